Context: an optimization exercise on an open-source flow, tuned for small area. The choices shown serve that exercise and are no tape-out recipe.
RTL that was checked went through simulation tests only; none was proved equivalent to the original.
Order is by start time. A run may have started before the one above it ended, and the first run may already hold edits.
The series may have gaps, and a smaller design here may also do less where the tests do not look.
The RTL of runs 3, 4 and 7 was laid out without a check of its function.
The clock cells of runs 8, 9 and 11 to 14 come from the design's own scripts or RTL, not from TritonCTS.
The clock input has no modelled driver; a real chip could not lean on it and would need a root buffer or a full tree.

<file path="flow/config.mk">
export PLATFORM = sky130hd
export DESIGN_NAME = pit
export DESIGN_NICKNAME = pit
export VERILOG_FILES = /design/flow/design.v
export SDC_FILE = /design/flow/constraint.sdc
export NUM_CORES = 4
export LEC_CHECK = 0
export CAP_MARGIN = 20
export CORE_MARGIN = 2
export CORE_UTILIZATION = 40
export SLEW_MARGIN = 20
</file>
<file path="flow/constraint.sdc">
create_clock -name core_clock -period 10.0 [get_ports {s_axi_aclk}]
set_input_delay 2.0000 -clock core_clock [delete_from_list [all_inputs] [get_ports {s_axi_aclk}]]
set_output_delay 2.0000 -clock core_clock [all_outputs]
set_load 0.01 [all_outputs]
</file>
<file path="flow/design.v">
`timescale 1 ns / 1 ps
module pit_sv #(
    parameter integer C_S_AXI_ADDR_WIDTH = 4
)
(
    input logic                             s_axi_aclk,
    input logic                             s_axi_aresetn,
    input logic                             s_axi_awvalid,
    output logic                            s_axi_awready,
    input logic [C_S_AXI_ADDR_WIDTH-1:0]    s_axi_awaddr,
    input logic [2:0]                       s_axi_awprot,
    input logic                             s_axi_wvalid,
    output logic                            s_axi_wready,
    input logic [31:0]                      s_axi_wdata,
    input logic [3:0]                       s_axi_wstrb,
    output logic                            s_axi_bvalid,
    input logic                             s_axi_bready,
    output logic [1:0]                      s_axi_bresp,
    input logic                             s_axi_arvalid,
    output logic                            s_axi_arready,
    input logic [C_S_AXI_ADDR_WIDTH-1:0]    s_axi_araddr,
    input logic [2:0]                       s_axi_arprot,
    output logic [31:0]                     s_axi_rdata,
    output logic [1:0]                      s_axi_rresp,
    output logic                            s_axi_rvalid,
    input logic                             s_axi_rready,
    output logic                            irq
);
typedef enum logic [2:0] { WRITE_IDLE, WRITE_WAIT_HANDSHAKE, WRITE_WAIT_RESPONSE } write_states;
typedef enum logic [2:0] { READ_IDLE, READ_WAIT_HANDSHAKE, READ_WAIT_RESPONSE } read_states;
write_states cs_write;
read_states cs_read;
logic reset;
logic [31:0] timer_counter;
logic [31:0] control_register;
logic [31:0] delay_value_register;
logic [C_S_AXI_ADDR_WIDTH-1:0] write_address;
logic [C_S_AXI_ADDR_WIDTH-1:0] read_address;
localparam CONTROL_REG_OFFSET = 32'h00;
localparam DELAY_REG_OFFSET = 32'h04;
assign s_axi_awready = (cs_write == WRITE_WAIT_HANDSHAKE);
assign s_axi_wready = (cs_write == WRITE_WAIT_HANDSHAKE);
assign s_axi_bvalid = (cs_write == WRITE_WAIT_RESPONSE);
assign s_axi_arready = (cs_read == READ_WAIT_HANDSHAKE);
assign s_axi_rvalid = (cs_read == READ_WAIT_RESPONSE);
assign s_axi_bresp = 0;
assign s_axi_rresp = 0;
assign reset = !s_axi_aresetn;
always_ff @(posedge s_axi_aclk) begin
    if (reset) begin 
        cs_write <= WRITE_IDLE;
        delay_value_register <= 0;
        control_register <= 0;
    end
    else begin
        if (cs_write == WRITE_IDLE) begin
            if (s_axi_awvalid && s_axi_wvalid) begin
                cs_write <= WRITE_WAIT_HANDSHAKE;
                write_address <= s_axi_awaddr;
            end
            else cs_write <= cs_write;
        end
        else if (cs_write == WRITE_WAIT_HANDSHAKE) begin
            cs_write <= WRITE_WAIT_RESPONSE;
            if (write_address == CONTROL_REG_OFFSET) control_register <= s_axi_wdata;
            else delay_value_register <= s_axi_wdata;
        end
        else begin 
            if (s_axi_bvalid && s_axi_bready) cs_write <= WRITE_IDLE;
            else cs_write <= cs_write;
        end
    end
end
always_ff @(posedge s_axi_aclk) begin
    if (reset) cs_read <= READ_IDLE;
    else begin
        if (cs_read == READ_IDLE) begin 
            if (s_axi_arvalid) begin 
                cs_read <= READ_WAIT_HANDSHAKE;
                read_address <= s_axi_araddr;
            end
            else cs_read <= cs_read;
        end
        else if (cs_read == READ_WAIT_HANDSHAKE) begin
            cs_read <= READ_WAIT_RESPONSE;
            if (read_address == CONTROL_REG_OFFSET) s_axi_rdata <= control_register;
            else s_axi_rdata <= delay_value_register;
        end
        else begin
            if (s_axi_rvalid && s_axi_rready) cs_read <= READ_IDLE;
            else cs_read <= cs_read;
        end
    end
end
always_ff @(posedge s_axi_aclk) begin 
    if (reset) begin
        timer_counter <= 0;
        irq <= 0;
    end
    else begin 
        if (s_axi_wready && write_address == DELAY_REG_OFFSET) timer_counter <= s_axi_wdata - 1;
        else if (control_register[0]) begin
            if (timer_counter == 0) begin
                timer_counter <= delay_value_register -1;
                if (control_register[1]) irq <= 1;
            end
            else begin
                timer_counter <= timer_counter -1;
                irq <= 0;
            end
        end
        else timer_counter <= timer_counter;
    end
end
endmodule
`timescale 1 ns / 1 ps
module pit #(
    parameter integer C_S_AXI_ADDR_WIDTH = 4
)
(
    input wire                              s_axi_aclk,
    input wire                              s_axi_aresetn,
    input wire                              s_axi_awvalid,
    output wire                             s_axi_awready,
    input wire [C_S_AXI_ADDR_WIDTH-1:0]     s_axi_awaddr,
    input wire [2:0]                        s_axi_awprot,
    input wire                              s_axi_wvalid,
    output wire                             s_axi_wready,
    input wire [31:0]                       s_axi_wdata,
    input wire [3:0]                        s_axi_wstrb,
    output wire                             s_axi_bvalid,
    input wire                              s_axi_bready,
    output wire [1:0]                       s_axi_bresp,
    input wire                              s_axi_arvalid,
    output wire                             s_axi_arready,
    input wire [C_S_AXI_ADDR_WIDTH-1:0]     s_axi_araddr,
    input wire [2:0]                        s_axi_arprot,
    output wire [31:0]                      s_axi_rdata,
    output wire [1:0]                       s_axi_rresp,
    output wire                             s_axi_rvalid,
    input wire                              s_axi_rready,
    output wire                             irq
);
	pit_sv 
        #(.C_S_AXI_ADDR_WIDTH(C_S_AXI_ADDR_WIDTH))
    pit_sv_inst (    
    .s_axi_aclk(s_axi_aclk),
    .s_axi_aresetn(s_axi_aresetn),
    .s_axi_awvalid(s_axi_awvalid),
    .s_axi_awready(s_axi_awready),
    .s_axi_awaddr(s_axi_awaddr),
    .s_axi_awprot(s_axi_awprot),
    .s_axi_wvalid(s_axi_wvalid),
    .s_axi_wready(s_axi_wready),
    .s_axi_wdata(s_axi_wdata),
    .s_axi_wstrb(s_axi_wstrb),
    .s_axi_bvalid(s_axi_bvalid),
    .s_axi_bready(s_axi_bready),
    .s_axi_bresp(s_axi_bresp),
    .s_axi_arvalid(s_axi_arvalid),
    .s_axi_arready(s_axi_arready),
    .s_axi_araddr(s_axi_araddr),
    .s_axi_arprot(s_axi_arprot),
    .s_axi_rdata(s_axi_rdata),
    .s_axi_rresp(s_axi_rresp),
    .s_axi_rvalid(s_axi_rvalid),
    .s_axi_rready(s_axi_rready),
    .irq(irq)
	);
endmodule
</file>
<file path="flow/run.sh">
#!/bin/bash
# synth_recipe.tcl (not shown) runs the flow's synth.tcl, then flattens the netlist and writes it again
# the make line also repeats each setting of config.mk as NAME=value (left out here)
make -C /OpenROAD-flow-scripts/flow DESIGN_CONFIG=/design/flow/config.mk WORK_HOME=/design/flow/orfs CLKGATE_MAP_FILE= SYNTH_SCRIPT=/design/flow/synth_recipe.tcl finish
</file>
==> impl_metrics.csv, run 1 <==
group,metric,value,unit
placed_design,portBuffers,84,
placed_design,gp_congestion,0.834,
hold_path,hp-start,"pit_sv_inst.control_register[11]",
worst_setup_path,worstPathMaxFanout,16,
logic_synthesis,yosysWarningCount,1,
route,drtIter0Drc,510,
route,first_pass_iters,5,
die,die_w,134,microns
finish,final_layout_size_suffix_gt1_frac,0.153,
logic_synthesis,synth_top_family_by_area,"simple AND/OR/NAND/NOR gates",
logic_synthesis,ys_types,62,
logic_synthesis,synth-xor-area-share,0.0104,
sta,period_share,0.517,
sta,fin_setup_tns,0,ns
route,antenna_left,0,
logic_synthesis,syn_inst,722,
finish,ff_latch_area,3220,sq um
run,cap_viol_max_count,0,
logic_synthesis,synth_compound_area_frac,0.179,
die,pin_count,99,
route,wl,18600,microns
sta,finClkSkew,0.00888,ns
logic_synthesis,syn_area_per_cell,9.33,sq um
logic_synthesis,synthArstFlopShare,0,
worst_setup_path,worst_setup_path_end_kind,"register",
sta,worst_hold_slack,0.451,ns
worst_setup_path,reg2reg_slack,5.41,ns
worst_setup_path,arrival,5.47,ns
clock_network,cts_hold_buf,0,
die,start_util,0.408,
sta,max_slew_margin,0.329,
global_route,grt_pass1_vias,5407,
logic_synthesis,synth_area,6740,sq um
finish,fin_nets,843,
run_status,status,"no timing/DRC/antenna violations",
clock_network,cts_resized,0,
global_route,grt.total_usage,0.214,
clock_network,cts_tree,"built",
sta,period_needed,5.17,ns
logic_synthesis,synth_seq_area_share,0.478,
placed_design,pre_cts_slack,4.47,ns
global_route,grt_pass1_wl,30000,microns
route,routedWlPerCell,18.3,microns
clock_network,cts.clk_slew.worst_paths,0.06,ns
worst_setup_path,critical_path_required,10.31,ns
worst_setup_path,reg2reg_to,"pit_sv_inst.timer_counter[18]",
finish,num-fill-cells,1504,
die,dieArea,17900,sq um
sta,setup_ws,4.83,ns
hold_path,holdPathEnd,"pit_sv_inst.control_register[11]",
sta,rsz0062_at_grt,"false",
clock_network,clock_sinks,141,
die,core,16500,sq um
placed_design,dp_hpwl,11900,microns
global_route,grt.overflow.total,0,
sta,timing.fmax,194,MHz
finish,fin_cells,1018,
logic_synthesis,synth_fa_ha_area_frac,0.00186,
worst_setup_path,reg2reg_depth,13,
clock_network,cts_setup_buffers,0,
clock_network,worstSkewPairLatency,0.43,ns
logic_synthesis,netlist.area_leader.share,0.300,
worst_setup_path,crit_type,"input pin to register",
sta,setup_violations,0,
die,die_y,134,microns
global_route,grt_max_degree,85,
logic_synthesis,synth.largest_area_cell,"dfxtp_1",
logic_synthesis,synthFlopType,"dfxtp_1",
die,num_rows,47,
worst_setup_path,cp-start-kind,"input pin",
logic_synthesis,synth-simple-area-share,0.188,
logic_synthesis,synth_seq_cells,141,
worst_setup_path,reg2reg_from,"pit_sv_inst.cs_write[1]",
route,vias_per_cell,5.64,
clock_network,cts_made_buffers,17,
sta,finalHoldViolCount,0,
sta,tightest_slew,1.00,ns
logic_synthesis,yosys-top-cells-area,"dfxtp_1, edfxtp_1, nand2_1",
clock_network,clockRootBuffer,"clkbuf_16",
hold_path,hold_class,"register to register",
finish,antenna_cells,0,
logic_synthesis,synth-edff-count,40,
global_route,antenna_found_initial,0,
clock_network,h-tree-depth,4,
route,vias,5744,
hold_path,hold_path_depth,2,
route,drc,0,
logic_synthesis,muxShareOfSynthArea,0.0997,
clock_network,clockBufferDepth,2,
finish,multi_input_comb_area,3270,sq um
sta,slew_viol_final,0,
finish,syn2layout_area_growth,23.2,%
placed_design,dp_cells,986,
[cells in the final DEF, fill, tap and decap left out, types with 3 or more instances in the layout]
cell type        instances
nand2_1                150
dfxtp_1                101
clkdlybuf4s50_1         84
a21oi_1                 74
edfxtp_1                40
mux2_2                  39
o21ai_0                 37
nor2_1                  27
clkbuf_16               18
nor4_1                  17
a31oi_1                 17
mux2i_1                 15
nand4_1                 12
buf_4                   12
nor3_1                  10
a311oi_1                10
a31o_2                   9
o21a_1                   7
xnor2_1                  7
clkinv_2                 6
a211oi_1                 6
a31oi_2                  5
nand2b_1                 5
nand3_1                  5
or3_1                    5
mux2_4                   4
and2_1                   4
conb_1                   4
nor2b_1                  3
nor4_2                   3
inv_1                    3
a21o_1                   3
and4_1                   3
inv_6                    3
[how the worst max path moves through the flow]
stage | from | endpoint | slack [ns]
floorplan | s_axi_aresetn | pit_sv_inst.s_axi_rdata[0] | 4.87
detailed placement | s_axi_wdata[1] | pit_sv_inst.timer_counter[18] | 4.47
global placement | s_axi_wdata[1] | pit_sv_inst.timer_counter[18] | 4.63
CTS | s_axi_wdata[1] | pit_sv_inst.timer_counter[18] | 4.92
global route | s_axi_wdata[1] | pit_sv_inst.timer_counter[18] | 4.52
finish | s_axi_wdata[1] | pit_sv_inst.timer_counter[18] | 4.83
[layer usage]
metal  track usage  part of all wire  vias up
met1         0.294              0.46     2793
met3        0.0480             0.055       29
met5             0                 0        -
met2         0.336              0.47      178
li1              -                 -     2744
met4        0.0691             0.013        0
[stage by stage]
step	cell area (sq um)	utilization
6_report	8300	0.502
5_1_grt	8300	0.502
3_3_place_gp	7720	0.467
2_1_floorplan	6750	-
3_5_place_dp	7720	0.467
4_1_cts	8300	0.502
[registers in the layout, indices dropped and copies added (netlist names)]
| register | cells |
|---|---|
| pit_sv_inst.control_register | 32 |
| pit_sv_inst.cs_read | 2 |
| pit_sv_inst.cs_write | 2 |
| pit_sv_inst.delay_value_register | 32 |
| pit_sv_inst.irq | 1 |
| pit_sv_inst.read_address | 4 |
| pit_sv_inst.s_axi_rdata | 32 |
| pit_sv_inst.timer_counter | 32 |
| pit_sv_inst.write_address | 4 |
[final cells by class]
class                           count  share of cell area
Clock buffer                       20              0.0576
Clock inverter                     12              0.0127
Inverter                            5             0.00241
Multi-Input combinational cell    524               0.394
Sequential cell                   141               0.388
Tap cell                          220              0.0332
Timing Repair Buffer               96               0.112
[synthesized netlist by cell type, types with 9 or more instances]
| master | count |
|---|---|
| mux2_2 | 39 |
| a31oi_1 | 17 |
| dfxtp_1 | 101 |
| nor4_1 | 18 |
| a21oi_1 | 74 |
| nor2_1 | 29 |
| mux2i_1 | 15 |
| clkbuf_1 | 38 |
| a311oi_1 | 10 |
| edfxtp_1 | 40 |
| a31o_2 | 9 |
| o21ai_0 | 37 |
| nand2_1 | 150 |
| nor3_1 | 11 |
| nand4_1 | 12 |
[cell families after synthesis]
family,count (synthesis)
and+or+nand+nor,265
adders and majority gates,1
DFF,141
buffers and inverters,60
AOI/OAI and AO/OA,186
muxes,60
xor gates and xnor gates,8
other,1
[critical path, cell delays in order]
cell	delay, ns
clkdlybuf4s50_1	0.45
mux2_1	0.29
a31oi_1	0.38
ha_1	0.26
inv_1	0.05
a311oi_2	0.36
nand4b_1	0.31
nor3_2	0.83
nor4bb_1	0.44
nor3_1	0.08
Power of run 1 is not shown: the default activity estimate is doubtful for this run.
==> run 2: changes to the inputs <==
--- a/flow/design.v
+++ b/flow/design.v
@@ -26,90 +26,62 @@
     input logic                             s_axi_rready,
     output logic                            irq
 );
-typedef enum logic [2:0] { WRITE_IDLE, WRITE_WAIT_HANDSHAKE, WRITE_WAIT_RESPONSE } write_states;
-typedef enum logic [2:0] { READ_IDLE, READ_WAIT_HANDSHAKE, READ_WAIT_RESPONSE } read_states;
-write_states cs_write;
-read_states cs_read;
-logic reset;
-logic [31:0] timer_counter;
-logic [31:0] control_register;
-logic [31:0] delay_value_register;
-logic [C_S_AXI_ADDR_WIDTH-1:0] write_address;
-logic [C_S_AXI_ADDR_WIDTH-1:0] read_address;
-localparam CONTROL_REG_OFFSET = 32'h00;
-localparam DELAY_REG_OFFSET = 32'h04;
-assign s_axi_awready = (cs_write == WRITE_WAIT_HANDSHAKE);
-assign s_axi_wready = (cs_write == WRITE_WAIT_HANDSHAKE);
-assign s_axi_bvalid = (cs_write == WRITE_WAIT_RESPONSE);
-assign s_axi_arready = (cs_read == READ_WAIT_HANDSHAKE);
-assign s_axi_rvalid = (cs_read == READ_WAIT_RESPONSE);
-assign s_axi_bresp = 0;
-assign s_axi_rresp = 0;
-assign reset = !s_axi_aresetn;
+logic rst;
+logic w_hs, w_resp, r_hs, r_resp;
+logic ctrl_z, dly_z, cnt_z;           
+logic [31:0] ctrl, dly, cnt;
+assign rst = !s_axi_aresetn;
+assign s_axi_awready = w_hs;
+assign s_axi_wready  = w_hs;
+assign s_axi_bvalid  = w_resp;
+assign s_axi_arready = r_hs;
+assign s_axi_rvalid  = r_resp;
+assign s_axi_bresp = 2'b00;
+assign s_axi_rresp = 2'b00;
+wire w_ctrl = w_hs && (s_axi_awaddr == 4'h0);
+wire w_dly  = w_hs && (s_axi_awaddr != 4'h0);
+wire w_cnt  = w_hs && (s_axi_awaddr == 4'h4);
+wire en0 = ctrl[0] && !ctrl_z;
+wire en1 = ctrl[1] && !ctrl_z;
+wire zero = cnt_z || (cnt == 32'd1);
 always_ff @(posedge s_axi_aclk) begin
-    if (reset) begin 
-        cs_write <= WRITE_IDLE;
-        delay_value_register <= 0;
-        control_register <= 0;
-    end
-    else begin
-        if (cs_write == WRITE_IDLE) begin
-            if (s_axi_awvalid && s_axi_wvalid) begin
-                cs_write <= WRITE_WAIT_HANDSHAKE;
-                write_address <= s_axi_awaddr;
-            end
-            else cs_write <= cs_write;
-        end
-        else if (cs_write == WRITE_WAIT_HANDSHAKE) begin
-            cs_write <= WRITE_WAIT_RESPONSE;
-            if (write_address == CONTROL_REG_OFFSET) control_register <= s_axi_wdata;
-            else delay_value_register <= s_axi_wdata;
-        end
-        else begin 
-            if (s_axi_bvalid && s_axi_bready) cs_write <= WRITE_IDLE;
-            else cs_write <= cs_write;
-        end
+    if (rst) begin
+        w_hs <= 1'b0; w_resp <= 1'b0;
+        r_hs <= 1'b0; r_resp <= 1'b0;
+    end else begin
+        w_hs   <= !w_hs && !w_resp && s_axi_awvalid && s_axi_wvalid;
+        w_resp <= w_hs || (w_resp && !s_axi_bready);
+        r_hs   <= !r_hs && !r_resp && s_axi_arvalid;
+        r_resp <= r_hs || (r_resp && !s_axi_rready);
     end
 end
 always_ff @(posedge s_axi_aclk) begin
-    if (reset) cs_read <= READ_IDLE;
-    else begin
-        if (cs_read == READ_IDLE) begin 
-            if (s_axi_arvalid) begin 
-                cs_read <= READ_WAIT_HANDSHAKE;
-                read_address <= s_axi_araddr;
-            end
-            else cs_read <= cs_read;
-        end
-        else if (cs_read == READ_WAIT_HANDSHAKE) begin
-            cs_read <= READ_WAIT_RESPONSE;
-            if (read_address == CONTROL_REG_OFFSET) s_axi_rdata <= control_register;
-            else s_axi_rdata <= delay_value_register;
-        end
-        else begin
-            if (s_axi_rvalid && s_axi_rready) cs_read <= READ_IDLE;
-            else cs_read <= cs_read;
-        end
+    if (w_ctrl) ctrl <= s_axi_wdata;
+    if (w_dly)  dly  <= s_axi_wdata;
+end
+always_ff @(posedge s_axi_aclk) begin
+    if (rst) begin
+        ctrl_z <= 1'b1; dly_z <= 1'b1; cnt_z <= 1'b1;
+    end else begin
+        if (w_ctrl) ctrl_z <= 1'b0;
+        if (w_dly)  dly_z  <= 1'b0;
+        if (w_cnt || en0) cnt_z <= 1'b0;
     end
 end
-always_ff @(posedge s_axi_aclk) begin 
-    if (reset) begin
-        timer_counter <= 0;
-        irq <= 0;
-    end
-    else begin 
-        if (s_axi_wready && write_address == DELAY_REG_OFFSET) timer_counter <= s_axi_wdata - 1;
-        else if (control_register[0]) begin
-            if (timer_counter == 0) begin
-                timer_counter <= delay_value_register -1;
-                if (control_register[1]) irq <= 1;
-            end
-            else begin
-                timer_counter <= timer_counter -1;
-                irq <= 0;
-            end
-        end
-        else timer_counter <= timer_counter;
+always_ff @(posedge s_axi_aclk) begin
+    if (!r_resp)
+        s_axi_rdata <= (s_axi_araddr == 4'h0) ? (ctrl_z ? 32'd0 : ctrl)
+                                              : (dly_z  ? 32'd0 : dly);
+end
+always_ff @(posedge s_axi_aclk) begin
+    if (w_cnt) cnt <= s_axi_wdata;
+    else if (en0) cnt <= zero ? (dly_z ? 32'd0 : dly) : cnt - 32'd1;
+end
+always_ff @(posedge s_axi_aclk) begin
+    if (rst) irq <= 1'b0;
+    else if (!w_cnt && en0) begin
+        if (zero) irq <= irq || en1;
+        else irq <= 1'b0;
     end
 end
 endmodule
==> run 2 against run 1 <==
Effect of this change:
- still clean
- worst hold slack about the same
- core utilization increased by 2.1 points
- critical path depth decreased by 5
- via count decreased by 27%
- worst setup slack improved by 1.1 ns
- largest cell class is now registers
==> impl_metrics.csv, run 2 <==
group,metric,value,unit
run_status,status,"no timing/DRC/antenna violations",
worst_setup_path,cp-start-kind,"input pin",
global_route,grt_pass1_vias,4216,
route,routedWlPerCell,17.7,microns
clock_network,cts_setup_buffers,0,
logic_synthesis,synth_seq_cells,136,
global_route,met2_usage,0.284,
placed_design,pre_cts_slack,5.46,ns
die,core,14600,sq um
hold_path,hp-start,"pit_sv_inst.r_hs",
die,dieArea,16000,sq um
finish,antenna_cells,0,
die,num_rows,44,
global_route,use_met1,0.227,
run,cap_viol_max_count,0,
sta,tightest_slew,1.04,ns
sta,fin_setup_tns,0,ns
logic_synthesis,yosys-top-cells-area,"edfxtp_1, nand3_1, nand2_1",
route,antenna_left,0,
global_route,use_met3,0.0409,
logic_synthesis,syn_area_per_cell,12.4,sq um
die,die_w,127,microns
route,vias,4169,
route,drtIter0Drc,346,
route,first_pass_iters,4,
global_route,grt_pass1_wl,21700,microns
route,vias_per_cell,5.47,
route,wl,13500,microns
die,start_util,0.411,
logic_synthesis,synth_area,6020,sq um
sta,rsz0062_at_grt,"false",
sta,slew_viol_final,0,
sta,max_slew_margin,0.308,
worst_setup_path,reg2reg_slack,6.82,ns
placed_design,dp_cells,730,
finish,fin_nets,624,
finish,final_cell_mix,"edfxtp_1, clkdlybuf4s50_1, nand2_1",
clock_network,cts_tree,"built",
clock_network,worstSkewPairLatency,0.42,ns
finish,syn2layout_area_growth,27.2,%
placed_design,dp_hpwl,8330,microns
clock_network,cts_hold_buf,0,
sta,timing.fmax,245,MHz
worst_setup_path,reg2reg_depth,5,
clock_network,clockBufferDepth,2,
worst_setup_path,crit_type,"input pin to register",
global_route,grt.total_usage,0.176,
hold_path,holdPathEnd,"pit_sv_inst.r_hs",
sta,setup_ws,5.91,ns
logic_synthesis,synthFlopType,"edfxtp_1",
sta,setup_violations,0,
sta,period_share,0.409,
clock_network,clock_sinks,136,
logic_synthesis,netlist.area_leader.share,0.638,
logic_synthesis,synthArstFlopShare,0,
finish,final_layout_size_suffix_gt1_frac,0.0882,
worst_setup_path,critical_path_required,10.12,ns
placed_design,portBuffers,84,
logic_synthesis,synth_seq_area_share,0.665,
die,pin_count,99,
logic_synthesis,yosysWarningCount,1,
global_route,grt_max_degree,66,
worst_setup_path,reg2reg_to,"pit_sv_inst.cnt[3]",
sta,finClkSkew,0.00672,ns
finish,num-fill-cells,1301,
worst_setup_path,worst_setup_path_end_kind,"register",
hold_path,hold_path_depth,1,
global_route,grt_busiest_layer,"met2",
die,die_y,127,microns
logic_synthesis,ys_types,51,
global_route,grt.overflow.total,0,
logic_synthesis,yosys-top-cells-count,"edfxtp_1, nand2_1, nand3_1",
sta,period_needed,4.09,ns
worst_setup_path,reg2reg_from,"pit_sv_inst.cnt[10]",
worst_setup_path,arrival,4.21,ns
clock_network,clockRootBuffer,"clkbuf_16",
clock_network,h-tree-depth,4,
hold_path,hold_class,"register to register",
finish,final_common_cell,"edfxtp_1",
logic_synthesis,syn_inst,485,
clock_network,cts_resized,0,
logic_synthesis,synth-edff-count,128,
route,drc,0,
worst_setup_path,worstPathMaxFanout,22,
logic_synthesis,yosysMostFrequentCell,"edfxtp_1",
global_route,antenna_found_initial,0,
logic_synthesis,synth.largest_area_cell,"edfxtp_1",
clock_network,cts_made_buffers,17,
placed_design,gp_congestion,0.866,
finish,fin_cells,762,
sta,finalHoldViolCount,0,
clock_network,cts.clk_slew.worst_paths,0.06,ns
[run 2: changes by cell type in the layout (fill, tap and decap cells not counted), moves of 16 or more]
cell      delta
nand3_1     +53
a21oi_1     -70
mux2_2      -39
edfxtp_1    +88
nand2_1     -89
dfxtp_1     -93
a31oi_1     -16
[run 2: cell families (layout without fill, tap and decap cells)]
family / Yosys count / count (layout) / share of synthesized area
other: 1 / 4 / 0.000623
XOR/XNOR: 26 / 26 / 0.0391
buffers and inverters: 39 / 129 / 0.0283
adder cells (fa/ha/maj): 2 / 2 / 0.00416
flip-flops: 136 / 136 / 0.665
AND/OR/NAND/NOR: 198 / 198 / 0.168
AO/OA/AOI/OAI: 83 / 83 / 0.0946
[run 2: through the flow]
stage	util	cell area, sq um	hold slack, ns
6_report	0.523	7660	0.451
4_1_cts	0.523	7660	0.450
3_3_place_gp	0.480	7030	0.426
3_5_place_dp	0.480	7030	0.444
5_1_grt	0.523	7660	0.467
2_1_floorplan	-	6030	0.446
[run 2: how the worst max path moves through the flow]
| stage | from | end | slack [ns] |
|---|---|---|---|
| 2_1_floorplan | s_axi_awaddr[0] | pit_sv_inst.dly[0] | 6.06 |
| 3_3_place_gp | s_axi_awaddr[1] | pit_sv_inst.cnt[26] | 5.54 |
| 3_5_place_dp | s_axi_awaddr[1] | pit_sv_inst.cnt[19] | 5.46 |
| 4_1_cts | s_axi_awaddr[1] | pit_sv_inst.cnt[19] | 5.85 |
| 5_1_grt | s_axi_awaddr[1] | pit_sv_inst.cnt[26] | 5.73 |
| 6_report | s_axi_awaddr[1] | pit_sv_inst.cnt[19] | 5.91 |
[run 2: cell type report]
cell class,count,area (sq um),area share
flip-flops and latches,136,4000,0.523
multi-input cells,313,1880,0.245
repair buffers,92,901,0.118
clock buffers,17,425,0.0555
well taps,184,230,0.0301
clock inverters,15,206,0.0269
inverters,5,18.8,0.00245
[run 2: critical path, stage by stage]
cell and delay (ns):
clkdlybuf4s50_1 0.43, nor3_1 0.24, nand3_1 0.74, nand2_1 0.61, o221ai_1 0.18
[run 2: metal layers]
metal / part of all wire / vias up
met3: 0.050 / 23
li1: - / 2037
met5: 0 / -
met4: 0.020 / 0
met2: 0.48 / 108
met1: 0.45 / 2001
Power of run 2 is not shown: the default activity estimate is doubtful for this run.
==> run 3: changes to the inputs <==
--- a/flow/design.v
+++ b/flow/design.v
@@ -29,7 +29,7 @@
 logic rst;
 logic w_hs, w_resp, r_hs, r_resp;
 logic ctrl_z, dly_z, cnt_z;           
-logic [31:0] ctrl, dly, cnt;
+logic [31:0] ctrl, dly;
 assign rst = !s_axi_aresetn;
 assign s_axi_awready = w_hs;
 assign s_axi_wready  = w_hs;
@@ -43,7 +43,6 @@
 wire w_cnt  = w_hs && (s_axi_awaddr == 4'h4);
 wire en0 = ctrl[0] && !ctrl_z;
 wire en1 = ctrl[1] && !ctrl_z;
-wire zero = cnt_z || (cnt == 32'd1);
 always_ff @(posedge s_axi_aclk) begin
     if (rst) begin
         w_hs <= 1'b0; w_resp <= 1'b0;
@@ -68,15 +67,30 @@
         if (w_cnt || en0) cnt_z <= 1'b0;
     end
 end
-always_ff @(posedge s_axi_aclk) begin
-    if (!r_resp)
-        s_axi_rdata <= (s_axi_araddr == 4'h0) ? (ctrl_z ? 32'd0 : ctrl)
-                                              : (dly_z  ? 32'd0 : dly);
-end
-always_ff @(posedge s_axi_aclk) begin
-    if (w_cnt) cnt <= s_axi_wdata;
-    else if (en0) cnt <= zero ? (dly_z ? 32'd0 : dly) : cnt - 32'd1;
-end
+logic [31:0] rdata_n;
+wire rd_c = !r_resp && (s_axi_araddr == 4'h0) && !ctrl_z;
+wire rd_d = !r_resp && (s_axi_araddr != 4'h0) && !dly_z;
+assign s_axi_rdata = ~rdata_n;
+always_ff @(posedge s_axi_aclk)
+    rdata_n <= ~(({32{rd_c}} & ctrl) | ({32{rd_d}} & dly) | ({32{r_resp}} & s_axi_rdata));
+logic [31:0] cnt_n;
+wire zero = cnt_z || (cnt_n == 32'hFFFF_FFFE);
+wire ld_w = w_cnt;                                
+wire ld_r = !w_cnt && en0 && zero && !dly_z;      
+wire dec  = !w_cnt && !(en0 && zero);             
+wire [32:0] brw;                                  
+assign brw[0] = !w_cnt && en0 && !zero;
+genvar i;
+generate for (i = 0; i < 32; i = i + 1) begin : g_cnt
+    assign brw[i+1] = brw[i] && cnt_n[i];
+end endgenerate
+wire ld = w_cnt || (en0 && zero);
+logic [31:0] cnt_nx;
+always_comb
+    for (int j = 0; j < 32; j++)
+        cnt_nx[j] = brw[j] ? !cnt_n[j] : (ld ? !((ld_w && s_axi_wdata[j]) || (ld_r && dly[j])) : cnt_n[j]);
+always_ff @(posedge s_axi_aclk)
+    cnt_n <= cnt_nx;
 always_ff @(posedge s_axi_aclk) begin
     if (rst) irq <= 1'b0;
     else if (!w_cnt && en0) begin
==> flow/flow/run.sh (new file) <==
#!/bin/bash
set -o pipefail
export BUFFER_PORTS_ARGS="-buffer_cell sky130_fd_sc_hd__buf_1"
export CTS_ARGS="-sink_clustering_enable -repair_clock_nets -dont_use_dummy_load -buf_list {sky130_fd_sc_hd__clkbuf_4 sky130_fd_sc_hd__clkbuf_8}"
bash standard.sh > standard.log 2>&1
==> flow/standard.sh (new file) <==
#!/bin/bash
# synth_recipe.tcl (not shown) runs the flow's synth.tcl, then flattens the netlist and writes it again
# the make line also repeats each setting of config.mk as NAME=value (left out here)
make -C /OpenROAD-flow-scripts/flow DESIGN_CONFIG=/design/flow/config.mk WORK_HOME=/design/flow/orfs CLKGATE_MAP_FILE= SYNTH_SCRIPT=/design/flow/synth_recipe.tcl "${@:-finish}"
removed: flow/run.sh
==> run 3 against run 2 <==
Effect of this change:
- critical path depth increased by 1
- design area decreased by 20%
- cell count decreased by 13%
- maximum frequency decreased by 0.86%
- critical endpoint is now pit_sv_inst.cnt_n[31]
- still clean on timing, DRC and antenna
- clock skew increased by 0.013 ns
- sequential cell count unchanged
- synthesized cell count decreased by 18%
- routed wire length decreased by 13%
- die area decreased by 9.4%
==> impl_metrics.csv, run 3 <==
group,metric,value,unit
run,cap_viol_max_count,0,
logic_synthesis,synth_fa_ha_area_frac,0,
sta,rsz0062_at_grt,"false",
sta,period_needed,4.12,ns
sta,finalHoldViolCount,0,
route,drc,0,
clock_network,cts.clk_slew.worst_paths,0.07,ns
finish,final_common_cell,"edfxtp_1",
placed_design,gp_congestion,0.755,
clock_network,cts_setup_buffers,0,
die,num_rows,42,
logic_synthesis,synth-edff-count,96,
route,antenna_left,0,
logic_synthesis,synth_seq_area_share,0.677,
logic_synthesis,syn_inst,400,
sta,slew_viol_final,0,
die,die_w,121,microns
clock_network,clockBufferDepth,2,
logic_synthesis,synthFlopType,"edfxtp_1",
hold_path,hold_class,"register to register",
logic_synthesis,synth_compound_area_frac,0.165,
worst_setup_path,critical_path_required,10.12,ns
global_route,grt_pass1_wl,18700,microns
logic_synthesis,syn_area_per_cell,13.6,sq um
logic_synthesis,synth.largest_area_cell,"edfxtp_1",
logic_synthesis,synth_top_family_by_area,"compound AO/OA/AOI/OAI gates",
worst_setup_path,crit_type,"input pin to register",
die,core,13200,sq um
logic_synthesis,yosysWarningCount,1,
sta,max_slew_margin,0.374,
sta,finClkSkew,0.0195,ns
sta,fin_setup_tns,0,ns
clock_network,cts_made_buffers,17,
global_route,grt_max_degree,37,
die,die_y,121,microns
placed_design,dp_hpwl,7720,microns
worst_setup_path,worstPathMaxFanout,33,
logic_synthesis,synth-simple-area-share,0.104,
sta,setup_ws,5.88,ns
worst_setup_path,worst_setup_path_end_kind,"register",
logic_synthesis,synth_area,5440,sq um
global_route,grt_pass1_vias,3592,
global_route,antenna_found_initial,0,
die,pin_count,99,
placed_design,portBuffers,84,
placed_design,pre_cts_slack,5.40,ns
route,wl,11800,microns
worst_setup_path,cp-start-kind,"input pin",
clock_network,cts_resized,0,
finish,fin_cells,660,
route,first_pass_iters,8,
clock_network,worstSkewPairLatency,0.43,ns
sta,setup_violations,0,
finish,final_cell_mix,"edfxtp_1, buf_1, nand2_1",
logic_synthesis,yosys-top-cells-count,"edfxtp_1, nand2_1, dfxtp_1",
finish,fin_nets,543,
clock_network,clockRootBuffer,"clkbuf_8",
clock_network,h-tree-depth,4,
logic_synthesis,netlist.area_leader.share,0.530,
global_route,grt.total_usage,0.168,
logic_synthesis,muxShareOfSynthArea,0,
finish,post-route-util,0.464,
logic_synthesis,synthArstFlopShare,0,
route,routedWlPerCell,17.9,microns
global_route,grt.overflow.total,0,
finish,syn2layout_area_growth,13.1,%
logic_synthesis,yosys-top-cells-area,"edfxtp_1, dfxtp_1, a222oi_1",
sta,period_share,0.412,
die,start_util,0.411,
logic_synthesis,synth-xor-area-share,0,
placed_design,dp_cells,643,
finish,final_layout_size_suffix_gt1_frac,0.110,
logic_synthesis,synth_seq_cells,136,
route,vias,3582,
clock_network,clock_sinks,136,
sta,timing.fmax,243,MHz
route,vias_per_cell,5.43,
sta,tightest_slew,0.939,ns
logic_synthesis,yosysMostFrequentCell,"edfxtp_1",
clock_network,cts_hold_buf,0,
logic_synthesis,ys_types,44,
run_status,status,"no timing/DRC/antenna violations",
die,dieArea,14500,sq um
finish,antenna_cells,0,
route,drtIter0Drc,350,
clock_network,cts_tree,"built",
finish,num-fill-cells,1241,
worst_setup_path,arrival,4.24,ns
run 3: changes by cell type in the layout (fill, tap and decap cells not counted), sizes merged, moves of 20 or more:
cell,delta
inv,+33
o21ai,-28
clkdlybuf4s50,-84
edfxtp,-32
nand3,-51
a222oi,+36
buf,+83
a221oi,+20
dfxtp,+32
run 3: area by class of cell:
cell class | instances | area [sq um] | area share
flip-flops and latches | 136 | 3680 | 0.599
repair buffers | 91 | 368 | 0.0598
well taps | 176 | 220 | 0.0358
inverters | 39 | 146 | 0.0238
multi-input cells | 201 | 1500 | 0.244
clock buffers | 17 | 234 | 0.0380
run 3: worst paths after layout:
kind / from / endpoint / slack, ns / depth (start not counted)
worst max-delay path: s_axi_awaddr[2] / pit_sv_inst.cnt_n[31] / 5.88 / 6
worst min register to register: pit_sv_inst.ctrl[21] / pit_sv_inst.rdata_n[21] / 0.44 / 1
worst max register to register: pit_sv_inst.cnt_n[4] / pit_sv_inst.cnt_n[31] / 6.60 / 6
worst min-delay path: pit_sv_inst.ctrl[21] / pit_sv_inst.rdata_n[21] / 0.44 / 1
run 3: worst max-delay path, cell delays in order:
cell	delay [ns]
buf_1	0.08
and2_1	0.18
and2_2	0.51
a2111oi_4	0.87
buf_4	0.46
a221oi_1	0.13
run 3: layer usage:
metal	vias up	track usage	routed length [microns]
met4	0	0.0531	119
met1	1741	0.224	5520
li1	1731	-	-
met3	11	0.0443	663
met5	-	0	0
met2	99	0.270	5500
run 3: cells by family (layout without fill, tap and decap cells):
group,after synthesis,count (layout)
compound gates,91,91
simple gates,106,106
flops,136,136
other cells,1,4
buf+inv,66,147
run 3: metrics by stage:
stage / area (sq um) / hold WS, ns
finish: 6150 / 0.436
global route: 6150 / 0.461
CTS: 6150 / 0.435
detailed placement: 5910 / 0.434
global placement: 5910 / 0.426
floorplan: 5450 / 0.425
Power of run 3 is not shown: the default activity estimate is doubtful for this run.
==> run 4: changes to the inputs <==
--- a/flow/design.v
+++ b/flow/design.v
@@ -81,16 +81,12 @@
 wire [32:0] brw;                                  
 assign brw[0] = !w_cnt && en0 && !zero;
 genvar i;
-generate for (i = 0; i < 32; i = i + 1) begin : g_cnt
+generate for (i = 0; i < 32; i = i + 2) begin : g_cnt
     assign brw[i+1] = brw[i] && cnt_n[i];
+    assign brw[i+2] = brw[i] && (cnt_n[i] && cnt_n[i+1]);
 end endgenerate
-wire ld = w_cnt || (en0 && zero);
-logic [31:0] cnt_nx;
-always_comb
-    for (int j = 0; j < 32; j++)
-        cnt_nx[j] = brw[j] ? !cnt_n[j] : (ld ? !((ld_w && s_axi_wdata[j]) || (ld_r && dly[j])) : cnt_n[j]);
 always_ff @(posedge s_axi_aclk)
-    cnt_n <= cnt_nx;
+    cnt_n <= ~(({32{ld_w}} & s_axi_wdata) | ({32{ld_r}} & dly) | ({32{dec}} & ~(cnt_n ^ brw[31:0])));
 always_ff @(posedge s_axi_aclk) begin
     if (rst) irq <= 1'b0;
     else if (!w_cnt && en0) begin
==> flow/flow/run.sh (replaced) <==
#!/bin/bash
set -o pipefail
export BUFFER_PORTS_ARGS="-buffer_cell sky130_fd_sc_hd__buf_1"
export CTS_ARGS="-sink_clustering_enable -repair_clock_nets -dont_use_dummy_load -buf_list {sky130_fd_sc_hd__clkbuf_4}"
bash standard.sh > standard.log 2>&1
==> run 4 against run 3 <==
Effect of this change:
- critical path depth fell by 1
- critical endpoint is now pit_sv_inst.rdata_n[16]
- sequential share of layout area fell by 4.0 points
- worst setup slack improved by 0.32 ns
- area after synthesis fell by 1.2%
- design area fell by 2.1%
- largest cell class unchanged
- highest routed layer unchanged
- clock skew rose by 0.0049 ns
- maximum frequency rose by 8.3%
- clock-buffer cell count did not move
- die area fell by 1.1%
- sequential cell count did not move
==> impl_metrics.csv, run 4 <==
group,metric,value,unit
run_status,status,"no timing/DRC/antenna violations",
finish,fin_nets,589,
sta,period_needed,3.80,ns
clock_network,clockRootBuffer,"clkbuf_4",
logic_synthesis,syn_inst,428,
die,dieArea,14400,sq um
die,die_w,120,microns
logic_synthesis,yosysWarningCount,1,
worst_setup_path,critical_path_required,10.35,ns
route,wl,12000,microns
finish,ff_latch_area,3360,sq um
logic_synthesis,synth_seq_area_share,0.626,
clock_network,cts_made_buffers,17,
finish,final_layout_size_suffix_gt1_frac,0.0720,
route,first_pass_iters,8,
clock_network,cts_resized,0,
logic_synthesis,ys_types,35,
worst_setup_path,arrival,4.16,ns
sta,finClkSkew,0.0244,ns
finish,antenna_cells,0,
clock_network,worstSkewPairLatency,0.52,ns
sta,fin_setup_tns,0,ns
global_route,antenna_found_initial,0,
route,antenna_left,0,
run,cap_viol_max_count,0,
sta,timing.fmax,263,MHz
route,routedWlPerCell,17.4,microns
sta,setup_ws,6.20,ns
finish,final_common_cell,"buf_1",
die,num_rows,42,
hold_path,hold_class,"register to register",
worst_setup_path,worstPathMaxFanout,19,
logic_synthesis,yosysMostFrequentCell,"dfxtp_1",
die,core,13200,sq um
sta,tightest_slew,0.988,ns
sta,setup_violations,0,
logic_synthesis,yosys-top-cells-area,"edfxtp_1, dfxtp_1, a222oi_1",
logic_synthesis,synth-edff-count,64,
logic_synthesis,synth.largest_area_cell,"edfxtp_1",
clock_network,cts.clk_slew.worst_paths,0.10,ns
sta,rsz0062_at_grt,"false",
die,pin_count,99,
route,vias_per_cell,5.32,
sta,max_slew_margin,0.335,
worst_setup_path,cp-start-kind,"input pin",
finish,syn2layout_area_growth,12.0,%
sta,period_share,0.380,
worst_setup_path,worst_setup_path_end_kind,"register",
logic_synthesis,synthFlopType,"dfxtp_1",
die,start_util,0.408,
placed_design,dp_hpwl,7620,microns
logic_synthesis,yosys-top-cells-count,"dfxtp_1, edfxtp_1, inv_1",
global_route,grt_pass1_wl,19200,microns
logic_synthesis,syn_area_per_cell,12.6,sq um
global_route,grt_pass1_vias,3663,
sta,worst_hold_slack,0.417,ns
global_route,grt_max_degree,38,
route,vias,3673,
clock_network,cts_tree,"built",
finish,final_cell_mix,"buf_1, dfxtp_1, edfxtp_1",
global_route,grt.total_usage,0.175,
sta,slew_viol_final,0,
placed_design,portBuffers,84,
route,drc,0,
route,drtIter0Drc,311,
clock_network,clock_sinks,136,
sta,finalHoldViolCount,0,
logic_synthesis,synthArstFlopShare,0,
die,die_y,120,microns
logic_synthesis,synth_area,5380,sq um
global_route,grt.overflow.total,0,
clock_network,cts_setup_buffers,0,
clock_network,cts_hold_buf,0,
worst_setup_path,crit_type,"input pin to register",
clock_network,clockBufferDepth,2,
placed_design,gp_congestion,0.787,
logic_synthesis,synth_seq_cells,136,
logic_synthesis,netlist.area_leader.share,0.358,
finish,post-route-util,0.457,
finish,num-fill-cells,1228,
placed_design,pre_cts_slack,5.43,ns
clock_network,h-tree-depth,4,
finish,multi_input_comb_area,1720,sq um
## run 4: cell count changes after synthesis, sizes merged, moves of 6 or more
cell and change:
a22o -6, o21ai +11, edfxtp -32, xor2 +16
nand2 -16, ha +16, nand2b -9, dfxtp +32
a222oi +10, xnor2 +16, inv +15, a21oi -9
## run 4: final timing paths
check                                          endpoint  cells past startpoint  slack [ns]                 start
worst max-delay path            pit_sv_inst.rdata_n[16]                      5        6.20       s_axi_araddr[1]
worst min-delay path            pit_sv_inst.rdata_n[17]                      1        0.42  pit_sv_inst.ctrl[17]
worst max register to register    pit_sv_inst.cnt_n[17]                      9        7.61  pit_sv_inst.cnt_n[5]
worst min register to register  pit_sv_inst.rdata_n[17]                      1        0.42  pit_sv_inst.ctrl[17]
## run 4: worst max-delay path: stages
cell,delay (ns)
buf_1,0.07
nor4_1,0.84
nor3b_4,0.76
buf_4,0.39
a222oi_1,0.10
## run 4: final cells by class
type | count | share of cell area
well taps | 176 | 0.0366
inverters | 54 | 0.0337
multi-input cells | 215 | 0.286
repair buffers | 92 | 0.0644
clock buffers | 17 | 0.0212
flip-flops and latches | 136 | 0.558
## run 4: kinds of logic (layout without fill, tap and decap cells)
family                     count (synthesis)  in the layout  synth area share
AOI/OAI and AO/OA                         89             89             0.142
xor gates and xnor gates                  32             32            0.0521
adders and majority gates                 16             16            0.0372
buffers and inverters                     80            163            0.0628
DFF                                      136            136             0.626
muxes                                      1              1           0.00186
other                                      1              4          0.000698
and+or+nand+nor                           73             73            0.0775
## run 4: routing by layer
layer,part of all wire,up-vias,track usage
met1,0.46,1778,0.229
met4,0.019,0,0.0735
met2,0.46,105,0.274
met3,0.056,18,0.0466
li1,-,1772,-
met5,0,-,0
## run 4: metrics by stage
stage / instances / cell area [sq um]
2_1_floorplan: 431 / 5390
3_3_place_gp: 672 / 5860
3_5_place_dp: 672 / 5860
4_1_cts: 689 / 5990
5_1_grt: 690 / 6020
6_report: 690 / 6020
Power of run 4 is not shown: the default activity estimate is doubtful for this run.
==> run 5: changes to the inputs <==
--- a/flow/design.v
+++ b/flow/design.v
@@ -81,9 +81,14 @@
 wire [32:0] brw;                                  
 assign brw[0] = !w_cnt && en0 && !zero;
 genvar i;
-generate for (i = 0; i < 32; i = i + 2) begin : g_cnt
+generate for (i = 0; i < 32; i = i + 4) begin : g_cnt
+    wire p1 = cnt_n[i] && cnt_n[i+1];
+    wire p2 = p1 && cnt_n[i+2];
+    wire p3 = p2 && cnt_n[i+3];
     assign brw[i+1] = brw[i] && cnt_n[i];
-    assign brw[i+2] = brw[i] && (cnt_n[i] && cnt_n[i+1]);
+    assign brw[i+2] = brw[i] && p1;
+    assign brw[i+3] = brw[i] && p2;
+    assign brw[i+4] = brw[i] && p3;
 end endgenerate
 always_ff @(posedge s_axi_aclk)
     cnt_n <= ~(({32{ld_w}} & s_axi_wdata) | ({32{ld_r}} & dly) | ({32{dec}} & ~(cnt_n ^ brw[31:0])));
--- a/flow/config.mk
+++ b/flow/config.mk
@@ -5,7 +5,7 @@
 export SDC_FILE = /design/flow/constraint.sdc
 export NUM_CORES = 4
 export LEC_CHECK = 0
-export CAP_MARGIN = 20
+export CAP_MARGIN = 0
 export CORE_MARGIN = 2
 export CORE_UTILIZATION = 40
-export SLEW_MARGIN = 20
+export SLEW_MARGIN = 0
==> run 5 against run 4 <==
Effect of this change:
- still clean on timing, DRC and antenna
- design area fell by 3.8%
- via count fell by 3.5%
- sequential share of layout area rose by 2.2 points
- die area fell by 3.5%
- first-iteration DRC count rose by 31%
- largest cell class unchanged
- maximum frequency rose by 3.6%
- global-route usage barely moved
- core utilization rose by 0.23 points
- cell count fell by 6.1%
- synthesized cell count fell by 8.9%
- worst hold slack improved by 0.014 ns
- area after synthesis fell by 3.6%
==> impl_metrics.csv, run 5 <==
group,metric,value,unit
run_status,status,"no timing/DRC/antenna violations",
global_route,grt.overflow.total,0,
logic_synthesis,synthArstFlopShare,0,
clock_network,worstSkewPairLatency,0.52,ns
global_route,grt_max_degree,38,
hold_path,holdPathEnd,"pit_sv_inst.rdata_n[24]",
finish,syn2layout_area_growth,11.8,%
sta,setup_violations,0,
finish,final_cell_mix,"buf_1, dfxtp_1, edfxtp_1",
worst_setup_path,crit_type,"input pin to register",
clock_network,cts_setup_buffers,0,
logic_synthesis,synth.largest_area_cell,"edfxtp_1",
sta,period_needed,3.67,ns
run,cap_viol_max_count,0,
finish,final_common_cell,"buf_1",
die,dieArea,13900,sq um
sta,fin_setup_tns,0,ns
logic_synthesis,synth_seq_area_share,0.649,
clock_network,cts.clk_slew.worst_paths,0.08,ns
hold_path,hold_class,"register to register",
worst_setup_path,worstPathMaxFanout,21,
logic_synthesis,synth-edff-count,64,
sta,timing.fmax,272,MHz
logic_synthesis,yosys-top-cells-count,"dfxtp_1, edfxtp_1, a222oi_1",
die,num_rows,41,
die,core,12600,sq um
sta,rsz0062_at_grt,"false",
finish,multi_input_comb_area,1540,sq um
worst_setup_path,crit_path_cell_trace,"buf_1 > nor4_1 > nor3b_2 > buf_4 > a222oi_1",
clock_network,cts_hold_buf,0,
clock_network,cts_resized,0,
clock_network,h-tree-depth,4,
sta,period_share,0.367,
finish,fin_cells,648,
worst_setup_path,reg2reg_to,"pit_sv_inst.cnt_n[1]",
worst_setup_path,reg2reg_from,"pit_sv_inst.cnt_n[6]",
worst_setup_path,reg2reg_slack,7.30,ns
die,die_w,118,microns
placed_design,portBuffers,84,
global_route,grt_pass1_wl,19000,microns
worst_setup_path,critical_path_required,10.36,ns
global_route,grt.total_usage,0.176,
sta,finClkSkew,0.0340,ns
sta,tightest_slew,1.05,ns
die,pin_count,99,
route,vias_per_cell,5.47,
logic_synthesis,yosysMostFrequentCell,"dfxtp_1",
clock_network,cts_tree,"built",
worst_setup_path,slowest_stage,"nor3b_2",
route,drc,0,
die,die_y,118,microns
clock_network,clockBufferDepth,2,
finish,fin_nets,543,
die,start_util,0.411,
logic_synthesis,synthFlopType,"dfxtp_1",
logic_synthesis,synth_seq_cells,136,
finish,num-fill-cells,1215,
logic_synthesis,ys_types,44,
logic_synthesis,yosysWarningCount,1,
placed_design,dp_cells,631,
clock_network,clock_sinks,136,
sta,worst_hold_slack,0.431,ns
clock_network,clockRootBuffer,"clkbuf_4",
route,routedWlPerCell,17.9,microns
logic_synthesis,netlist.area_leader.share,0.371,
logic_synthesis,synth_area,5180,sq um
hold_path,hp-start,"pit_sv_inst.ctrl[24]",
route,first_pass_iters,10,
sta,max_slew_margin,0.296,
worst_setup_path,arrival,4.04,ns
logic_synthesis,syn_inst,390,
route,antenna_left,0,
route,drtIter0Drc,406,
sta,finalHoldViolCount,0,
placed_design,gp_congestion,0.787,
finish,ff_latch_area,3360,sq um
worst_setup_path,slowest_delay,0.77,ns
global_route,grt_pass1_vias,3646,
worst_setup_path,worst_setup_path_end_kind,"register",
worst_setup_path,cp-start-kind,"input pin",
route,vias,3544,
finish,final_layout_size_suffix_gt1_frac,0.0777,
logic_synthesis,syn_area_per_cell,13.3,sq um
finish,antenna_cells,0,
placed_design,dp_hpwl,7350,microns
route,wl,11600,microns
global_route,antenna_found_initial,0,
worst_setup_path,reg2reg_depth,6,
sta,slew_viol_final,0,
hold_path,hold_path_depth,1,
logic_synthesis,yosys-top-cells-area,"edfxtp_1, dfxtp_1, a222oi_1",
clock_network,cts_made_buffers,17,
run 5: cells by family (layout without fill, tap and decap cells):
group / Yosys count / after routing / synth area share
adder cells (fa/ha/maj): 8 / 8 / 0.0193
AND/OR/NAND/NOR: 72 / 72 / 0.0872
flip-flops: 136 / 136 / 0.649
XOR/XNOR: 21 / 21 / 0.0355
buffers and inverters: 70 / 153 / 0.0596
AO/OA/AOI/OAI: 82 / 82 / 0.149
other: 1 / 4 / 0.000724
run 5: layer usage:
layer,track usage,share of wire,up-vias
li1,-,-,1692
met1,0.236,0.47,1714
met2,0.264,0.45,130
met3,0.0577,0.071,8
met4,0.0648,0.0080,0
met5,0,0,-
run 5: worst max-delay path: cells and delay by family:
| family | cells | cell delay, ns |
|---|---|---|
| AO/OA/AOI/OAI | 1 | 0.10 |
| buffers and inverters | 2 | 0.51 |
| AND/OR/NAND/NOR | 2 | 1.42 |
run 5: worst max path at each step:
stage / start / to / slack [ns]
2_1_floorplan: s_axi_awaddr[0] / pit_sv_inst.dly[0] / 6.06
3_3_place_gp: s_axi_araddr[1] / pit_sv_inst.rdata_n[20] / 5.75
3_5_place_dp: s_axi_araddr[1] / pit_sv_inst.rdata_n[17] / 5.71
4_1_cts: s_axi_araddr[1] / pit_sv_inst.rdata_n[3] / 6.31
5_1_grt: s_axi_araddr[1] / pit_sv_inst.rdata_n[2] / 6.15
6_report: s_axi_araddr[1] / pit_sv_inst.rdata_n[2] / 6.33
run 5: through the flow:
stage                     utilization  cell area, sq um  worst slack, ns
after floorplan                     -              5190             6.06
after global placement          0.449              5660             5.75
after detailed placement        0.449              5660             5.71
after CTS                       0.459              5790             6.31
after global routing            0.459              5790             6.15
final                           0.459              5790             6.33
run 5: area by class of cell:
type | instances | share of cell area
Sequential cell | 136 | 0.581
Tap cell | 172 | 0.0372
Timing Repair Buffer | 92 | 0.0648
Multi-Input combinational cell | 187 | 0.267
Clock buffer | 17 | 0.0220
Inverter | 44 | 0.0285
Power of run 5 is not shown: the default activity estimate is doubtful for this run.
==> run 6: changes to the inputs <==
--- a/flow/config.mk
+++ b/flow/config.mk
@@ -5,7 +5,7 @@
 export SDC_FILE = /design/flow/constraint.sdc
 export NUM_CORES = 4
 export LEC_CHECK = 0
-export CAP_MARGIN = 0
+export CAP_MARGIN = 20
 export CORE_MARGIN = 2
 export CORE_UTILIZATION = 40
-export SLEW_MARGIN = 0
+export SLEW_MARGIN = 20
==> run 6 against run 5 <==
Effect of this change:
- design area stayed put
- die area stayed put
- critical path type unchanged
- highest routed layer unchanged
- cell count stayed put
- largest cell class unchanged
- sequential cell count stayed put
- routed wire length stayed put
- critical endpoint unchanged
- still clean on timing, DRC and antenna
- worst hold slack stayed put
- global-route usage stayed put
- worst setup slack stayed put
==> impl_metrics.csv, run 6 <==
group,metric,value,unit
worst_setup_path,crit_type,"input pin to register",
logic_synthesis,yosysWarningCount,1,
worst_setup_path,critical_path_required,10.36,ns
placed_design,dp_cells,631,
route,first_pass_iters,10,
global_route,grt_max_degree,38,
worst_setup_path,startpoint,"s_axi_araddr[1]",
finish,antenna_cells,0,
clock_network,cts_hold_buf,0,
logic_synthesis,netlist.area_leader.share,0.371,
route,drtIter0Drc,406,
finish,final_layout_size_suffix_gt1_frac,0.0777,
route,drc,0,
sta,period_needed,3.67,ns
finish,ff_latch_area,3360,sq um
logic_synthesis,synth-edff-count,64,
clock_network,worstSkewPairLatency,0.52,ns
run,cap_viol_max_count,0,
die,dieArea,13900,sq um
sta,slew_viol_final,0,
sta,max_slew_margin,0.296,
finish,fin_cells,648,
clock_network,clockRootBuffer,"clkbuf_4",
logic_synthesis,synth_area,5180,sq um
logic_synthesis,synthFlopType,"dfxtp_1",
clock_network,clockBufferDepth,2,
sta,worst_hold_slack,0.431,ns
clock_network,cts_resized,0,
logic_synthesis,yosys-top-cells-count,"dfxtp_1, edfxtp_1, a222oi_1",
hold_path,hold_class,"register to register",
die,start_util,0.411,
finish,num-fill-cells,1215,
worst_setup_path,worstPathMaxFanout,21,
clock_network,cts_made_buffers,17,
sta,finClkSkew,0.0340,ns
worst_setup_path,cp-start-kind,"input pin",
route,wl,11600,microns
die,core,12600,sq um
route,antenna_left,0,
sta,timing.fmax,272,MHz
global_route,grt_pass1_vias,3646,
placed_design,gp_congestion,0.787,
logic_synthesis,synth_seq_area_share,0.649,
clock_network,cts_setup_buffers,0,
clock_network,cts.clk_slew.worst_paths,0.08,ns
logic_synthesis,yosys-top-cells-area,"edfxtp_1, dfxtp_1, a222oi_1",
die,die_w,118,microns
hold_path,hp-start,"pit_sv_inst.ctrl[24]",
placed_design,portBuffers,84,
finish,multi_input_comb_area,1540,sq um
logic_synthesis,synth_seq_cells,136,
sta,fin_setup_tns,0,ns
sta,period_share,0.367,
finish,fin_nets,543,
worst_setup_path,reg2reg_from,"pit_sv_inst.cnt_n[6]",
global_route,grt_pass1_wl,19000,microns
route,vias,3544,
sta,tightest_slew,1.05,ns
clock_network,clock_sinks,136,
clock_network,cts_tree,"built",
route,vias_per_cell,5.47,
die,die_y,118,microns
worst_setup_path,arrival,4.04,ns
logic_synthesis,synth.largest_area_cell,"edfxtp_1",
worst_setup_path,reg2reg_depth,6,
worst_setup_path,reg2reg_to,"pit_sv_inst.cnt_n[1]",
die,pin_count,99,
die,num_rows,41,
logic_synthesis,ys_types,44,
worst_setup_path,reg2reg_slack,7.30,ns
run_status,status,"no timing/DRC/antenna violations",
placed_design,dp_hpwl,7350,microns
clock_network,h-tree-depth,4,
logic_synthesis,yosysMostFrequentCell,"dfxtp_1",
worst_setup_path,cp-endpoint,"pit_sv_inst.rdata_n[2]",
sta,finalHoldViolCount,0,
sta,rsz0062_at_grt,"false",
finish,final_common_cell,"buf_1",
sta,setup_violations,0,
logic_synthesis,syn_area_per_cell,13.3,sq um
finish,syn2layout_area_growth,11.8,%
global_route,antenna_found_initial,0,
logic_synthesis,syn_inst,390,
route,routedWlPerCell,17.9,microns
global_route,grt.total_usage,0.176,
global_route,grt.overflow.total,0,
worst_setup_path,worst_setup_path_end_kind,"register",
logic_synthesis,synthArstFlopShare,0,
finish,final_cell_mix,"buf_1, dfxtp_1, edfxtp_1",
-- run 6: cell counts in the layout (fill, tap and decap cells not counted) --
Identical to the previous run, type by type.
-- run 6: how the worst min path moves through the flow --
stage	endpoint	slack, ns	cells after the start
after global placement	pit_sv_inst.rdata_n[11]	0.41	1
after global routing	pit_sv_inst.rdata_n[24]	0.45	1
final	pit_sv_inst.rdata_n[24]	0.43	1
after floorplan	pit_sv_inst.rdata_n[10]	0.41	1
after CTS	pit_sv_inst.rdata_n[24]	0.43	1
after detailed placement	pit_sv_inst.rdata_n[24]	0.42	1
-- run 6: cells by family (layout without fill, tap and decap cells) --
family / count (synthesis) / after routing / share of synthesized area
AOI/OAI and AO/OA: 82 / 82 / 0.149
xor gates and xnor gates: 21 / 21 / 0.0355
adders and majority gates: 8 / 8 / 0.0193
buffers and inverters: 70 / 153 / 0.0596
DFF: 136 / 136 / 0.649
other: 1 / 4 / 0.000724
and+or+nand+nor: 72 / 72 / 0.0872
-- run 6: worst max-delay path, stage by stage --
cell and delay (ns):
buf_1 0.09, nor4_1 0.65, nor3b_2 0.77, buf_4 0.42, a222oi_1 0.10
-- run 6: metrics by stage --
step / util / cell area (sq um) / worst slack, ns
global route: 0.459 / 5790 / 6.15
CTS: 0.459 / 5790 / 6.31
finish: 0.459 / 5790 / 6.33
detailed placement: 0.449 / 5660 / 5.71
floorplan: - / 5190 / 6.06
global placement: 0.449 / 5660 / 5.75
-- run 6: layer usage --
layer / wire length, microns / global-route usage
met1: 5490 / 0.236
met2: 5210 / 0.264
met3: 820 / 0.0577
met4: 93 / 0.0648
met5: 0 / 0
-- run 6: final cells by class --
class                   instances  area share
multi-input cells             187       0.267
flip-flops and latches        136       0.581
inverters                      44      0.0285
well taps                     172      0.0372
clock buffers                  17      0.0220
repair buffers                 92      0.0648
Power of run 6 is not shown: the default activity estimate is doubtful for this run.
==> run 7: changes to the inputs <==
--- a/flow/design.v
+++ b/flow/design.v
@@ -91,7 +91,7 @@
     assign brw[i+4] = brw[i] && p3;
 end endgenerate
 always_ff @(posedge s_axi_aclk)
-    cnt_n <= ~(({32{ld_w}} & s_axi_wdata) | ({32{ld_r}} & dly) | ({32{dec}} & ~(cnt_n ^ brw[31:0])));
+    cnt_n <= ~(({32{ld_w}} & s_axi_wdata) | ({32{ld_r}} & dly) | ({32{dec}} & ~(cnt_n | brw[31:0])) | brw[32:1]);
 always_ff @(posedge s_axi_aclk) begin
     if (rst) irq <= 1'b0;
     else if (!w_cnt && en0) begin
==> flow/flow/run.sh (replaced) <==
#!/bin/bash
# Layout flow: the standard flow (standard.sh) with three changes.
# - Synthesis is the standard synthesis script, except that ABC maps the
#   combinational logic with the area-oriented script flow/abc_area.script
#   and half adders are not extracted (ADDER_MAP_FILE empty). Registers are
#   mapped exactly as in the standard synthesis (ABC does not touch them).
# - Ports are buffered with the smallest buffer, sky130_fd_sc_hd__buf_1.
# - The clock tree uses clkbuf_4 and no dummy loads.
set -euo pipefail
HERE=$(pwd)
cat > my_synth.tcl <<EOT
proc abc {args} {
  set i [lsearch \$args -script]
  if {\$i >= 0} { lset args [expr {\$i + 1}] $HERE/flow/abc_area.script }
  yosys abc {*}\$args
}
source $HERE/synth_recipe.tcl
EOT
bash standard.sh SYNTH_SCRIPT=$HERE/my_synth.tcl ADDER_MAP_FILE= synth > synth.log 2>&1
export BUFFER_PORTS_ARGS="-buffer_cell sky130_fd_sc_hd__buf_1"
export CTS_ARGS="-sink_clustering_enable -repair_clock_nets -dont_use_dummy_load -buf_list {sky130_fd_sc_hd__clkbuf_4}"
bash standard.sh > standard.log 2>&1
==> flow/flow/abc_area.script (new file) <==
strash
dch
amap
==> run 7 against run 6 <==
Effect of this change:
- global-route usage barely moved
- clock-buffer cell count did not move
- sequential cell count did not move
- first-iteration DRC count fell by 22%
- non-clock buffer count did not move
- area after synthesis fell by 5.7%
- via count barely moved
- cell count fell by 1.1%
==> impl_metrics.csv, run 7 <==
group,metric,value,unit
die,num_rows,40,
die,die_y,115,microns
finish,syn2layout_area_growth,14.8,%
logic_synthesis,yosysWarningCount,1,
logic_synthesis,synth_seq_area_share,0.688,
sta,rsz0062_at_grt,"false",
route,first_pass_iters,5,
run_status,status,"no timing/DRC/antenna violations",
die,dieArea,13100,sq um
finish,post-route-util,0.469,
logic_synthesis,synth.largest_area_cell,"edfxtp_1",
sta,finalHoldViolCount,0,
sta,tightest_slew,1.07,ns
logic_synthesis,synth_seq_cells,136,
sta,finClkSkew,0.0292,ns
clock_network,clockRootBuffer,"clkbuf_4",
worst_setup_path,crit_type,"input pin to register",
finish,final_cell_mix,"buf_1, dfxtp_1, edfxtp_1",
logic_synthesis,syn_area_per_cell,12.6,sq um
clock_network,cts_made_buffers,17,
logic_synthesis,synthArstFlopShare,0,
worst_setup_path,cp-start-kind,"input pin",
finish,final_layout_size_suffix_gt1_frac,0.0628,
clock_network,cts.clk_slew.worst_paths,0.10,ns
global_route,grt.total_usage,0.175,
hold_path,hold_class,"register to register",
logic_synthesis,yosys-top-cells-count,"dfxtp_1, edfxtp_1, clkinv_1",
finish,final_common_cell,"buf_1",
route,antenna_left,0,
global_route,grt_max_degree,36,
clock_network,clockBufferDepth,2,
die,pin_count,99,
logic_synthesis,synthFlopType,"dfxtp_1",
global_route,antenna_found_initial,0,
clock_network,clock_sinks,136,
clock_network,cts_tree,"built",
global_route,grt_pass1_wl,17600,microns
sta,slew_viol_final,0,
logic_synthesis,ys_types,26,
die,start_util,0.409,
route,drtIter0Drc,318,
run,cap_viol_max_count,0,
finish,num-fill-cells,1092,
route,wl,11000,microns
die,core,12000,sq um
logic_synthesis,synth-edff-count,64,
logic_synthesis,yosys-top-cells-area,"edfxtp_1, dfxtp_1, a222oi_1",
die,die_w,115,microns
sta,period_needed,5.69,ns
placed_design,gp_congestion,0.772,
global_route,grt.overflow.total,0,
logic_synthesis,yosysMostFrequentCell,"dfxtp_1",
logic_synthesis,netlist.area_leader.share,0.393,
route,drc,0,
route,vias_per_cell,5.53,
finish,fin_nets,553,
logic_synthesis,synth_area,4890,sq um
sta,period_share,0.569,
route,vias,3546,
worst_setup_path,reg2reg_depth,15,
worst_setup_path,worst_setup_path_end_kind,"register",
sta,fin_setup_tns,0,ns
placed_design,dp_hpwl,7020,microns
worst_setup_path,worstPathMaxFanout,34,
sta,timing.fmax,176,MHz
global_route,grt_pass1_vias,3523,
clock_network,worstSkewPairLatency,0.50,ns
clock_network,cts_hold_buf,0,
sta,setup_violations,0,
worst_setup_path,critical_path_required,10.43,ns
finish,antenna_cells,0,
clock_network,cts_resized,0,
logic_synthesis,syn_inst,387,
hold_path,hold_path_depth,1,
sta,max_slew_margin,0.285,
route,routedWlPerCell,17.1,microns
clock_network,h-tree-depth,4,
worst_setup_path,arrival,6.12,ns
clock_network,cts_setup_buffers,0,
placed_design,portBuffers,84,
==> run 7: cell types whose count changed after synthesis, sizes merged, moves of 6 or more <==
cell / before / now
and3: 3 / 11
xor2: 8 / 0
a222oi: 62 / 33
o31ai: 1 / 7
clkinv: 0 / 43
ha: 8 / 0
a21oi: 4 / 21
clkbuf: 14 / 0
xnor2: 13 / 0
a22o: 0 / 18
buf: 12 / 5
inv: 44 / 0
nor3: 9 / 41
==> run 7: worst paths after layout <==
path / end / slack (ns) / start
worst min register to register: pit_sv_inst.rdata_n[16] / 0.43 / pit_sv_inst.ctrl[16]
worst max-delay path: pit_sv_inst.cnt_n[27] / 4.31 / s_axi_awaddr[1]
worst min-delay path: pit_sv_inst.rdata_n[16] / 0.43 / pit_sv_inst.ctrl[16]
worst max register to register: pit_sv_inst.cnt_n[27] / 5.54 / pit_sv_inst.cnt_n[25]
==> run 7: final cells by class <==
type | instances | area, sq um | area share
well taps | 147 | 184 | 0.0328
repair buffers | 92 | 388 | 0.0691
flip-flops and latches | 136 | 3360 | 0.599
multi-input cells | 206 | 1390 | 0.247
inverters | 43 | 161 | 0.0288
clock buffers | 17 | 128 | 0.0227
==> run 7: kinds of logic after synthesis <==
family | share of synthesized area
other | 0.000767
AOI/OAI and AO/OA | 0.153
DFF | 0.688
buffers and inverters | 0.0407
and+or+nand+nor | 0.118
==> run 7: through the flow <==
step / cells / area (sq um) / setup WS [ns] / hold slack [ns]
6_report: 641 / 5610 / 4.31 / 0.432
4_1_cts: 640 / 5580 / 4.37 / 0.434
2_1_floorplan: 390 / 4900 / 4.21 / 0.422
5_1_grt: 641 / 5610 / 3.87 / 0.454
3_3_place_gp: 623 / 5450 / 3.89 / 0.434
3_5_place_dp: 623 / 5450 / 3.80 / 0.440
==> run 7: per-layer routing <==
layer	routed length, microns	vias to the layer above	track usage
met1	5190	1700	0.231
met5	0	-	0
met3	655	7	0.0561
met4	92	0	0.0520
li1	-	1733	-
met2	5030	106	0.278
==> run 7: critical path: stages <==
cell and delay [ns]:
buf_1 0.06, or2_0 0.13, nor2_1 0.05, nand3_1 0.16, clkinv_1 0.08, buf_4 0.27, nor2_1 0.18, nand2_1 0.11
nor4_1 0.57, nor2b_1 0.34, clkinv_1 0.20, nor4_1 0.70, clkinv_1 0.29, nor2_1 0.29, and2_0 0.23, and3_1 0.21
nor3_1 0.06, nor3_1 0.17
Power of run 7 is not shown: the default activity estimate is doubtful for this run.
==> run 8: changes to the inputs <==
--- a/flow/design.v
+++ b/flow/design.v
@@ -81,17 +81,11 @@
 wire [32:0] brw;                                  
 assign brw[0] = !w_cnt && en0 && !zero;
 genvar i;
-generate for (i = 0; i < 32; i = i + 4) begin : g_cnt
-    wire p1 = cnt_n[i] && cnt_n[i+1];
-    wire p2 = p1 && cnt_n[i+2];
-    wire p3 = p2 && cnt_n[i+3];
+generate for (i = 0; i < 32; i = i + 1) begin : g_cnt
     assign brw[i+1] = brw[i] && cnt_n[i];
-    assign brw[i+2] = brw[i] && p1;
-    assign brw[i+3] = brw[i] && p2;
-    assign brw[i+4] = brw[i] && p3;
 end endgenerate
 always_ff @(posedge s_axi_aclk)
-    cnt_n <= ~(({32{ld_w}} & s_axi_wdata) | ({32{ld_r}} & dly) | ({32{dec}} & ~(cnt_n | brw[31:0])) | brw[32:1]);
+    cnt_n <= ~(({32{ld_w}} & s_axi_wdata) | ({32{ld_r}} & dly) | ({32{dec}} & ~(cnt_n ^ brw[31:0])));
 always_ff @(posedge s_axi_aclk) begin
     if (rst) irq <= 1'b0;
     else if (!w_cnt && en0) begin
--- a/flow/flow/run.sh
+++ b/flow/flow/run.sh
@@ -5,7 +5,8 @@
 #   and half adders are not extracted (ADDER_MAP_FILE empty). Registers are
 #   mapped exactly as in the standard synthesis (ABC does not touch them).
 # - Ports are buffered with the smallest buffer, sky130_fd_sc_hd__buf_1.
-# - The clock tree uses clkbuf_4 and no dummy loads.
+# - The clock tree: TritonCTS runs, then flow/post_cts.tcl replaces its tree
+#   with one level of four clkbuf_16, one per k-means cluster of flip-flops.
 set -euo pipefail
 HERE=$(pwd)
 cat > my_synth.tcl <<EOT
@@ -19,4 +20,5 @@
 bash standard.sh SYNTH_SCRIPT=$HERE/my_synth.tcl ADDER_MAP_FILE= synth > synth.log 2>&1
 export BUFFER_PORTS_ARGS="-buffer_cell sky130_fd_sc_hd__buf_1"
 export CTS_ARGS="-sink_clustering_enable -repair_clock_nets -dont_use_dummy_load -buf_list {sky130_fd_sc_hd__clkbuf_4}"
+export POST_CTS_TCL=$HERE/flow/post_cts.tcl
 bash standard.sh > standard.log 2>&1
==> flow/flow/abc_area.script (replaced) <==
&get -n
&st
&dch -f
&nf -a
&put
==> flow/flow/post_cts.tcl (new file) <==
# Replace the clock tree that TritonCTS built with a single level of
# NBUF (default 4) clock buffers (BUFM, default clkbuf_16), each driving one cluster of flip-flops (k-means on
# the flip-flop locations), all fed straight from the clock port.
set nbuf [expr {[info exists ::env(NBUF)] ? $::env(NBUF) : 4}]
set bufm [expr {[info exists ::env(BUFM)] ? $::env(BUFM) : "sky130_fd_sc_hd__clkbuf_16"}]
set block [ord::get_db_block]
set db [ord::get_db]
set clk_net [$block findNet s_axi_aclk]
set sinks {}
set old_insts {}
foreach inst [$block getInsts] {
  set m [[$inst getMaster] getName]
  if {[string match "clkbuf_*" [$inst getName]] && [string match "sky130_fd_sc_hd__clkbuf_*" $m]} {
    lappend old_insts $inst
    continue
  }
  set ck [$inst findITerm CLK]
  if {$ck != "NULL" && $ck != ""} { lappend sinks $ck }
}
puts "post_cts: [llength $sinks] sinks, removing [llength $old_insts] clock buffers"
foreach it $sinks { $it disconnect }
foreach inst $old_insts {
  set on [[$inst findITerm X] getNet]
  odb::dbInst_destroy $inst
  if {$on != "NULL" && $on != ""} { odb::dbNet_destroy $on }
}
# k-means
set pts {}
foreach it $sinks {
  set b [[$it getInst] getBBox]
  lappend pts [list [expr {([$b xMin] + [$b xMax]) / 2.0}] [expr {([$b yMin] + [$b yMax]) / 2.0}]]
}
set n [llength $pts]
set cents {}
set sorted [lsort -real -index 0 $pts]
for {set k 0} {$k < $nbuf} {incr k} {
  lappend cents [lindex $sorted [expr {int(($k + 0.5) * $n / $nbuf)}]]
}
for {set iter 0} {$iter < 50} {incr iter} {
  set asg {}
  foreach p $pts {
    set best 0; set bd 1e30
    for {set k 0} {$k < $nbuf} {incr k} {
      set c [lindex $cents $k]
      set d [expr {abs([lindex $p 0] - [lindex $c 0]) + abs([lindex $p 1] - [lindex $c 1])}]
      if {$d < $bd} { set bd $d; set best $k }
    }
    lappend asg $best
  }
  set newc {}
  for {set k 0} {$k < $nbuf} {incr k} {
    set sx 0; set sy 0; set cnt 0
    foreach p $pts a $asg { if {$a == $k} { set sx [expr {$sx + [lindex $p 0]}]; set sy [expr {$sy + [lindex $p 1]}]; incr cnt } }
    if {$cnt > 0} { lappend newc [list [expr {$sx / $cnt}] [expr {$sy / $cnt}]] } else { lappend newc [lindex $cents $k] }
  }
  set cents $newc
}
set master [$db findMaster $bufm]
for {set k 0} {$k < $nbuf} {incr k} {
  set b [odb::dbInst_create $block $master "clkbuf_leaf_$k"]
  set c [lindex $cents $k]
  $b setLocation [expr {int([lindex $c 0])}] [expr {int([lindex $c 1])}]
  $b setPlacementStatus PLACED
  set net [odb::dbNet_create $block "clknet_leaf_$k"]
  $net setSigType CLOCK
  [$b findITerm A] connect $clk_net
  [$b findITerm X] connect $net
  set cnt 0
  foreach it $sinks a $asg { if {$a == $k} { $it connect $net; incr cnt } }
  puts "post_cts: clkbuf_leaf_$k drives $cnt flip-flops"
}
detailed_placement
check_placement -verbose
estimate_parasitics -placement
report_clock_skew
report_checks -path_delay min -format end
report_checks -path_delay max -format end
==> run 8 against run 7 <==
Effect of this change:
- still clean on timing, DRC and antenna
- global-route usage decreased by 1.6 points
- core utilization shrank 0.46 points
- sequential share of layout area increased by 0.85 points
- clock skew shrank 0.020 ns
- critical endpoint is now pit_sv_inst.cnt_n[31]
==> impl_metrics.csv, run 8 <==
group,metric,value,unit
run_status,status,"no timing/DRC/antenna violations",
clock_network,clock_sinks,136,
logic_synthesis,ys_types,34,
global_route,grt.total_usage,0.159,
worst_setup_path,cp-endpoint,"pit_sv_inst.cnt_n[31]",
logic_synthesis,syn_inst,352,
route,vias,3333,
logic_synthesis,synth.largest_area_cell,"edfxtp_1",
die,die_w,114,microns
sta,max_slew_margin,0.259,
worst_setup_path,reg2reg_from,"pit_sv_inst.cnt_n[22]",
sta,period_share,0.491,
worst_setup_path,crit_path_cell_trace,"buf_1 > nand2_1 > nor4_2 > buf_4 > nor2_1 > nand4_1 > nor4_1 > buf_4 > nor4b_2 > nand4_1 > or3_1 > a31oi_1",
finish,final_layout_size_suffix_gt1_frac,0.0404,
clock_network,worstSkewPairLatency,0.18,ns
worst_setup_path,startpoint,"s_axi_awaddr[2]",
route,drtIter0Drc,327,
logic_synthesis,yosysWarningCount,1,
global_route,grt_pass1_vias,3120,
logic_synthesis,yosys-top-cells-area,"edfxtp_1, dfxtp_1, a222oi_1",
worst_setup_path,slowest_stage,"nor4b_2",
placed_design,portBuffers,84,
sta,timing.fmax,204,MHz
worst_setup_path,cp-start-kind,"input pin",
finish,fin_nets,505,
logic_synthesis,synth_seq_area_share,0.692,
placed_design,gp_congestion,0.727,
die,num_rows,40,
die,start_util,0.408,
worst_setup_path,worstPathMaxFanout,37,
route,routedWlPerCell,17.2,microns
worst_setup_path,arrival,5.02,ns
logic_synthesis,netlist.area_leader.share,0.395,
sta,period_needed,4.91,ns
route,wl,10200,microns
sta,rsz0062_at_grt,"false",
die,core,11900,sq um
worst_setup_path,critical_path_required,10.11,ns
finish,antenna_cells,0,
finish,ff_latch_area,3360,sq um
worst_setup_path,crit_type,"input pin to register",
route,drc,0,
run,cap_viol_max_count,0,
sta,tightest_slew,1.11,ns
global_route,antenna_found_initial,0,
route,first_pass_iters,8,
worst_setup_path,slowest_delay,0.82,ns
worst_setup_path,reg2reg_depth,10,
logic_synthesis,yosys-top-cells-count,"dfxtp_1, edfxtp_1, a222oi_1",
finish,final_cell_mix,"buf_1, dfxtp_1, edfxtp_1",
sta,finClkSkew,0.00957,ns
global_route,grt_pass1_wl,16300,microns
sta,fin_setup_tns,0,ns
logic_synthesis,syn_area_per_cell,13.8,sq um
sta,slew_viol_final,0,
die,dieArea,13000,sq um
route,antenna_left,0,
placed_design,dp_hpwl,6570,microns
finish,stdcell_area,5530,sq um
worst_setup_path,reg2reg_slack,6.41,ns
die,die_y,114,microns
worst_setup_path,worst_setup_path_end_kind,"register",
logic_synthesis,synth_area,4860,sq um
logic_synthesis,synthArstFlopShare,0,
logic_synthesis,synth-edff-count,64,
die,pin_count,99,
logic_synthesis,synth_seq_cells,136,
sta,finalHoldViolCount,0,
global_route,grt.overflow.total,0,
logic_synthesis,yosysMostFrequentCell,"dfxtp_1",
worst_setup_path,reg2reg_to,"pit_sv_inst.cnt_n[31]",
global_route,grt_max_degree,38,
sta,setup_violations,0,
hold_path,hold_class,"register to register",
finish,final_common_cell,"buf_1",
clock_network,cts.clk_slew.worst_paths,0.12,ns
placed_design,post_dp_cell_area,5430,sq um
finish,syn2layout_area_growth,13.9,%
logic_synthesis,synthFlopType,"dfxtp_1",
finish,num-fill-cells,1104,
route,vias_per_cell,5.62,
finish,multi_input_comb_area,1370,sq um
-- run 8: worst min path at each step --
stage / startpoint / slack, ns / to / cells after the start
after floorplan: pit_sv_inst.ctrl[31] / 0.42 / pit_sv_inst.rdata_n[31] / 1
after global placement: pit_sv_inst.w_resp / 0.42 / pit_sv_inst.w_hs / 1
after detailed placement: pit_sv_inst.ctrl[2] / 0.44 / pit_sv_inst.rdata_n[2] / 1
after global routing: pit_sv_inst.ctrl[17] / 0.46 / pit_sv_inst.rdata_n[17] / 1
final: pit_sv_inst.r_hs / 0.45 / pit_sv_inst.r_hs / 1
-- run 8: worst max-delay path, delay by kind of cell --
family,cells,cell delay (ns)
buf+inv,3,0.54
compound gates,1,0.15
simple gates,8,2.32
-- run 8: stage by stage --
| stage | std cells | hold WS, ns | util | setup slack, ns |
|---|---|---|---|---|
| floorplan | 355 | 0.425 | - | 3.46 |
| global placement | 589 | 0.418 | 0.456 | 4.93 |
| detailed placement | 589 | 0.435 | 0.456 | 4.84 |
| global route | 593 | 0.465 | 0.464 | 4.71 |
| finish | 593 | 0.449 | 0.464 | 5.09 |
-- run 8: cell families after synthesis --
logic type	synth area share
AOI/OAI and AO/OA	0.170
xor gates and xnor gates	0.0324
buffers and inverters	0.0371
DFF	0.692
other	0.000772
and+or+nand+nor	0.0677
-- run 8: routing by layer --
layer	vias to the layer above	share of wire	global-route usage
met3	4	0.053	0.0328
met5	-	0	0
met2	94	0.49	0.273
met4	0	0.0067	0.0244
li1	1627	-	-
met1	1608	0.45	0.213
-- run 8: area by class of cell --
class | count | share of cell area
tap | 147 | 0.0332
inverter | 38 | 0.0258
multi-input combinational | 176 | 0.247
sequential | 136 | 0.608
buffer | 4 | 0.0181
timing repair buffer | 92 | 0.0678
Power of run 8 is not shown: the default activity estimate is doubtful for this run.
==> run 9: changes to the inputs <==
--- a/flow/config.mk
+++ b/flow/config.mk
@@ -7,5 +7,6 @@
 export LEC_CHECK = 0
 export CAP_MARGIN = 20
 export CORE_MARGIN = 2
-export CORE_UTILIZATION = 40
+export CORE_UTILIZATION = 65
+export PLACE_DENSITY = 0.75
 export SLEW_MARGIN = 20
==> run 9 against run 8 <==
Effect of this change:
- routed wire length increased by 0.87%
- clock skew rose by 0.0026 ns
- die area shrank 37%
- core utilization rose by 29 points
- critical path depth stayed put
- synthesized cell count unchanged
- sequential share of layout area grew 0.63 points
- critical path type unchanged
- largest cell class unchanged
- sequential cell count unchanged
- cell count down 7.9%
==> impl_metrics.csv, run 9 <==
group,metric,value,unit
finish,multi_input_comb_area,1360,sq um
worst_setup_path,slowest_stage,"nor4b_2",
placed_design,portBuffers,84,
sta,setup_violations,0,
hold_path,hold_class,"register to register",
logic_synthesis,syn_area_per_cell,13.8,sq um
worst_setup_path,reg2reg_from,"pit_sv_inst.cnt_n[22]",
global_route,grt_max_degree,38,
worst_setup_path,crit_path_cell_trace,"buf_1 > nand2_1 > nor4_2 > buf_4 > nor2_1 > nand4_1 > nor4_1 > buf_4 > nor4b_2 > nand4_1 > or3_1 > a31oi_1",
logic_synthesis,synth_seq_area_share,0.692,
global_route,grt_pass1_vias,3380,
run_status,status,"no timing/DRC/antenna violations",
worst_setup_path,reg2reg_depth,10,
finish,final_cell_mix,"buf_1, dfxtp_1, edfxtp_1",
clock_network,cts.clk_slew.worst_paths,0.12,ns
sta,tightest_slew,1.06,ns
sta,max_slew_margin,0.292,
logic_synthesis,synth-edff-count,64,
die,die_w,90.5,microns
sta,finClkSkew,0.0122,ns
route,antenna_left,0,
worst_setup_path,cp-endpoint,"pit_sv_inst.cnt_n[31]",
finish,antenna_cells,0,
sta,finalHoldViolCount,0,
worst_setup_path,cp-start-kind,"input pin",
logic_synthesis,ys_types,34,
sta,timing.fmax,201,MHz
worst_setup_path,critical_path_required,10.11,ns
sta,rsz0062_at_grt,"false",
worst_setup_path,arrival,5.08,ns
sta,period_share,0.497,
worst_setup_path,reg2reg_to,"pit_sv_inst.cnt_n[31]",
route,routedWlPerCell,18.8,microns
sta,period_needed,4.97,ns
route,vias,3476,
die,start_util,0.670,
clock_network,worstSkewPairLatency,0.18,ns
worst_setup_path,startpoint,"s_axi_awaddr[2]",
route,drtIter0Drc,377,
worst_setup_path,reg2reg_slack,6.31,ns
sta,slew_viol_final,0,
logic_synthesis,yosysWarningCount,1,
die,pin_count,99,
finish,ff_latch_area,3360,sq um
die,core,7250,sq um
route,vias_per_cell,6.37,
global_route,grt.total_usage,0.253,
finish,final_layout_size_suffix_gt1_frac,0.0447,
placed_design,dp_hpwl,6690,microns
logic_synthesis,synth_seq_cells,136,
route,first_pass_iters,8,
finish,final_common_cell,"buf_1",
worst_setup_path,crit_family,"simple AND/OR/NAND/NOR gates",
finish,fin_nets,506,
route,drc,0,
global_route,antenna_found_initial,0,
worst_setup_path,slowest_delay,0.83,ns
clock_network,clock_sinks,136,
worst_setup_path,timing.critical_path.depth,12,
die,dieArea,8180,sq um
logic_synthesis,yosys-top-cells-count,"dfxtp_1, edfxtp_1, a222oi_1",
finish,num-fill-cells,506,
placed_design,gp_congestion,0.783,
worst_setup_path,crit_buf_inv,3,
finish,syn2layout_area_growth,12.7,%
logic_synthesis,yosys-top-cells-area,"edfxtp_1, dfxtp_1, a222oi_1",
die,num_rows,31,
sta,fin_setup_tns,0,ns
global_route,grt_pass1_wl,16400,microns
logic_synthesis,netlist.area_leader.share,0.395,
logic_synthesis,synth_area,4860,sq um
logic_synthesis,syn_inst,352,
global_route,grt.overflow.total,0,
logic_synthesis,synthArstFlopShare,0,
logic_synthesis,synthFlopType,"dfxtp_1",
worst_setup_path,worst_setup_path_end_kind,"register",
run,cap_viol_max_count,0,
logic_synthesis,yosysMostFrequentCell,"dfxtp_1",
worst_setup_path,crit_type,"input pin to register",
route,wl,10300,microns
die,die_y,90.5,microns
logic_synthesis,synth.largest_area_cell,"edfxtp_1",
worst_setup_path,worstPathMaxFanout,37,
run 9: cell counts after synthesis:
No cell type changed its count.
run 9: worst min path at each step:
stage                                     from  cells after the start                      end
final                      pit_sv_inst.ctrl[6]                      1   pit_sv_inst.rdata_n[6]
after global routing        pit_sv_inst.w_resp                      1         pit_sv_inst.w_hs
after detailed placement   pit_sv_inst.ctrl[9]                      1   pit_sv_inst.rdata_n[9]
after global placement      pit_sv_inst.w_resp                      1         pit_sv_inst.w_hs
after floorplan           pit_sv_inst.ctrl[31]                      1  pit_sv_inst.rdata_n[31]
run 9: cell families (layout without fill, tap and decap cells):
logic type      after synthesis  after routing  share of synthesized area
flops                       136            136                      0.692
compound gates               93             93                      0.170
simple gates                 61             61                     0.0677
buf+inv                      43            135                     0.0371
xor+xnor                     18             18                     0.0324
other cells                   1              4                   0.000772
run 9: area by class of cell:
cell class,instances,area share
flip-flops and latches,136,0.614
multi-input cells,176,0.249
repair buffers,93,0.0699
inverters,38,0.0260
well taps,99,0.0226
plain buffers,4,0.0183
run 9: worst reg2reg max path, stage by stage, from the launching register on:
cell and delay (ns):
dfxtp_1 0.35, and4_1 0.25, and4_1 0.27, a31oi_1 0.32, nand4_1 0.28, nor4_1 0.25, buf_4 0.21, nor4b_2 0.83
nand4_1 0.31, or3_1 0.39, a31oi_1 0.17
run 9: layer usage:
metal	track usage	routed length, microns	share of wire	vias to the layer above
met5	0	0	0	-
met4	0.0628	92	0.0090	0
met3	0.0476	732	0.071	9
met2	0.442	5270	0.51	135
met1	0.327	4170	0.41	1715
li1	-	-	-	1617
run 9: through the flow:
step,hold WS [ns],setup WS [ns],utilization,instance area [sq um],instances
finish,0.450,5.03,0.755,5480,546
global placement,0.414,4.98,0.741,5370,542
global route,0.468,4.77,0.755,5480,546
detailed placement,0.436,4.83,0.741,5370,542
floorplan,0.425,3.46,-,4870,355
Power of run 9 is not shown: the default activity estimate is doubtful for this run.
==> run 10: changes to the inputs <==
--- a/flow/flow/run.sh
+++ b/flow/flow/run.sh
@@ -5,8 +5,7 @@
 #   and half adders are not extracted (ADDER_MAP_FILE empty). Registers are
 #   mapped exactly as in the standard synthesis (ABC does not touch them).
 # - Ports are buffered with the smallest buffer, sky130_fd_sc_hd__buf_1.
-# - The clock tree: TritonCTS runs, then flow/post_cts.tcl replaces its tree
-#   with one level of four clkbuf_16, one per k-means cluster of flip-flops.
+# - The clock tree uses clkbuf_4 and no dummy loads.
 set -euo pipefail
 HERE=$(pwd)
 cat > my_synth.tcl <<EOT
@@ -20,5 +19,4 @@
 bash standard.sh SYNTH_SCRIPT=$HERE/my_synth.tcl ADDER_MAP_FILE= synth > synth.log 2>&1
 export BUFFER_PORTS_ARGS="-buffer_cell sky130_fd_sc_hd__buf_1"
 export CTS_ARGS="-sink_clustering_enable -repair_clock_nets -dont_use_dummy_load -buf_list {sky130_fd_sc_hd__clkbuf_4}"
-export POST_CTS_TCL=$HERE/flow/post_cts.tcl
 bash standard.sh > standard.log 2>&1
--- a/flow/config.mk
+++ b/flow/config.mk
@@ -7,6 +7,5 @@
 export LEC_CHECK = 0
 export CAP_MARGIN = 20
 export CORE_MARGIN = 2
-export CORE_UTILIZATION = 65
-export PLACE_DENSITY = 0.75
+export CORE_UTILIZATION = 40
 export SLEW_MARGIN = 20
removed: flow/flow/post_cts.tcl
==> run 10 against run 9 <==
Effect of this change:
- design area up 1.5%
- worst hold slack worse by 0.027 ns
- synthesized cell count unchanged
- die area up 59%
- sequential share of layout area down 0.93 points
- routed wire length up 1.5%
- register-to-register slack better by 0.07 ns
- maximum frequency up 8.3%
- cell count up 11%
- still clean on timing, DRC and antenna
- critical path depth unchanged
- highest routed layer unchanged
- area after synthesis unchanged
==> impl_metrics.csv, run 10 <==
group,metric,value,unit
run_status,status,"no timing/DRC/antenna violations",
clock_network,worstSkewPairLatency,0.53,ns
sta,setup_violations,0,
clock_network,cts_made_buffers,17,
worst_setup_path,arrival,5.01,ns
sta,finClkSkew,0.0361,ns
clock_network,cts.clk_slew.worst_paths,0.12,ns
clock_network,cts_tree,"built",
logic_synthesis,muxShareOfSynthArea,0,
clock_network,cts_setup_buffers,0,
route,drtIter0Drc,351,
global_route,antenna_found_initial,0,
die,dieArea,13000,sq um
logic_synthesis,synth_seq_cells,136,
logic_synthesis,yosys-top-cells-count,"dfxtp_1, edfxtp_1, a222oi_1",
die,core,11900,sq um
sta,fin_setup_tns,0,ns
sta,period_share,0.459,
sta,slew_viol_final,0,
logic_synthesis,syn_area_per_cell,13.8,sq um
clock_network,cts_resized,0,
worst_setup_path,slowest_stage,"nor4b_2",
worst_setup_path,slowest_delay,0.83,ns
logic_synthesis,synthFlopType,"dfxtp_1",
worst_setup_path,crit_buf_inv,3,
logic_synthesis,synth-edff-count,64,
worst_setup_path,crit_path_cell_trace,"buf_1 > nand2_1 > nor4_2 > buf_4 > nor2_1 > nand4_1 > nor4_1 > buf_4 > nor4b_2 > nand4_1 > xnor2_1 > a222oi_1",
worst_setup_path,worst_setup_path_end_kind,"register",
logic_synthesis,netlist.area_leader.share,0.395,
global_route,grt_pass1_wl,16600,microns
global_route,grt.overflow.total,0,
logic_synthesis,yosys-top-cells-area,"edfxtp_1, dfxtp_1, a222oi_1",
logic_synthesis,synth-simple-area-share,0.0677,
clock_network,clock_sinks,136,
route,vias_per_cell,5.69,
worst_setup_path,worstPathMaxFanout,37,
logic_synthesis,yosysWarningCount,1,
route,vias,3446,
logic_synthesis,yosysMostFrequentCell,"dfxtp_1",
die,die_y,114,microns
logic_synthesis,synth.largest_area_cell,"edfxtp_1",
logic_synthesis,ys_types,34,
logic_synthesis,synth-xor-area-share,0.0324,
worst_setup_path,cp-start-kind,"input pin",
sta,period_needed,4.59,ns
placed_design,dp_cells,589,
finish,fin_nets,518,
sta,finalHoldViolCount,0,
sta,rsz0062_at_grt,"false",
clock_network,h-tree-depth,4,
worst_setup_path,crit_type,"input pin to register",
die,start_util,0.408,
global_route,grt_max_degree,38,
finish,antenna_cells,0,
route,wl,10400,microns
worst_setup_path,critical_path_required,10.42,ns
clock_network,clockRootBuffer,"clkbuf_4",
sta,timing.fmax,218,MHz
die,pin_count,99,
finish,final_cell_mix,"buf_1, dfxtp_1, edfxtp_1",
route,routedWlPerCell,17.2,microns
finish,syn2layout_area_growth,14.4,%
logic_synthesis,synth_compound_area_frac,0.170,
placed_design,portBuffers,84,
logic_synthesis,synth_seq_area_share,0.692,
die,num_rows,40,
logic_synthesis,syn_inst,352,
route,antenna_left,0,
logic_synthesis,synth_fa_ha_area_frac,0,
die,die_w,114,microns
logic_synthesis,synth_top_family_by_area,"compound AO/OA/AOI/OAI gates",
clock_network,cts_hold_buf,0,
finish,final_layout_size_suffix_gt1_frac,0.0675,
route,first_pass_iters,8,
finish,final_common_cell,"buf_1",
clock_network,clockBufferDepth,2,
logic_synthesis,synthArstFlopShare,0,
finish,fin_cells,606,
sta,max_slew_margin,0.268,
placed_design,dp_hpwl,6570,microns
worst_setup_path,crit_family,"simple AND/OR/NAND/NOR gates",
hold_path,hold_class,"register to register",
route,drc,0,
global_route,grt_pass1_vias,3245,
sta,tightest_slew,1.10,ns
placed_design,gp_congestion,0.727,
finish,num-fill-cells,1105,
run,cap_viol_max_count,0,
logic_synthesis,synth_area,4860,sq um
global_route,grt.total_usage,0.168,
==> run 10: cell counts after synthesis <==
No cell type changed its count.
==> run 10: stage by stage <==
stage	setup WS (ns)	area [sq um]	utilization	hold WS, ns
after CTS	5.40	5560	0.467	0.421
after global placement	4.93	5430	0.456	0.418
after global routing	5.08	5560	0.467	0.448
final	5.41	5560	0.467	0.424
after floorplan	3.46	4870	-	0.425
after detailed placement	4.84	5430	0.456	0.435
==> run 10: metal layers <==
| layer | share of wire | vias up | wire length [microns] | global-route usage |
|---|---|---|---|---|
| met5 | 0 | - | 0 | 0 |
| met4 | 0.0079 | 0 | 82 | 0.0488 |
| met3 | 0.057 | 8 | 590 | 0.0551 |
| met2 | 0.48 | 120 | 5010 | 0.275 |
| met1 | 0.45 | 1661 | 4730 | 0.213 |
| li1 | - | 1657 | - | - |
==> run 10: path summary, 6_finish.rpt <==
path / start / to / slack [ns] / cells past startpoint
hold reg to reg: pit_sv_inst.ctrl[31] / pit_sv_inst.rdata_n[31] / 0.42 / 1
setup reg to reg: pit_sv_inst.cnt_n[21] / pit_sv_inst.cnt_n[30] / 6.38 / 10
setup / recovery: s_axi_awaddr[2] / pit_sv_inst.cnt_n[30] / 5.41 / 12
hold / removal: pit_sv_inst.ctrl[31] / pit_sv_inst.rdata_n[31] / 0.42 / 1
==> run 10: final cells by class <==
class / instances / area (sq um) / share of cell area
inverters: 38 / 143 / 0.0257
flip-flops and latches: 136 / 3360 / 0.605
repair buffers: 92 / 375 / 0.0675
clock buffers: 17 / 128 / 0.0230
well taps: 147 / 184 / 0.0331
multi-input cells: 176 / 1370 / 0.246
==> run 10: cells by family after synthesis <==
| group | count (synthesis) |
|---|---|
| xor+xnor | 18 |
| flops | 136 |
| other cells | 1 |
| simple gates | 61 |
| compound gates | 93 |
| buf+inv | 43 |
==> run 10: worst reg2reg max path, cell delays in order (launching register included) <==
cell and delay (ns):
dfxtp_1 0.35, and4_1 0.22, and4_1 0.27, a31oi_1 0.32, nand4_1 0.28, nor4_1 0.23
buf_4 0.20, nor4b_2 0.83, nand4_1 0.32, xnor2_1 0.20, a222oi_1 0.30
Power of run 10 is not shown: the default activity estimate is doubtful for this run.
==> run 11: changes to the inputs <==
--- a/flow/flow/run.sh
+++ b/flow/flow/run.sh
@@ -5,7 +5,8 @@
 #   and half adders are not extracted (ADDER_MAP_FILE empty). Registers are
 #   mapped exactly as in the standard synthesis (ABC does not touch them).
 # - Ports are buffered with the smallest buffer, sky130_fd_sc_hd__buf_1.
-# - The clock tree uses clkbuf_4 and no dummy loads.
+# - The clock tree: TritonCTS runs, then flow/post_cts.tcl replaces its tree
+#   with one level of four clkbuf_16, one per k-means cluster of flip-flops.
 set -euo pipefail
 HERE=$(pwd)
 cat > my_synth.tcl <<EOT
@@ -19,4 +20,5 @@
 bash standard.sh SYNTH_SCRIPT=$HERE/my_synth.tcl ADDER_MAP_FILE= synth > synth.log 2>&1
 export BUFFER_PORTS_ARGS="-buffer_cell sky130_fd_sc_hd__buf_1"
 export CTS_ARGS="-sink_clustering_enable -repair_clock_nets -dont_use_dummy_load -buf_list {sky130_fd_sc_hd__clkbuf_4}"
+export POST_CTS_TCL=$HERE/flow/post_cts.tcl
 bash standard.sh > standard.log 2>&1
==> flow/flow/abc_area.script (replaced) <==
&get -n
&st
&dch -f
&nf -a -R 20
&put
==> flow/flow/post_cts.tcl: back to that of run 8 <==
==> run 11 against run 10 <==
Effect of this change:
- core utilization down 0.28 points
- global-route usage up 0.14 points
- first-iteration DRC count up 2.8%
- worst setup slack worse by 0.33 ns
- register-to-register slack better by 0.13 ns
- critical endpoint is now pit_sv_inst.cnt_n[31]
- sequential cell count unchanged
==> impl_metrics.csv, run 11 <==
group,metric,value,unit
logic_synthesis,synth_seq_cells,136,
logic_synthesis,synthArstFlopShare,0,
die,dieArea,13000,sq um
worst_setup_path,timing.critical_path.depth,13,
sta,max_slew_margin,0.275,
logic_synthesis,synth_area,4850,sq um
worst_setup_path,arrival,5.01,ns
hold_path,hold_class,"register to register",
sta,tightest_slew,1.08,ns
route,vias_per_cell,5.72,
worst_setup_path,critical_path_required,10.09,ns
worst_setup_path,slowest_stage,"nor3b_1",
worst_setup_path,crit_type,"input pin to register",
placed_design,gp_congestion,0.749,
logic_synthesis,ys_types,30,
clock_network,cts.clk_slew.worst_paths,0.12,ns
global_route,grt_pass1_wl,17200,microns
logic_synthesis,netlist.area_leader.share,0.396,
route,vias,3386,
die,die_y,114,microns
sta,period_needed,4.92,ns
route,drtIter0Drc,361,
sta,period_share,0.492,
worst_setup_path,reg2reg_depth,11,
finish,fin_nets,504,
placed_design,portBuffers,84,
hold_path,hold_path_depth,1,
clock_network,clock_sinks,136,
logic_synthesis,yosysWarningCount,1,
logic_synthesis,synthFlopType,"dfxtp_1",
finish,antenna_cells,0,
sta,finalHoldViolCount,0,
sta,rsz0062_at_grt,"false",
logic_synthesis,syn_area_per_cell,13.8,sq um
die,die_w,114,microns
route,drc,0,
worst_setup_path,cp-start-kind,"input pin",
sta,slew_viol_final,0,
worst_setup_path,worstPathMaxFanout,37,
logic_synthesis,yosys-top-cells-count,"dfxtp_1, edfxtp_1, a222oi_1",
global_route,grt_pass1_vias,3300,
logic_synthesis,yosys-top-cells-area,"edfxtp_1, dfxtp_1, a222oi_1",
finish,final_common_cell,"buf_1",
logic_synthesis,synth-edff-count,64,
die,start_util,0.407,
sta,setup_violations,0,
global_route,grt.overflow.total,0,
worst_setup_path,crit_family,"simple AND/OR/NAND/NOR gates",
worst_setup_path,worst_setup_path_end_kind,"register",
sta,timing.fmax,203,MHz
global_route,grt.total_usage,0.169,
logic_synthesis,synth.largest_area_cell,"edfxtp_1",
die,core,11900,sq um
route,first_pass_iters,5,
worst_setup_path,crit_path_cell_trace,"buf_1 > nand2_1 > nor4_2 > buf_4 > nor2_1 > and4_1 > nand4_1 > nor4_1 > buf_4 > nor3b_1 > nand4_1 > xor2_1 > a222oi_1",
global_route,antenna_found_initial,0,
logic_synthesis,synth_seq_area_share,0.693,
route,wl,10900,microns
worst_setup_path,crit_buf_inv,3,
finish,final_cell_mix,"buf_1, dfxtp_1, edfxtp_1",
logic_synthesis,yosysMostFrequentCell,"dfxtp_1",
route,routedWlPerCell,18.3,microns
finish,syn2layout_area_growth,13.9,%
run_status,status,"no timing/DRC/antenna violations",
die,pin_count,99,
placed_design,dp_hpwl,6950,microns
die,num_rows,40,
sta,finClkSkew,0.0144,ns
route,antenna_left,0,
sta,fin_setup_tns,0,ns
run,cap_viol_max_count,0,
clock_network,worstSkewPairLatency,0.18,ns
global_route,grt_max_degree,38,
worst_setup_path,slowest_delay,0.58,ns
logic_synthesis,syn_inst,351,
finish,final_layout_size_suffix_gt1_frac,0.0382,
==> run 11: logic make-up after synthesis <==
family                 after synthesis  share of synthesized area
AND/OR/NAND/NOR                     65                     0.0701
other                                1                   0.000773
buffers and inverters               40                     0.0348
AO/OA/AOI/OAI                       88                      0.163
XOR/XNOR                            21                     0.0379
flip-flops                         136                      0.693
==> run 11: layer usage <==
layer / global-route usage / vias up / part of all wire
li1: - / 1613 / -
met1: 0.224 / 1654 / 0.44
met2: 0.292 / 110 / 0.49
met3: 0.0334 / 9 / 0.058
met4: 0.0309 / 0 / 0.013
met5: 0 / - / 0
==> run 11: worst paths after layout <==
kind,start,slack (ns),endpoint
max,s_axi_awaddr[2],5.08,pit_sv_inst.cnt_n[31]
min reg2reg,pit_sv_inst.ctrl[7],0.44,pit_sv_inst.rdata_n[7]
max reg2reg,pit_sv_inst.cnt_n[0],6.51,pit_sv_inst.cnt_n[31]
min,pit_sv_inst.ctrl[7],0.44,pit_sv_inst.rdata_n[7]
==> run 11: stage by stage <==
step                hold slack (ns)   util  cell area, sq um  setup slack (ns)  instances
floorplan                     0.425      -              4860              3.50        354
global placement              0.417  0.454              5410              5.00        587
detailed placement            0.435  0.454              5410              4.93        587
global route                  0.455  0.464              5530              4.87        592
finish                        0.444  0.464              5530              5.08        592
==> run 11: cell type report <==
class,count,area [sq um]
Buffer,4,100
Multi-Input combinational cell,178,1370
Fill cell,1125,6380
Sequential cell,136,3360
Timing Repair Buffer,92,375
Tap cell,147,184
Inverter,35,131
Power of run 11 is not shown: the default activity estimate is doubtful for this run.
==> run 12: changes to the inputs <==
--- a/flow/design.v
+++ b/flow/design.v
@@ -28,7 +28,7 @@
 );
 logic rst;
 logic w_hs, w_resp, r_hs, r_resp;
-logic ctrl_z, dly_z, cnt_z;           
+logic ctrl_z, dly_z;                  
 logic [31:0] ctrl, dly;
 assign rst = !s_axi_aresetn;
 assign s_axi_awready = w_hs;
@@ -60,11 +60,10 @@
 end
 always_ff @(posedge s_axi_aclk) begin
     if (rst) begin
-        ctrl_z <= 1'b1; dly_z <= 1'b1; cnt_z <= 1'b1;
+        ctrl_z <= 1'b1; dly_z <= 1'b1;
     end else begin
         if (w_ctrl) ctrl_z <= 1'b0;
         if (w_dly)  dly_z  <= 1'b0;
-        if (w_cnt || en0) cnt_z <= 1'b0;
     end
 end
 logic [31:0] rdata_n;
@@ -74,10 +73,10 @@
 always_ff @(posedge s_axi_aclk)
     rdata_n <= ~(({32{rd_c}} & ctrl) | ({32{rd_d}} & dly) | ({32{r_resp}} & s_axi_rdata));
 logic [31:0] cnt_n;
-wire zero = cnt_z || (cnt_n == 32'hFFFF_FFFE);
-wire ld_w = w_cnt;                                
-wire ld_r = !w_cnt && en0 && zero && !dly_z;      
-wire dec  = !w_cnt && !(en0 && zero);             
+wire zero = (cnt_n == 32'hFFFF_FFFE);
+wire ld_w = !rst && w_cnt;                        
+wire ld_r = !rst && !w_cnt && en0 && zero && !dly_z;  
+wire dec  = !rst && !w_cnt && !(en0 && zero);     
 wire [32:0] brw;                                  
 assign brw[0] = !w_cnt && en0 && !zero;
 genvar i;
@@ -85,7 +84,7 @@
     assign brw[i+1] = brw[i] && cnt_n[i];
 end endgenerate
 always_ff @(posedge s_axi_aclk)
-    cnt_n <= ~(({32{ld_w}} & s_axi_wdata) | ({32{ld_r}} & dly) | ({32{dec}} & ~(cnt_n ^ brw[31:0])));
+    cnt_n <= ~(({32{ld_w}} & s_axi_wdata) | ({32{ld_r}} & dly) | ({32{dec}} & ~(cnt_n ^ brw[31:0])) | {31'd0, rst});
 always_ff @(posedge s_axi_aclk) begin
     if (rst) irq <= 1'b0;
     else if (!w_cnt && en0) begin
==> flow/flow/abc_area.script (replaced) <==
strash
dch -f
amap
==> run 12 against run 11 <==
Effect of this change:
- clock skew increased by 0.0037 ns
- area after synthesis shrank 0.98%
- die area decreased by 0.95%
- worst setup slack got worse by 0.33 ns
- design area is 0.95% lower
- synthesized cell count is 3.4% higher
- first-iteration DRC count up 24%
- critical endpoint unchanged
- via count up 1.1%
- largest cell class unchanged
- cell count up 1.9%
- sequential cell count decreased by 1
- still clean on timing, DRC and antenna
- core utilization down 0.25 points
- worst hold slack gained 0.0096 ns
==> impl_metrics.csv, run 12 <==
group,metric,value,unit
run_status,status,"no timing/DRC/antenna violations",
hold_path,hold_class,"register to register",
route,wl,10700,microns
logic_synthesis,ys_types,28,
logic_synthesis,yosysMostFrequentCell,"dfxtp_1",
die,core,11900,sq um
sta,tightest_slew,1.04,ns
die,start_util,0.405,
die,dieArea,12900,sq um
clock_network,cts.clk_slew.worst_paths,0.12,ns
logic_synthesis,synth_seq_cells,135,
logic_synthesis,netlist.area_leader.share,0.400,
global_route,antenna_found_initial,0,
sta,period_share,0.525,
route,drtIter0Drc,449,
logic_synthesis,synth.largest_area_cell,"edfxtp_1",
route,drc,0,
finish,syn2layout_area_growth,13.9,%
logic_synthesis,synth_area,4800,sq um
route,antenna_left,0,
placed_design,dp_hpwl,6820,microns
logic_synthesis,synth_seq_area_share,0.696,
clock_network,worstSkewPairLatency,0.18,ns
route,vias,3424,
global_route,grt_max_degree,39,
logic_synthesis,synth-simple-area-share,0.0786,
logic_synthesis,synth-edff-count,64,
worst_setup_path,cp-start-kind,"input pin",
logic_synthesis,synthArstFlopShare,0,
die,die_w,114,microns
logic_synthesis,synth_fa_ha_area_frac,0,
sta,finClkSkew,0.0181,ns
logic_synthesis,synth_compound_area_frac,0.173,
global_route,grt.total_usage,0.168,
run,cap_viol_max_count,0,
finish,num-fill-cells,1100,
sta,setup_violations,0,
sta,timing.fmax,190,MHz
placed_design,dp_cells,598,
worst_setup_path,worst_setup_path_end_kind,"register",
finish,fin_nets,515,
sta,slew_viol_final,0,
logic_synthesis,yosys-top-cells-area,"edfxtp_1, dfxtp_1, a222oi_1",
worst_setup_path,worstPathMaxFanout,6,
route,first_pass_iters,5,
finish,antenna_cells,0,
worst_setup_path,crit_type,"input pin to register",
sta,max_slew_margin,0.303,
global_route,grt.overflow.total,0,
logic_synthesis,syn_inst,363,
route,vias_per_cell,5.68,
logic_synthesis,synth_top_family_by_area,"compound AO/OA/AOI/OAI gates",
logic_synthesis,syn_area_per_cell,13.2,sq um
sta,period_needed,5.25,ns
logic_synthesis,synth-xor-area-share,0.00729,
global_route,grt_pass1_vias,3298,
die,num_rows,40,
finish,final_layout_size_suffix_gt1_frac,0.0373,
placed_design,portBuffers,84,
sta,fin_setup_tns,0,ns
placed_design,gp_congestion,0.779,
logic_synthesis,yosysWarningCount,1,
logic_synthesis,synthFlopType,"dfxtp_1",
sta,finalHoldViolCount,0,
finish,fin_cells,603,
worst_setup_path,arrival,5.32,ns
finish,final_cell_mix,"buf_1, dfxtp_1, edfxtp_1",
die,pin_count,99,
finish,final_common_cell,"buf_1",
global_route,grt_pass1_wl,17200,microns
worst_setup_path,critical_path_required,10.07,ns
sta,worst_hold_slack,0.454,ns
route,routedWlPerCell,17.8,microns
clock_network,clock_sinks,135,
sta,rsz0062_at_grt,"false",
logic_synthesis,yosys-top-cells-count,"dfxtp_1, edfxtp_1, a222oi_1",
logic_synthesis,muxShareOfSynthArea,0,
finish,post-route-util,0.461,
die,die_y,114,microns
run 12: cell types whose count changed after synthesis, sizes merged, moves of 7 or more:
| cell | change |
|---|---|
| a221oi | -8 |
| a222oi | +7 |
| clkinv | +12 |
| nor2 | +8 |
| o21ai | +13 |
| xnor2 | -10 |
| xor2 | -7 |
run 12: through the flow:
step,worst slack (ns),area (sq um)
3_3_place_gp,4.58,5350
5_1_grt,4.29,5470
6_report,4.75,5470
2_1_floorplan,4.84,4820
3_5_place_dp,4.54,5350
run 12: logic make-up (layout without fill, tap and decap cells):
| group | after synthesis | after routing |
|---|---|---|
| and+or+nand+nor | 75 | 75 |
| AOI/OAI and AO/OA | 96 | 96 |
| other | 1 | 4 |
| buffers and inverters | 52 | 142 |
| DFF | 135 | 135 |
| xor gates and xnor gates | 4 | 4 |
run 12: worst paths after layout:
path                                 from                       to  slack [ns]  cells past startpoint
setup / recovery          s_axi_awaddr[0]    pit_sv_inst.cnt_n[31]        4.75                     17
hold reg to reg   pit_sv_inst.rdata_n[18]  pit_sv_inst.rdata_n[18]        0.45                      2
hold / removal    pit_sv_inst.rdata_n[18]  pit_sv_inst.rdata_n[18]        0.45                      2
setup reg to reg    pit_sv_inst.cnt_n[20]    pit_sv_inst.cnt_n[31]        6.04                     16
run 12: area by class of cell:
type | instances | area, sq um | area share
flip-flops and latches | 135 | 3340 | 0.611
repair buffers | 91 | 380 | 0.0695
multi-input cells | 179 | 1290 | 0.236
well taps | 147 | 184 | 0.0336
plain buffers | 4 | 100 | 0.0183
inverters | 47 | 176 | 0.0322
run 12: per-layer routing:
layer  share of wire  track usage
met1            0.46        0.238
met2            0.46        0.275
met3           0.068       0.0356
met4          0.0053       0.0236
met5               0            0
run 12: worst max-delay path: stages:
cell and delay [ns]:
buf_1 0.06, or2_0 0.13, nor2_1 0.05, nand3_1 0.16, nand4_1 0.15, nor2_1 0.23
and3_1 0.23, nand2_1 0.09, or2_0 0.33, or3_1 0.47, nor2_1 0.20, clkinv_1 0.21
nor2_1 0.21, and3_1 0.22, nand2_1 0.09, a2111oi_0 0.40, a221oi_1 0.08
Power of run 12 is not shown: the default activity estimate is doubtful for this run.
==> run 13: changes to the inputs <==
--- a/flow/design.v
+++ b/flow/design.v
@@ -28,7 +28,7 @@
 );
 logic rst;
 logic w_hs, w_resp, r_hs, r_resp;
-logic ctrl_z, dly_z;                  
+logic ctrl_z, dly_z, cnt_z;           
 logic [31:0] ctrl, dly;
 assign rst = !s_axi_aresetn;
 assign s_axi_awready = w_hs;
@@ -60,10 +60,11 @@
 end
 always_ff @(posedge s_axi_aclk) begin
     if (rst) begin
-        ctrl_z <= 1'b1; dly_z <= 1'b1;
+        ctrl_z <= 1'b1; dly_z <= 1'b1; cnt_z <= 1'b1;
     end else begin
         if (w_ctrl) ctrl_z <= 1'b0;
         if (w_dly)  dly_z  <= 1'b0;
+        if (w_cnt || en0) cnt_z <= 1'b0;
     end
 end
 logic [31:0] rdata_n;
@@ -73,10 +74,10 @@
 always_ff @(posedge s_axi_aclk)
     rdata_n <= ~(({32{rd_c}} & ctrl) | ({32{rd_d}} & dly) | ({32{r_resp}} & s_axi_rdata));
 logic [31:0] cnt_n;
-wire zero = (cnt_n == 32'hFFFF_FFFE);
-wire ld_w = !rst && w_cnt;                        
-wire ld_r = !rst && !w_cnt && en0 && zero && !dly_z;  
-wire dec  = !rst && !w_cnt && !(en0 && zero);     
+wire zero = cnt_z || (cnt_n == 32'hFFFF_FFFE);
+wire ld_w = w_cnt;                                
+wire ld_r = !w_cnt && en0 && zero && !dly_z;      
+wire dec  = !w_cnt && !(en0 && zero);             
 wire [32:0] brw;                                  
 assign brw[0] = !w_cnt && en0 && !zero;
 genvar i;
@@ -84,7 +85,7 @@
     assign brw[i+1] = brw[i] && cnt_n[i];
 end endgenerate
 always_ff @(posedge s_axi_aclk)
-    cnt_n <= ~(({32{ld_w}} & s_axi_wdata) | ({32{ld_r}} & dly) | ({32{dec}} & ~(cnt_n ^ brw[31:0])) | {31'd0, rst});
+    cnt_n <= ~(({32{ld_w}} & s_axi_wdata) | ({32{ld_r}} & dly) | ({32{dec}} & ~(cnt_n ^ brw[31:0])));
 always_ff @(posedge s_axi_aclk) begin
     if (rst) irq <= 1'b0;
     else if (!w_cnt && en0) begin
==> flow/flow/abc_area.script (replaced) <==
strash
dch -f -p
amap
==> run 13 against run 12 <==
Effect of this change:
- area after synthesis is essentially flat
- routed wire length up 2.8%
- critical path depth increased by 50
- synthesized cell count rose by 4.4%
- first-iteration DRC count increased by 6.0%
- die area about the same
- design area is 0.89% higher
- via count is 1.4% higher
- core utilization is 0.41 points higher
- register-to-register slack worse by 2.9 ns
- global-route usage grew 0.43 points
==> impl_metrics.csv, run 13 <==
group,metric,value,unit
route,antenna_left,0,
finish,ff_latch_area,3360,sq um
sta,period_share,0.826,
logic_synthesis,syn_area_per_cell,12.7,sq um
logic_synthesis,synth_seq_area_share,0.699,
global_route,grt_pass1_vias,3439,
clock_network,clock_sinks,136,
worst_setup_path,slowest_stage,"nor4b_4",
global_route,antenna_found_initial,0,
die,dieArea,12900,sq um
placed_design,gp_congestion,0.741,
run,cap_viol_max_count,0,
sta,setup_ws,1.74,ns
route,top_layer,"met4",
finish,post-route-util,0.466,
sta,max_slew_margin,0.514,
finish,final_common_cell,"buf_1",
finish,syn2layout_area_growth,14.9,%
global_route,grt.overflow.total,0,
clock_network,cts.clk_slew.worst_paths,0.12,ns
clock_network,worstSkewPairLatency,0.18,ns
logic_synthesis,netlist.area_leader.share,0.400,
logic_synthesis,synth_area,4810,sq um
sta,rsz0062_at_grt,"false",
worst_setup_path,arrival,8.36,ns
logic_synthesis,synthArstFlopShare,0,
worst_setup_path,crit_type,"input pin to register",
global_route,grt_pass1_wl,17500,microns
finish,fin_cells,620,
logic_synthesis,syn_inst,379,
worst_setup_path,critical_path_required,10.09,ns
hold_path,hold_path_depth,1,
route,routed-wl-met3,706,microns
worst_setup_path,slowest_delay,0.64,ns
run_status,status,"no timing/DRC/antenna violations",
logic_synthesis,synth-edff-count,64,
route,wl,11000,microns
logic_synthesis,yosys-top-cells-area,"edfxtp_1, dfxtp_1, a222oi_1",
route,m1WireLength,4620,microns
die,die_w,114,microns
route,drc,0,
die,core,11900,sq um
logic_synthesis,yosys-top-cells-count,"dfxtp_1, clkinv_1, edfxtp_1",
logic_synthesis,synth.largest_area_cell,"edfxtp_1",
worst_setup_path,cpMostUsedCell,"nand2_1",
worst_setup_path,cp-start-kind,"input pin",
logic_synthesis,synthFlopType,"dfxtp_1",
global_route,grt.total_usage,0.172,
route,vias,3473,
route,drtIter0Drc,476,
sta,finalHoldViolCount,0,
logic_synthesis,yosysWarningCount,1,
sta,setup_violations,0,
sta,fin_setup_tns,0,ns
finish,num-fill-cells,1136,
placed_design,dp_cells,614,
placed_design,portBuffers,84,
worst_setup_path,reg2reg_depth,69,
finish,fin_nets,532,
die,die_y,114,microns
placed_design,dp_hpwl,6960,microns
finish,antenna_cells,0,
sta,timing.fmax,121,MHz
sta,period_needed,8.26,ns
logic_synthesis,synth_seq_cells,136,
sta,finClkSkew,0.0137,ns
route,routedWlPerCell,17.8,microns
finish,final_cell_mix,"buf_1, dfxtp_1, clkinv_1",
route,wl_met2,5650,microns
sta,slew_viol_final,0,
hold_path,hold_class,"register to register",
worst_setup_path,worst_setup_path_end_kind,"register",
route,vias_per_cell,5.60,
finish,multi_input_comb_area,1210,sq um
die,num_rows,40,
global_route,grt_max_degree,37,
logic_synthesis,yosysMostFrequentCell,"dfxtp_1",
worst_setup_path,worstPathMaxFanout,11,
die,pin_count,99,
placed_design,pre_cts_slack,1.50,ns
finish,final_layout_size_suffix_gt1_frac,0.0381,
sta,tightest_slew,0.725,ns
die,start_util,0.405,
logic_synthesis,ys_types,24,
route,first_pass_iters,7,
[run 13: logic make-up (layout without fill, tap and decap cells)]
| group | count (synthesis) | in the layout | synth area share |
|---|---|---|---|
| flip-flops | 136 | 136 | 0.699 |
| AO/OA/AOI/OAI | 102 | 102 | 0.174 |
| buffers and inverters | 74 | 165 | 0.0617 |
| AND/OR/NAND/NOR | 66 | 66 | 0.0645 |
| other | 1 | 4 | 0.000780 |
[run 13: layout make-up]
class | instances | share of cell area
Multi-Input combinational cell | 172 | 0.219
Timing Repair Buffer | 92 | 0.0739
Inverter | 69 | 0.0469
Sequential cell | 136 | 0.609
Buffer | 4 | 0.0181
Tap cell | 147 | 0.0333
[run 13: per-stage QoR]
step / area, sq um / hold slack, ns
after floorplan: 4830 / 0.420
after global placement: 5370 / 0.426
after detailed placement: 5380 / 0.435
after global routing: 5520 / 0.465
final: 5520 / 0.439
[run 13: path summary, 6_finish.rpt]
kind	start	end	slack, ns
worst min register to register	pit_sv_inst.ctrl[31]	pit_sv_inst.rdata_n[31]	0.44
worst min-delay path	pit_sv_inst.ctrl[31]	pit_sv_inst.rdata_n[31]	0.44
worst max register to register	pit_sv_inst.cnt_n[19]	pit_sv_inst.cnt_n[30]	3.11
worst max-delay path	s_axi_awaddr[1]	pit_sv_inst.cnt_n[30]	1.74
[run 13: worst max-delay path, delay by kind of cell]
kind            cells  cell delay, ns
compound gates      2            0.32
simple gates       34            3.77
buf+inv            31            2.24
[run 13: routing by layer]
layer  GRT usage  up-vias
met5           0        -
met4      0.0260        0
met3      0.0367        5
met2       0.310       95
met1       0.219     1709
li1            -     1664
Power of run 13 is not shown: the default activity estimate is doubtful for this run.
==> run 14: changes to the inputs <==
--- a/flow/design.v
+++ b/flow/design.v
@@ -28,7 +28,7 @@
 );
 logic rst;
 logic w_hs, w_resp, r_hs, r_resp;
-logic ctrl_z, dly_z, cnt_z;           
+logic ctrl_z, dly_z;                  
 logic [31:0] ctrl, dly;
 assign rst = !s_axi_aresetn;
 assign s_axi_awready = w_hs;
@@ -60,11 +60,10 @@
 end
 always_ff @(posedge s_axi_aclk) begin
     if (rst) begin
-        ctrl_z <= 1'b1; dly_z <= 1'b1; cnt_z <= 1'b1;
+        ctrl_z <= 1'b1; dly_z <= 1'b1;
     end else begin
         if (w_ctrl) ctrl_z <= 1'b0;
         if (w_dly)  dly_z  <= 1'b0;
-        if (w_cnt || en0) cnt_z <= 1'b0;
     end
 end
 logic [31:0] rdata_n;
@@ -74,10 +73,10 @@
 always_ff @(posedge s_axi_aclk)
     rdata_n <= ~(({32{rd_c}} & ctrl) | ({32{rd_d}} & dly) | ({32{r_resp}} & s_axi_rdata));
 logic [31:0] cnt_n;
-wire zero = cnt_z || (cnt_n == 32'hFFFF_FFFE);
-wire ld_w = w_cnt;                                
-wire ld_r = !w_cnt && en0 && zero && !dly_z;      
-wire dec  = !w_cnt && !(en0 && zero);             
+wire zero = (cnt_n == 32'hFFFF_FFFE);
+wire ld_w = !rst && w_cnt;                        
+wire ld_r = !rst && !w_cnt && en0 && zero && !dly_z;  
+wire dec  = !rst && !w_cnt && !(en0 && zero);     
 wire [32:0] brw;                                  
 assign brw[0] = !w_cnt && en0 && !zero;
 genvar i;
@@ -85,7 +84,7 @@
     assign brw[i+1] = brw[i] && cnt_n[i];
 end endgenerate
 always_ff @(posedge s_axi_aclk)
-    cnt_n <= ~(({32{ld_w}} & s_axi_wdata) | ({32{ld_r}} & dly) | ({32{dec}} & ~(cnt_n ^ brw[31:0])));
+    cnt_n <= ~(({32{ld_w}} & s_axi_wdata) | ({32{ld_r}} & dly) | ({32{dec}} & ~(cnt_n ^ brw[31:0])) | {31'd0, rst});
 always_ff @(posedge s_axi_aclk) begin
     if (rst) irq <= 1'b0;
     else if (!w_cnt && en0) begin
==> run 14 against run 13 <==
Effect of this change:
- clock skew hardly changed
- sequential share of layout area is 0.11 points higher
- worst hold slack better by 0.0090 ns
- routed wire length down 3.1%
- sequential cell count down 1
- die area is 0.50% lower
- synthesized cell count is 1.1% lower
- largest cell class unchanged
==> impl_metrics.csv, run 14 <==
group,metric,value,unit
run_status,status,"no timing/DRC/antenna violations",
logic_synthesis,muxShareOfSynthArea,0,
sta,fin_setup_tns,0,ns
route,vias,3426,
logic_synthesis,synth_compound_area_frac,0.171,
die,dieArea,12800,sq um
die,die_y,113,microns
logic_synthesis,yosys-top-cells-area,"edfxtp_1, dfxtp_1, a222oi_1",
global_route,antenna_found_initial,0,
worst_setup_path,slowest_stage,"nor4b_1",
global_route,grt.overflow.total,0,
placed_design,dp_hpwl,6800,microns
route,first_pass_iters,5,
sta,tightest_slew,1.08,ns
sta,timing.fmax,126,MHz
placed_design,gp_congestion,0.759,
logic_synthesis,synthArstFlopShare,0,
global_route,grt_max_degree,36,
route,routedWlPerCell,17.5,microns
worst_setup_path,slowest_delay,0.52,ns
logic_synthesis,synth_area,4780,sq um
logic_synthesis,ys_types,24,
route,drc,0,
sta,rsz0062_at_grt,"false",
clock_network,worstSkewPairLatency,0.18,ns
route,wl,10700,microns
route,antenna_left,0,
logic_synthesis,synth-edff-count,64,
hold_path,hold_class,"register to register",
finish,syn2layout_area_growth,14.6,%
worst_setup_path,crit_type,"input pin to register",
logic_synthesis,synth_seq_cells,135,
finish,ff_latch_area,3340,sq um
logic_synthesis,netlist.area_leader.share,0.402,
route,drtIter0Drc,420,
sta,finClkSkew,0.0138,ns
logic_synthesis,synth-xor-area-share,0,
sta,finalHoldViolCount,0,
worst_setup_path,worstPathMaxFanout,4,
route,vias_per_cell,5.60,
clock_network,cts.clk_slew.worst_paths,0.12,ns
finish,antenna_cells,0,
finish,fin_nets,528,
sta,max_slew_margin,0.277,
finish,multi_input_comb_area,1210,sq um
die,start_util,0.414,
logic_synthesis,synth_top_family_by_area,"compound AO/OA/AOI/OAI gates",
die,core,11600,sq um
worst_setup_path,cp-start-kind,"input pin",
finish,final_layout_size_suffix_gt1_frac,0.0362,
worst_setup_path,critical_path_required,10.08,ns
sta,period_needed,7.95,ns
worst_setup_path,cpMostUsedCell,"nand2_1",
placed_design,portBuffers,84,
logic_synthesis,yosys-top-cells-count,"dfxtp_1, edfxtp_1, a222oi_1, clkinv_1",
sta,period_share,0.795,
logic_synthesis,synth_fa_ha_area_frac,0,
logic_synthesis,yosysMostFrequentCell,"dfxtp_1",
sta,slew_viol_final,0,
logic_synthesis,synthFlopType,"dfxtp_1",
finish,num-fill-cells,1081,
sta,setup_violations,0,
logic_synthesis,synth-simple-area-share,0.0719,
finish,final_cell_mix,"buf_1, dfxtp_1, edfxtp_1",
finish,final_common_cell,"buf_1",
run,cap_viol_max_count,0,
logic_synthesis,syn_area_per_cell,12.8,sq um
die,pin_count,99,
global_route,grt.total_usage,0.165,
die,die_w,113,microns
worst_setup_path,worst_setup_path_end_kind,"register",
global_route,grt_pass1_wl,16600,microns
worst_setup_path,arrival,8.03,ns
logic_synthesis,synth.largest_area_cell,"edfxtp_1",
logic_synthesis,yosysWarningCount,1,
clock_network,clock_sinks,135,
global_route,grt_pass1_vias,3195,
logic_synthesis,syn_inst,375,
die,num_rows,39,
logic_synthesis,synth_seq_area_share,0.699,
## run 14: cell types whose count changed after synthesis, moves of 2 or more
cell	previous run	this run
nand3_1	1	3
nand2_1	34	29
a21oi_1	1	4
clkinv_1	69	63
nor3_1	7	4
nor2b_1	2	4
o21ai_0	34	29
nor2_1	6	14
## run 14: final timing paths
check                            start                      end  slack (ns)  depth (start not counted)
setup / recovery       s_axi_awaddr[1]    pit_sv_inst.cnt_n[30]        2.05                         62
setup reg to reg      pit_sv_inst.w_hs    pit_sv_inst.cnt_n[30]        3.47                         61
hold / removal    pit_sv_inst.ctrl[31]  pit_sv_inst.rdata_n[31]        0.45                          1
hold reg to reg   pit_sv_inst.ctrl[31]  pit_sv_inst.rdata_n[31]        0.45                          1
## run 14: routing by layer
metal / track usage / wire, microns / vias up
met1: 0.236 / 4990 / 1626
met2: 0.261 / 5010 / 125
li1: - / - / 1673
met3: 0.0402 / 646 / 2
met4: 0.0276 / 48 / 0
met5: 0 / 0 / -
## run 14: kinds of logic (layout without fill, tap and decap cells)
group	count (synthesis)	count (layout)
flops	135	135
compound gates	99	99
simple gates	72	72
buf+inv	68	159
other cells	1	4
## run 14: metrics by stage
step	instance area [sq um]	utilization	hold WS [ns]	std cells	worst slack, ns
finish	5480	0.474	0.448	612	2.05
global route	5480	0.474	0.462	612	1.04
detailed placement	5330	0.460	0.433	606	1.83
global placement	5330	0.460	0.427	606	2.02
floorplan	4790	-	0.425	378	2.81
## run 14: critical path, delay by kind of cell
kind                   cells  cell delay, ns
and+or+nand+nor           35            3.74
AOI/OAI and AO/OA          2            0.31
buffers and inverters     25            1.94
## run 14: cell type report
class                           count  area share
Buffer                              4      0.0183
Timing Repair Buffer               92      0.0758
Multi-Input combinational cell    175       0.220
Sequential cell                   135       0.610
Inverter                           63      0.0432
Tap cell                          143      0.0326
Power of run 14 is not shown: the default activity estimate is doubtful for this run.

[afterwards: timing with drivers on the ports]
Ports are ideal in the flow. The routed layouts listed here were re-timed in OpenROAD. Step 1: set_driving_cell puts a clkbuf_16 on s_axi_aclk and a buf_2 on each other input, an assumption about the parent block. Step 2 times the ports against the registers' clock, not the clock port: input delays grow and output delays shrink by t, the midpoint of the rising clock arrivals with the driver on. Slacks: ideal ports / drivers / drivers and shift; pairs: ideal ports / drivers.
run | t (ns) | setup WS [ns] | clock arrival spread, ns
run 1 | 0.472 | 4.835 / 4.852 / 4.380 | 0.009 / 0.009
run 2 | 0.459 | 5.914 / 5.934 / 5.475 | 0.006 / 0.007
run 3 | 0.456 | 5.879 / 5.889 / 5.433 | 0.020 / 0.020
run 4 | 0.541 | 6.197 / 6.202 / 5.661 | 0.025 / 0.024
run 5 | 0.540 | 6.329 / 6.328 / 5.787 | 0.035 / 0.035
run 6 | 0.540 | 6.329 / 6.328 / 5.787 | 0.035 / 0.035
run 7 | 0.519 | 4.307 / 4.315 / 3.796 | 0.030 / 0.030
run 8 | 0.256 | 5.092 / 5.156 / 4.900 | 0.013 / 0.013
run 9 | 0.254 | 5.026 / 5.085 / 4.832 | 0.013 / 0.013
run 10 | 0.547 | 5.409 / 5.420 / 4.873 | 0.037 / 0.036
run 11 | 0.258 | 5.077 / 5.140 / 4.882 | 0.014 / 0.015
run 12 | 0.253 | 4.746 / 4.802 / 4.550 | 0.019 / 0.019
run 13 | 0.260 | 1.737 / 1.799 / 1.540 | 0.017 / 0.017
run 14 | 0.259 | 2.054 / 2.119 / 1.861 | 0.016 / 0.015
After both steps every run listed still meets setup and hold.
